This is an optimization exercise on Yosys and OpenROAD, whose aim is small area, a short achievable clock period and few clock cycles per item, not a production implementation.
Function was checked by simulation only, so behaviour that the tests miss may differ from the original.
Runs are listed by start time; runs that overlapped did not see each other's results, and the first one shown may already differ from the original design.
Some runs may be left out. An edit can pass the tests and still lose a function that they never use.

[design/flow/run.sh]
#!/bin/bash
# synth_recipe.tcl (not shown) runs the flow's synth.tcl, then flattens the netlist and writes it again
# the make line also repeats each setting of config.mk as NAME=value (left out here)
make -C /OpenROAD-flow-scripts/flow DESIGN_CONFIG=/design/flow/config.mk WORK_HOME=/design/flow/orfs CLKGATE_MAP_FILE= SYNTH_SCRIPT=/design/flow/synth_recipe.tcl finish
[design/flow/design.v]
`timescale 1ns/100ps
module QuantizeBlock#(
 parameter BLOCK_SIZE   = 4,
 parameter IW   = 16
)(
 input                                             clk
,input                                             rst_n
,input                                             start
,input      [IW * BLOCK_SIZE * BLOCK_SIZE - 1 : 0] in
,input      [16 * BLOCK_SIZE * BLOCK_SIZE - 1 : 0] q
,input      [16 * BLOCK_SIZE * BLOCK_SIZE - 1 : 0] iq
,input      [32 * BLOCK_SIZE * BLOCK_SIZE - 1 : 0] bias
,input      [32 * BLOCK_SIZE * BLOCK_SIZE - 1 : 0] zthresh
,input      [16 * BLOCK_SIZE * BLOCK_SIZE - 1 : 0] sharpen
,output     [16 * BLOCK_SIZE * BLOCK_SIZE - 1 : 0] Rout
,output     [16 * BLOCK_SIZE * BLOCK_SIZE - 1 : 0] out
,output                                            nz
,output reg                                        done
);
wire signed [IW - 1:0]in_i     [BLOCK_SIZE * BLOCK_SIZE - 1 : 0];
wire signed [15    :0]q_i      [BLOCK_SIZE * BLOCK_SIZE - 1 : 0];
wire signed [15    :0]iq_i     [BLOCK_SIZE * BLOCK_SIZE - 1 : 0];
wire signed [31    :0]bias_i   [BLOCK_SIZE * BLOCK_SIZE - 1 : 0];
wire signed [31    :0]zthresh_i[BLOCK_SIZE * BLOCK_SIZE - 1 : 0];
wire signed [15    :0]sharpen_i[BLOCK_SIZE * BLOCK_SIZE - 1 : 0];
reg  signed [31    :0]level    [BLOCK_SIZE * BLOCK_SIZE - 1 : 0];
reg  signed [15    :0]Rout_i   [BLOCK_SIZE * BLOCK_SIZE - 1 : 0];
reg  signed [15    :0]out_i    [BLOCK_SIZE * BLOCK_SIZE - 1 : 0];
wire        [15    :0]t;
reg shift;
always @ (posedge clk or negedge rst_n)begin
    if(!rst_n)begin
        done  <= 'b0;
        shift <= 'b0;
    end
    else begin
        shift <= start;
        done  <= shift;
    end
end
genvar i;
generate
for(i = 0; i < BLOCK_SIZE * BLOCK_SIZE; i = i + 1)begin
    assign in_i     [i] = in     [IW * (i + 1) - 1 : IW * i];
    assign q_i      [i] = q      [16 * (i + 1) - 1 : 16 * i];
    assign iq_i     [i] = iq     [16 * (i + 1) - 1 : 16 * i];
    assign bias_i   [i] = bias   [32 * (i + 1) - 1 : 32 * i];
    assign zthresh_i[i] = zthresh[32 * (i + 1) - 1 : 32 * i];
    assign sharpen_i[i] = sharpen[16 * (i + 1) - 1 : 16 * i];
    assign Rout[16 * (i + 1) - 1 : 16 * i] = Rout_i[i];
end
for(i = 0; i < BLOCK_SIZE * BLOCK_SIZE; i = i + 1)begin
    wire sign;
    assign sign = in_i[i][IW - 1];
    wire[31:0]coeff;
    assign coeff = sign ? (sharpen_i[i] - in_i[i]) : (sharpen_i[i] + in_i[i]); 
    wire[31:0]mul_tmp;
    assign mul_tmp = coeff * iq_i[i];
    reg sign_tmp;
    reg[31:0]coeff_tmp;
    always @ (posedge clk or negedge rst_n)begin
        if(!rst_n)begin
            sign_tmp  <= 'b0;
            coeff_tmp <= 'b0;
            level[i]  <= 'b0;
        end
        else begin
            sign_tmp  <= sign;
            coeff_tmp <= coeff;
            level[i]  <= (mul_tmp + bias_i[i]) >>> 17;
        end
    end
    wire signed [31:0]level1;
    assign level1 = (level[i] > 'd2047) ? 'd2047 : level[i];
    wire signed [31:0]level2;
    assign level2 = sign_tmp ? (~level1 + 1'b1) : level1;
    always @ (posedge clk or negedge rst_n)begin
        if(!rst_n)begin
            Rout_i[i] <= 'b0;
            out_i [i] <= 'b0;
        end
        else begin
            if(coeff_tmp > zthresh_i[i])begin
                Rout_i[i] <= level2 * q_i[i];
                out_i [i] <= level2;
            end
            else begin
                Rout_i[i] <= 'b0;
                out_i [i] <= 'b0;
            end
        end
    end
    assign t[i] = out_i[i] != 'b0;
end
endgenerate
assign nz = t[ 0] | t[ 1] | t[ 2] | t[ 3] | t[ 4] | t[ 5] | t[ 6] | t[ 7] |
            t[ 8] | t[ 9] | t[10] | t[11] | t[12] | t[13] | t[14] | t[15];
assign out[ 15:  0] = out_i[ 0];
assign out[ 31: 16] = out_i[ 1];
assign out[ 47: 32] = out_i[ 4];
assign out[ 63: 48] = out_i[ 8];
assign out[ 79: 64] = out_i[ 5];
assign out[ 95: 80] = out_i[ 2];
assign out[111: 96] = out_i[ 3];
assign out[127:112] = out_i[ 6];
assign out[143:128] = out_i[ 9];
assign out[159:144] = out_i[12];
assign out[175:160] = out_i[13];
assign out[191:176] = out_i[10];
assign out[207:192] = out_i[ 7];
assign out[223:208] = out_i[11];
assign out[239:224] = out_i[14];
assign out[255:240] = out_i[15];
endmodule
[design/flow/config.mk]
export PLATFORM = sky130hd
export DESIGN_NAME = QuantizeBlock
export DESIGN_NICKNAME = QuantizeBlock
export VERILOG_FILES = /design/flow/design.v
export SDC_FILE = /design/flow/constraint.sdc
export NUM_CORES = 4
export LEC_CHECK = 0
export CAP_MARGIN = 20
export CORE_MARGIN = 2
export CORE_UTILIZATION = 40
export SLEW_MARGIN = 20
[design/flow/constraint.sdc]
create_clock -name core_clock -period 14.0 [get_ports {clk}]
set_input_delay 2.8000 -clock core_clock [delete_from_list [all_inputs] [get_ports {clk}]]
set_output_delay 2.8000 -clock core_clock [all_outputs]
set_load 0.01 [all_outputs]
==> results_dict.tcl, run 1 <==
set metrics [dict create \
    area_delta_synth_final_pct 15.6 \
    async_flop_share_pct 100 \
    fin_skew_ns 0.0616 \
    startpoint_type "input pin" \
    grt-ovfl-total 0 \
    rsz0062_at_grt "false" \
    syn_area_sq_um 294000 \
    post_cts_buffers 0 \
    netlist_top_cells_area "fa_1, ha_1, inv_1" \
    synth.top_cell.area_share_pct 40.4 \
    h-tree-depth 4 \
    setup_tns_ns 0 \
    crit_required_ns 14.90 \
    core_area_sq_um 732000 \
    holdWs_ns 0.357 \
    finalNetCount 46000 \
    track_usage_pct 28.7 \
    grt_start_max_net_pins 140 \
    syn_nets 43700 \
    via_per_inst 5.03 \
    wl_per_cell_um 23.5 \
    dp_slack_ns 0.463 \
    drt_iter0_markers 14500 \
    die_area_sq_um 742000 \
    start_util_pct 40.2 \
    cp_slowest_cell "xnor2_2" \
    hold_viol 0 \
    layout-drive-gt1-share_pct 3.04 \
    cpPeakStageDelay_ns 0.87 \
    min_to "done$_DFF_PN0_" \
    io_pins 2565 \
    dpl.hpwl_um 904000 \
    nFillCells 70500 \
    layout_min_cycle_time_ns 12.65 \
    ys_seq_area_share_pct 8.87 \
    holdPathStages 0 \
    hold_buffers 0 \
    die_w_um 861 \
    rrSetupSlack_ns 4.87 \
    post_dp_cell_area_sq_um 333000 \
    num_rows 314 \
    worstPathMaxFanout 8 \
    synthCells 32800 \
    slew-limit-headroom_pct 15.2 \
    gp_congestion 0.980 \
    critPathMostFrequentCell "fa_1" \
    ctsResizeCount 0 \
    r2r_cells 30 \
    grt_pass1_wl_um 1580000 \
    avgSynthCellArea_sq_um 8.97 \
    clock_sinks 1042 \
    port_buffers 2564 \
    netlist_top_cells_count "inv_1, fa_1, nand2_1, and2_1, ha_1" \
    critPathArrivalTime_ns 13.55 \
    yosysTopAreaCell "fa_1" \
    wl_um 1060000 \
    yosysUniqueCellTypes 107 \
    hp-class "reg2reg" \
    cts_root_buffer "clkbuf_16" \
    end_kind "flop" \
    first_global_vias 246000 \
    route.detailed.drc 0 \
    ys_ff_latch 1042 \
    clkLatencyLatePin_ns 1.01 \
    period_share_pct 90.4 \
    final_max_slew_viol_count 0 \
    antenna_found_initial 490 \
    timing.rr.start "level[7][13]$_DFF_PN0_" \
    synthFlopType "dfrtp_1" \
    worst_slew_pin_slew_ns 1.26 \
    final_area_sq_um 340000 \
    setup_slack_ns 1.35 \
    status "complete, no violations" \
    ant_nets 0 \
    cap_violations 0 \
    clk_pin_slew_ns 0.06 \
    cts_tree "done" \
    rr_endpoint "Rout_i[7][15]$_DFF_PN0_" \
    setup_violations 0 \
    max_freq_ghz 0.0790 \
    clk_path_buf_depth 4 \
    ys_warn_count 4 \
    min_from "shift$_DFF_PN0_" \
    yosysMostFrequentCell "inv_1" \
    vias 228000 \
    synth_enable_flop_cells 0 \
    crit_type "in2reg" \
    numCtsBuffers 165 \
    die_h_um 861 \
    drt_pre_antenna_iters 8 \
]
==> cell usage in the layout (no fill, tap or decap), types with 29 or more instances in the layout <==
| master | count |
|---|---|
| clkbuf_16 | 166 |
| o21a_1 | 163 |
| clkdlybuf4s50_1 | 2563 |
| or4_1 | 38 |
| o311ai_2 | 29 |
| o21bai_1 | 39 |
| xnor2_2 | 41 |
| and2_1 | 2891 |
| a21oi_1 | 666 |
| nand4_1 | 164 |
| buf_4 | 519 |
| xor2_1 | 353 |
| nor2b_1 | 664 |
| diode_2 | 314 |
| a31oi_1 | 48 |
| a211oi_1 | 52 |
| a21o_1 | 225 |
| or2_2 | 32 |
| fa_1 | 5935 |
| xnor2_1 | 1355 |
| o211ai_1 | 31 |
| ha_1 | 2873 |
| a22oi_1 | 51 |
| nand3_1 | 131 |
| dfrtp_1 | 1041 |
| a21boi_0 | 76 |
| nor4_1 | 125 |
| or3_1 | 65 |
| nand2b_1 | 195 |
| inv_1 | 8486 |
| nor2_1 | 1068 |
| o21ai_0 | 461 |
| and3_1 | 117 |
| nor3_1 | 300 |
| nand2_1 | 3572 |
==> worst max-delay path: cells and delay by family <==
family          cells  cell delay (ns)
compound gates     10             1.98
fa+ha+maj           8             4.06
simple gates       11             2.78
buf+inv             4             0.63
xor+xnor            4             1.27
==> area by class of cell <==
cell class                 count  area (sq um)  share of cell area [%]
antenna                      314           786                   0.231
clock buffer                 195          4400                    1.29
clock inverter                98          1340                   0.394
inverter                    8491         31900                    9.37
multi-input combinational  22300        234000                    68.7
sequential                  1042         26100                    7.67
tap                         9796         12300                    3.60
timing repair buffer        3091         29700                    8.74
==> metrics by stage <==
| step | util [%] | cells |
|---|---|---|
| final | 46.5 | 45300 |
| after global routing | 46.4 | 45200 |
| after CTS | 46.3 | 45000 |
| after detailed placement | 45.6 | 44700 |
| after global placement | 45.6 | 44700 |
| after floorplan | - | 32800 |
==> per-layer routing <==
metal	vias up	GRT usage, %	wire, um	part of all wire [%]
li1	102000	-	-	-
met4	212	18.0	80200	7.5
met2	7887	45.8	484000	46
met5	-	0	1370	0.13
met1	116000	35.1	411000	39
met3	2048	6.66	87300	8.2
==> registers in the layout, summed over array words and instances (netlist names) <==
| register | count |
|---|---|
| level | 240 |
| shift | 1 |
| done | 1 |
| Rout_i | 256 |
| out_i | 256 |
| genblk2.sign_tmp | 16 |
| genblk2.coeff_tmp | 272 |
==> kinds of logic (layout without fill, tap and decap cells) <==
family | count (synthesis) | count (layout) | share of synthesized area [%]
DFF | 1042 | 1042 | 8.87
AOI/OAI and AO/OA | 2197 | 2197 | 4.87
xor gates and xnor gates | 1777 | 1777 | 5.34
other | 0 | 314 | 0
buffers and inverters | 9464 | 11900 | 12.1
muxes | 23 | 23 | 0.0842
and+or+nand+nor | 9495 | 9495 | 16.1
adders and majority gates | 8808 | 8808 | 52.6
==> worst max-delay path by stage <==
stage | startpoint | end | slack [ns] | depth (start not counted)
4_1_cts | in[20] | level[1][14]$_DFF_PN0_ | 1.56 | 37
6_report | in[20] | level[1][14]$_DFF_PN0_ | 1.35 | 37
3_3_place_gp | in[20] | level[1][14]$_DFF_PN0_ | 0.39 | 38
2_1_floorplan | in[31] | level[1][14]$_DFF_PN0_ | 2.10 | 38
5_1_grt | in[20] | level[1][14]$_DFF_PN0_ | 0.76 | 40
3_5_place_dp | in[20] | level[1][14]$_DFF_PN0_ | 0.46 | 37
Testbench counts, summed over its fixed seeds: cycles 35,848, blocks 32,000.
Power of run 1 is left out: the tool's default activity adds up to more than one toggle a clock period on the data nets, which glitch-free logic cannot reach.
==> inputs of run 2 (changes only) <==
==> design/flow/design.v (replaced) <==
`timescale 1ns/100ps
module QuantizeBlock#(
 parameter BLOCK_SIZE   = 4,
 parameter IW   = 16
)(
 input                                             clk
,input                                             rst_n
,input                                             start
,input      [IW * BLOCK_SIZE * BLOCK_SIZE - 1 : 0] in
,input      [16 * BLOCK_SIZE * BLOCK_SIZE - 1 : 0] q
,input      [16 * BLOCK_SIZE * BLOCK_SIZE - 1 : 0] iq
,input      [32 * BLOCK_SIZE * BLOCK_SIZE - 1 : 0] bias
,input      [32 * BLOCK_SIZE * BLOCK_SIZE - 1 : 0] zthresh
,input      [16 * BLOCK_SIZE * BLOCK_SIZE - 1 : 0] sharpen
,output     [16 * BLOCK_SIZE * BLOCK_SIZE - 1 : 0] Rout
,output     [16 * BLOCK_SIZE * BLOCK_SIZE - 1 : 0] out
,output                                            nz
,output reg                                        done
);
reg s1, s2;
always @ (posedge clk or negedge rst_n)begin
    if(!rst_n)begin
        s1   <= 1'b0;
        s2   <= 1'b0;
        done <= 1'b0;
    end
    else begin
        s1   <= start;
        s2   <= s1;
        done <= s2;
    end
end
wire [15:0] lvl_o [15:0];
wire [15:0] t;
reg         nz_r;
localparam [31:0] SGN_K = 32'hAAAC0000;
genvar i, j;
generate
for(i = 0; i < 16; i = i + 1)begin : lane
    wire [15:0] x   = in     [16*i +: 16];
    wire [15:0] sh  = sharpen[16*i +: 16];
    wire [15:0] iqv = iq     [16*i +: 16];
    wire [31:0] zt  = zthresh[32*i +: 32];
    wire        neg = x[15];
    wire [17:0] c   = {{2{sh[15]}}, sh} + ({{2{x[15]}}, x} ^ {18{neg}}) + {17'd0, neg};
    wire [17:0] y   = {1'b0, iqv, 1'b0};
    wire [8:0]  b_one, b_two, b_neg;
    for(j = 0; j < 8; j = j + 1)begin : enc
        assign b_one[j] = y[2*j+1] ^ y[2*j];
        assign b_two[j] = (y[2*j+2] & ~y[2*j+1] & ~y[2*j]) | (~y[2*j+2] & y[2*j+1] & y[2*j]);
        assign b_neg[j] = y[2*j+2];
    end
    assign b_one[8] = iqv[15];
    assign b_two[8] = 1'b0;
    assign b_neg[8] = 1'b0;
    reg  [17:0] c_r;
    reg         neg_r;
    reg  [8:0]  one_r, two_r, ngd_r;
    reg  [15:0] q_r;
    reg  [31:0] bias_r;
    always @ (posedge clk) begin
        c_r    <= c;
        neg_r  <= neg;
        one_r  <= b_one;
        two_r  <= b_two;
        ngd_r  <= b_neg;
        q_r    <= q   [16*i +: 16];
        bias_r <= bias[32*i +: 32];
    end
    wire [18:0] cx = {c_r[17], c_r};
    wire [18:0] c2 = {c_r, 1'b0};
    wire [31:0] row [8:0];
    wire [31:0] ngv;
    for(j = 0; j < 9; j = j + 1)begin : pp
        wire [18:0] sel = ({19{one_r[j]}} & cx) | ({19{two_r[j]}} & c2);
        wire [18:0] pj  = sel ^ {19{ngd_r[j]}};
        if (j < 7) begin : lo
            wire [18:0] e = {~pj[18], pj[17:0]};
            assign row[j] = {{(13-2*j){1'b0}}, e[18:0], {(2*j){1'b0}}};
        end else if (j == 7) begin : r7
            assign row[j] = {pj[17:0], 14'd0};
        end else begin : r8
            assign row[j] = {pj[15:0], 16'd0};
        end
    end
    assign ngv = {15'd0, ngd_r[7], 1'b0, ngd_r[6], 1'b0, ngd_r[5], 1'b0, ngd_r[4], 1'b0,
                  ngd_r[3], 1'b0, ngd_r[2], 1'b0, ngd_r[1], 1'b0, ngd_r[0]};
    wire [31:0] s = row[0] + row[1] + row[2] + row[3] + row[4] + row[5] + row[6]
                  + row[7] + row[8] + ngv + bias_r + SGN_K;
    wire        ovf = |s[31:28];
    wire        zhz = ~|zt[31:17];
    wire        zho = &zt[31:17];
    wire        clo_gt = c_r[16:0] > zt[16:0];
    wire        gt  = c_r[17] ? (~zho | clo_gt) : (zhz & clo_gt);
    reg  [10:0] lq_r;
    reg         ovf_r, neg2_r, gt_r;
    always @ (posedge clk) begin
        lq_r   <= s[27:17];
        ovf_r  <= ovf;
        neg2_r <= neg_r;
        gt_r   <= gt;
    end
    wire        n3  = neg2_r;
    wire [15:0] kq  = q_r - {q_r[4:0], 11'd0};    
    wire [15:0] rr [10:0];
    for(j = 0; j < 11; j = j + 1)begin : rp
        wire [15:0] sq = q_r << j;
        assign rr[j] = (lq_r[j] ^ n3) ? sq : 16'd0;
    end
    wire [15:0] tsum = rr[0] + rr[1] + rr[2] + rr[3] + rr[4] + rr[5] + rr[6] + rr[7]
                     + rr[8] + rr[9] + rr[10] + (n3 ? kq : 16'd0);
    wire [15:0] rsat = n3 ? kq : (16'd0 - kq);
    wire [15:0] rv   = ovf_r ? rsat : tsum;
    wire [10:0] l1   = ovf_r ? 11'd2047 : lq_r;
    wire [15:0] l2   = ({5'd0, l1} ^ {16{n3}}) + {15'd0, n3};
    reg  [15:0] out_r, rout_r;
    always @ (posedge clk) begin
        out_r  <= gt_r ? l2 : 16'd0;
        rout_r <= gt_r ? rv : 16'd0;
    end
    assign t[i] = gt_r & (ovf_r | (|lq_r));
    assign lvl_o[i] = out_r;
    assign Rout[16*i +: 16] = rout_r;
end
endgenerate
always @ (posedge clk) nz_r <= |t;
assign nz = nz_r;
assign out[ 15:  0] = lvl_o[ 0];
assign out[ 31: 16] = lvl_o[ 1];
assign out[ 47: 32] = lvl_o[ 4];
assign out[ 63: 48] = lvl_o[ 8];
assign out[ 79: 64] = lvl_o[ 5];
assign out[ 95: 80] = lvl_o[ 2];
assign out[111: 96] = lvl_o[ 3];
assign out[127:112] = lvl_o[ 6];
assign out[143:128] = lvl_o[ 9];
assign out[159:144] = lvl_o[12];
assign out[175:160] = lvl_o[13];
assign out[191:176] = lvl_o[10];
assign out[207:192] = lvl_o[ 7];
assign out[223:208] = lvl_o[11];
assign out[239:224] = lvl_o[14];
assign out[255:240] = lvl_o[15];
endmodule
==> results_dict.tcl, run 2 <==
set metrics [dict create \
    status "complete, no violations" \
    clock_sinks 2196 \
    clkLatencyLatePin_ns 1.02 \
    period_share_pct 50.9 \
    final_common_cell "inv_1" \
    drt_iter0_markers 18200 \
    max_freq_ghz 0.140 \
    cts_tree "done" \
    netlist_top_cells_area "fa_1, dfxtp_1, ha_1" \
    clk_path_buf_depth 4 \
    critPathTopFamily "adder cells" \
    grt_start_max_net_pins 75 \
    clk_pin_slew_ns 0.06 \
    h-tree-depth 5 \
    port_buffers 2564 \
    setup_violations 0 \
    num_rows 303 \
    slew-limit-headroom_pct 19.0 \
    numCtsBuffers 280 \
    worstPathCellList "clkinv_1 -> xnor2_1 -> fa_1 -> fa_1 -> inv_1 -> fa_1 -> fa_1 -> fa_1 -> ha_1 -> a2111o_1 -> a211oi_1 -> o31a_1 -> o32ai_1 -> o311ai_1 -> o211ai_2 -> o211ai_2 -> a21oi_1 -> nor2_1 -> o21ai_0 -> a211o_1" \
    dpl.hpwl_um 819000 \
    finalNetCount 38900 \
    syn_nets 37800 \
    core_area_sq_um 681000 \
    crit_buf_inv 2 \
    start_util_pct 40.1 \
    route.detailed.drc 0 \
    netlist_top_cells_count "inv_1, fa_1, xnor2_1, ha_1, dfxtp_1" \
    async_flop_share_pct 0.137 \
    ctsResizeCount 0 \
    crit_type "reg2reg" \
    gp_congestion 0.982 \
    grt_pass1_wl_um 1490000 \
    cts_root_buffer "clkbuf_16" \
    yosysUniqueCellTypes 103 \
    yosysTopAreaCell "fa_1" \
    layout-drive-gt1-share_pct 3.32 \
    cap_violations 0 \
    hp-class "reg2reg" \
    reg.largest.list "lane.bias_r (512), lane.c_r (288)" \
    worst_slew_pin_slew_ns 1.21 \
    track_usage_pct 28.7 \
    grtUsageMet3_pct 6.16 \
    grt_util_met2_pct 46.0 \
    worstPathMaxFanout 14 \
    via_per_inst 5.39 \
    setup_tns_ns 0 \
    die_w_um 831 \
    grt-busiest-layer "met2" \
    syn_area_sq_um 273000 \
    drt_pre_antenna_iters 8 \
    fin_skew_ns 0.0717 \
    first_global_vias 223000 \
    synth_enable_flop_cells 0 \
    io_pins 2565 \
    startpoint_type "flop" \
    layout_common_cells "inv_1, fa_1, xnor2_1, clkdlybuf4s50_1, ha_1" \
    synthFlopType "dfxtp_1" \
    hold_buffers 0 \
    hold_viol 0 \
    final_max_slew_viol_count 0 \
    largest_register_ffs 512 \
    die_h_um 831 \
    ys_warn_count 1 \
    cp_slowest_cell "clkinv_1" \
    wl_per_cell_um 25.2 \
    vias 217000 \
    ys_seq_area_share_pct 16.1 \
    synth.top_cell.area_share_pct 27.4 \
    grt-ovfl-total 0 \
    crit_required_ns 14.84 \
    use_met1_pct 34.6 \
    layout_min_cycle_time_ns 7.13 \
    critPathArrivalTime_ns 7.97 \
    synthCells 29500 \
    cpPeakStageDelay_ns 0.72 \
    wl_um 1010000 \
    avgSynthCellArea_sq_um 9.25 \
    ys_ff_latch 2196 \
    regMostFlops "lane.bias_r" \
    area_delta_synth_final_pct 15.7 \
    antenna_found_initial 348 \
    rsz0062_at_grt "false" \
    critPathMostFrequentCell "fa_1" \
    die_area_sq_um 690000 \
    end_kind "flop" \
    ant_nets 0 \
    yosysMostFrequentCell "inv_1" \
    post_cts_buffers 0 \
]
[run 2: cell type report]
class	count	area, sq um
Antenna cell	399	998
Tap cell	8997	11300
Clock inverter	155	2110
Fill cell	64900	365000
Sequential cell	2196	44000
Timing Repair Buffer	2926	28400
Inverter	4307	16200
Multi-Input combinational cell	20900	205000
Clock buffer	353	7700
[run 2: cells by family (layout without fill, tap and decap cells)]
| family | Yosys count | after routing | share of synthesized area (%) |
|---|---|---|---|
| xor+xnor | 4246 | 4246 | 13.6 |
| other cells | 0 | 399 | 0 |
| flops | 2196 | 2196 | 16.1 |
| fa+ha+maj | 6177 | 6177 | 38.6 |
| simple gates | 5516 | 5516 | 10.1 |
| compound gates | 4930 | 4930 | 12.6 |
| buf+inv | 6396 | 7741 | 8.81 |
| mux | 69 | 69 | 0.255 |
[run 2: per-layer routing]
layer | part of all wire [%] | up-vias | routed length (um)
li1 | - | 97700 | -
met1 | 38 | 108000 | 385000
met2 | 46 | 8861 | 465000
met3 | 8.2 | 1922 | 83300
met4 | 7.8 | 120 | 79400
met5 | 0.081 | - | 817
[run 2: through the flow]
step                hold slack [ns]  area (sq um)  cells  setup slack [ns]  util, %
floorplan                     0.310        273000  29500              7.49        -
global placement              0.310        305000  39400              7.06     44.8
detailed placement            0.312        305000  39400              6.93     44.8
CTS                           0.321        315000  39900              6.92     46.3
global route                  0.323        316000  40200              6.45     46.4
finish                        0.323        316000  40300              6.87     46.4
[run 2: path summary, 6_finish.rpt]
| path | cells past startpoint | from | endpoint | slack (ns) |
|---|---|---|---|---|
| worst max register to register | 20 | lane[7].ngd_r[5]$_DFF_P_ | lane[7].ovf_r$_DFF_P_ | 6.87 |
| worst min-delay path | 0 | lane[5].neg_r$_DFF_P_ | lane[5].neg2_r$_DFF_P_ | 0.32 |
| worst max-delay path | 20 | lane[7].ngd_r[5]$_DFF_P_ | lane[7].ovf_r$_DFF_P_ | 6.87 |
| worst min register to register | 0 | lane[5].neg_r$_DFF_P_ | lane[5].neg2_r$_DFF_P_ | 0.32 |
| min in group asynchronous | 1 | rst_n | s1$_DFF_PN0_ | 1.99 |
| max in group asynchronous | 1 | rst_n | s2$_DFF_PN0_ | 11.87 |
[run 2: worst reg2reg max path, cell delays in order (launching register included)]
cell,delay (ns)
dfxtp_1,0.59
clkinv_1,0.72
xnor2_1,0.44
fa_1,0.48
fa_1,0.51
inv_1,0.06
fa_1,0.56
fa_1,0.44
fa_1,0.39
ha_1,0.25
a2111o_1,0.42
a211oi_1,0.23
o31a_1,0.25
o32ai_1,0.20
o311ai_1,0.39
o211ai_2,0.18
o211ai_2,0.24
a21oi_1,0.13
nor2_1,0.16
o21ai_0,0.11
a211o_1,0.26
Testbench counts for the RTL of run 2, summed over its fixed seeds: cycles 39,688, blocks 32,000.
Power of run 2 is left out for the same reason.
==> inputs of run 3 (changes only) <==
--- a/design/flow/design.v
+++ b/design/flow/design.v
@@ -42,7 +42,9 @@
     wire [15:0] iqv = iq     [16*i +: 16];
     wire [31:0] zt  = zthresh[32*i +: 32];
     wire        neg = x[15];
-    wire [17:0] c   = {{2{sh[15]}}, sh} + ({{2{x[15]}}, x} ^ {18{neg}}) + {17'd0, neg};
+    wire [17:0] ca  = {{2{sh[15]}}, sh} + {{2{x[15]}}, x};
+    wire [17:0] cb  = {{2{sh[15]}}, sh} - {{2{x[15]}}, x};
+    wire [17:0] c   = neg ? cb : ca;
     wire [17:0] y   = {1'b0, iqv, 1'b0};
     wire [8:0]  b_one, b_two, b_neg;
     for(j = 0; j < 8; j = j + 1)begin : enc
@@ -87,30 +89,33 @@
                   ngd_r[3], 1'b0, ngd_r[2], 1'b0, ngd_r[1], 1'b0, ngd_r[0]};
     wire [31:0] s = row[0] + row[1] + row[2] + row[3] + row[4] + row[5] + row[6]
                   + row[7] + row[8] + ngv + bias_r + SGN_K;
-    wire        ovf = |s[31:28];
     wire        zhz = ~|zt[31:17];
     wire        zho = &zt[31:17];
     wire        clo_gt = c_r[16:0] > zt[16:0];
     wire        gt  = c_r[17] ? (~zho | clo_gt) : (zhz & clo_gt);
-    reg  [10:0] lq_r;
-    reg         ovf_r, neg2_r, gt_r;
+    wire [15:0] kq  = q_r - {q_r[4:0], 11'd0};
+    wire [15:0] kqn = {q_r[4:0], 11'd0} - q_r;
+    wire [15:0] rsat = neg_r ? kq : kqn;
+    reg  [14:0] lv_r;
+    reg  [15:0] rsat_r;
+    reg         neg2_r, gt_r;
     always @ (posedge clk) begin
-        lq_r   <= s[27:17];
-        ovf_r  <= ovf;
+        lv_r   <= s[31:17];
+        rsat_r <= rsat;
         neg2_r <= neg_r;
         gt_r   <= gt;
     end
+    wire        ovf_r = |lv_r[14:11];
+    wire [10:0] lq_r  = lv_r[10:0];
     wire        n3  = neg2_r;
-    wire [15:0] kq  = q_r - {q_r[4:0], 11'd0};    
     wire [15:0] rr [10:0];
     for(j = 0; j < 11; j = j + 1)begin : rp
         wire [15:0] sq = q_r << j;
         assign rr[j] = (lq_r[j] ^ n3) ? sq : 16'd0;
     end
     wire [15:0] tsum = rr[0] + rr[1] + rr[2] + rr[3] + rr[4] + rr[5] + rr[6] + rr[7]
-                     + rr[8] + rr[9] + rr[10] + (n3 ? kq : 16'd0);
-    wire [15:0] rsat = n3 ? kq : (16'd0 - kq);
-    wire [15:0] rv   = ovf_r ? rsat : tsum;
+                     + rr[8] + rr[9] + rr[10] + (n3 ? rsat_r : 16'd0);
+    wire [15:0] rv   = ovf_r ? rsat_r : tsum;
     wire [10:0] l1   = ovf_r ? 11'd2047 : lq_r;
     wire [15:0] l2   = ({5'd0, l1} ^ {16{n3}}) + {15'd0, n3};
     reg  [15:0] out_r, rout_r;
--- a/design/flow/config.mk
+++ b/design/flow/config.mk
@@ -5,6 +5,7 @@
 export SDC_FILE = /design/flow/constraint.sdc
 export NUM_CORES = 4
 export LEC_CHECK = 0
+export ABC_AREA = 1
 export CAP_MARGIN = 20
 export CORE_MARGIN = 2
 export CORE_UTILIZATION = 40
==> results_dict.tcl, run 3 <==
set metrics [dict create \
    status "complete, no violations" \
    hold_buffers 0 \
    port_buffers 2564 \
    regMostFlops "lane.bias_r" \
    period_share_pct 45.5 \
    clk_pin_slew_ns 0.06 \
    dpl.hpwl_um 982000 \
    final_max_slew_viol_count 0 \
    yosysMostFrequentCell "inv_1" \
    ctsResizeCount 0 \
    post_cts_buffers 0 \
    first_global_vias 251000 \
    synthCells 35000 \
    ys_ff_latch 2484 \
    finalNetCount 45200 \
    slew-limit-headroom_pct 18.6 \
    cap_violations 0 \
    grt_util_met2_pct 49.4 \
    yosysTopAreaCell "fa_1" \
    min_to "done$_DFF_PN0_" \
    syn_area_sq_um 287000 \
    hp-class "reg2reg" \
    final_common_cell "inv_1" \
    area_delta_synth_final_pct 16.1 \
    fin_skew_ns 0.0608 \
    synthFlopType "dfxtp_1" \
    rsz0062_at_grt "false" \
    grtUsageMet3_pct 7.08 \
    drt_pre_antenna_iters 9 \
    numCtsBuffers 328 \
    die_area_sq_um 725000 \
    cts_tree "done" \
    netlist_top_cells_count "inv_1, nand2_1, fa_1, xor2_1, nor2_1" \
    clkLatencyLatePin_ns 1.05 \
    gp_congestion 1.01 \
    ys_warn_count 1 \
    io_pins 2565 \
    min_from "s2$_DFF_PN0_" \
    num_rows 311 \
    layout-drive-gt1-share_pct 2.89 \
    worstPathMaxFanout 35 \
    layout_min_cycle_time_ns 6.37 \
    ys_seq_area_share_pct 17.3 \
    clk_path_buf_depth 4 \
    clock_sinks 2484 \
    async_flop_share_pct 0.121 \
    h-tree-depth 5 \
    die_h_um 852 \
    end_kind "flop" \
    route.detailed.drc 0 \
    die_w_um 852 \
    crit_required_ns 14.98 \
    largest_register_ffs 512 \
    antenna_found_initial 451 \
    rrSetupSlack_ns 7.63 \
    holdPathStages 0 \
    critPathArrivalTime_ns 7.35 \
    use_met1_pct 37.3 \
    netlist_top_cells_area "fa_1, dfxtp_1, ha_1" \
    start_util_pct 40.1 \
    layout_common_cells "inv_1, nand2_1, fa_1, xor2_1, nor2_1" \
    grt_start_max_net_pins 37 \
    ant_nets 0 \
    grt-ovfl-total 0 \
    r2r_cells 24 \
    hold_viol 0 \
    rr_endpoint "lane[10].rout_r[14]$_SDFF_PN0_" \
    wl_um 1170000 \
    reg.largest.list "lane.bias_r (512), lane.c_r (272)" \
    startpoint_type "flop" \
    timing.rr.start "lane[10].neg2_r$_DFF_P_" \
    grt_pass1_wl_um 1690000 \
    syn_nets 43300 \
    wl_per_cell_um 24.9 \
    grt-busiest-layer "met2" \
    vias 249000 \
    worst_slew_pin_slew_ns 1.21 \
    avgSynthCellArea_sq_um 8.22 \
    setup_violations 0 \
    track_usage_pct 31.3 \
    synth_enable_flop_cells 0 \
    synth.top_cell.area_share_pct 26.1 \
    yosysUniqueCellTypes 68 \
    crit_type "reg2reg" \
    drt_iter0_markers 21200 \
    core_area_sq_um 717000 \
    max_freq_ghz 0.157 \
    via_per_inst 5.30 \
    cts_root_buffer "clkbuf_16" \
    setup_tns_ns 0 \
]
-- run 3: cell types whose count changed after synthesis, sizes merged, moves of 775 or more --
cell	change
nand2	+2867
nor2	+1919
a22oi	-2183
xnor2	-2498
a21oi	+775
and2	-1193
inv	+2572
clkbuf	-876
o22ai	+1989
xor2	+1781
-- run 3: per-stage QoR --
stage	area [sq um]	setup WS, ns	std cells	hold slack [ns]	util, %
after floorplan	287000	8.62	35000	0.329	-
after global placement	321000	6.16	46000	0.333	44.8
after detailed placement	321000	7.53	46000	0.337	44.8
after CTS	333000	7.51	46600	0.351	46.5
after global routing	334000	7.21	46900	0.359	46.5
final	334000	7.63	47000	0.358	46.6
-- run 3: worst max-delay path by stage --
stage                             start                        endpoint  slack, ns  cells past startpoint
2_1_floorplan  lane[6].ngd_r[6]$_DFF_P_        lane[6].lv_r[11]$_DFF_P_       8.62                     21
3_3_place_gp               zthresh[268]            lane[8].gt_r$_DFF_P_       6.16                      8
3_5_place_dp   lane[6].ngd_r[6]$_DFF_P_         lane[6].lv_r[0]$_DFF_P_       7.53                     16
4_1_cts        lane[6].ngd_r[6]$_DFF_P_         lane[6].lv_r[0]$_DFF_P_       7.51                     16
5_1_grt         lane[10].neg2_r$_DFF_P_  lane[10].rout_r[14]$_SDFF_PN0_       7.21                     24
6_report        lane[10].neg2_r$_DFF_P_  lane[10].rout_r[14]$_SDFF_PN0_       7.63                     24
-- run 3: layout make-up --
class | count | area [sq um]
fillers | 70400 | 383000
multi-input cells | 24100 | 206000
flip-flops and latches | 2484 | 49700
inverters | 7222 | 27100
repair buffers | 2657 | 26400
well taps | 9546 | 11900
clock buffers | 407 | 9020
clock inverters | 193 | 2590
diodes | 344 | 861
-- run 3: kinds of logic after synthesis --
logic type,synth area share (%)
adder cells (fa/ha/maj),37.1
AND/OR/NAND/NOR,12.8
multiplexers,0.449
XOR/XNOR,10.8
flip-flops,17.3
buffers and inverters,11.0
AO/OA/AOI/OAI,10.5
-- run 3: metal layers --
layer  up-vias  part of all wire, %
met5         -                 0.11
met4       192                  8.8
met3      2651                  8.5
met2     10900                   45
met1    121000                   38
li1     114000                    -
-- run 3: worst max-delay path: stages, from the launching register on --
cell and delay (ns):
dfxtp_1 0.30, buf_4 0.39, inv_2 0.23, nand2_1 0.12, nand2_1 0.25, inv_1 0.52
nand2_1 0.16, fa_1 0.51, inv_1 0.05, fa_1 0.47, inv_1 0.05, fa_1 0.47
fa_1 0.51, inv_1 0.06, fa_1 0.44, ha_1 0.36, a21oi_1 0.15, a21boi_0 0.32
o21ai_0 0.20, a21oi_1 0.15, o21ai_0 0.10, or2_2 0.29, nand3_1 0.09, nand2_1 0.07
inv_1 0.05
Testbench counts for the RTL of run 3, summed over its fixed seeds: cycles 39,688, blocks 32,000.
Power of run 3 is left out for the same reason.
==> inputs of run 4 (changes only) <==
--- a/design/flow/design.v
+++ b/design/flow/design.v
@@ -93,36 +93,37 @@
     wire        zho = &zt[31:17];
     wire        clo_gt = c_r[16:0] > zt[16:0];
     wire        gt  = c_r[17] ? (~zho | clo_gt) : (zhz & clo_gt);
-    wire [15:0] kq  = q_r - {q_r[4:0], 11'd0};
-    wire [15:0] kqn = {q_r[4:0], 11'd0} - q_r;
-    wire [15:0] rsat = neg_r ? kq : kqn;
     reg  [14:0] lv_r;
-    reg  [15:0] rsat_r;
     reg         neg2_r, gt_r;
     always @ (posedge clk) begin
         lv_r   <= s[31:17];
-        rsat_r <= rsat;
         neg2_r <= neg_r;
         gt_r   <= gt;
     end
     wire        ovf_r = |lv_r[14:11];
     wire [10:0] lq_r  = lv_r[10:0];
-    wire        n3  = neg2_r;
+    wire        n3   = neg2_r;
+    wire [15:0] kq   = q_r - {q_r[4:0], 11'd0};
+    wire [15:0] kqn  = {q_r[4:0], 11'd0} - q_r;
+    wire [15:0] rsat = n3 ? kq : kqn;
     wire [15:0] rr [10:0];
     for(j = 0; j < 11; j = j + 1)begin : rp
         wire [15:0] sq = q_r << j;
         assign rr[j] = (lq_r[j] ^ n3) ? sq : 16'd0;
     end
     wire [15:0] tsum = rr[0] + rr[1] + rr[2] + rr[3] + rr[4] + rr[5] + rr[6] + rr[7]
-                     + rr[8] + rr[9] + rr[10] + (n3 ? rsat_r : 16'd0);
-    wire [15:0] rv   = ovf_r ? rsat_r : tsum;
+                     + rr[8] + rr[9] + rr[10] + (n3 ? kq : 16'd0);
+    wire [15:0] rv   = ovf_r ? rsat : tsum;
     wire [10:0] l1   = ovf_r ? 11'd2047 : lq_r;
-    wire [15:0] l2   = ({5'd0, l1} ^ {16{n3}}) + {15'd0, n3};
-    reg  [15:0] out_r, rout_r;
+    reg  [10:0] mag_r;
+    reg         sgn_r;
+    reg  [15:0] rout_r;
     always @ (posedge clk) begin
-        out_r  <= gt_r ? l2 : 16'd0;
+        mag_r  <= gt_r ? l1 : 11'd0;
+        sgn_r  <= gt_r & n3;
         rout_r <= gt_r ? rv : 16'd0;
     end
+    wire [15:0] out_r = ({5'd0, mag_r} ^ {16{sgn_r}}) + {15'd0, sgn_r};
     assign t[i] = gt_r & (ovf_r | (|lq_r));
     assign lvl_o[i] = out_r;
     assign Rout[16*i +: 16] = rout_r;
==> design/flow/flow/run.sh (new file) <==
#!/bin/bash
# Layout flow: the standard layout (standard.sh, with flow/config.mk's
# settings), except that repair_timing after CTS and after global routing aims
# for a larger setup margin, so that it keeps shortening the critical paths
# past the point where the 14 ns clock is met. The synthesis, clock period and
# constraints are the standard ones.
set -euo pipefail
cd "$(dirname "$0")/.."
bash ./standard.sh SETUP_SLACK_MARGIN=8 finish > flow_make.log 2>&1
==> design/flow/standard.sh (new file) <==
#!/bin/bash
# synth_recipe.tcl (not shown) runs the flow's synth.tcl, then flattens the netlist and writes it again
# the make line also repeats each setting of config.mk as NAME=value (left out here)
make -C /OpenROAD-flow-scripts/flow DESIGN_CONFIG=/design/flow/config.mk WORK_HOME=/design/flow/orfs CLKGATE_MAP_FILE= SYNTH_SCRIPT=/design/flow/synth_recipe.tcl "${@:-finish}"
removed: design/flow/run.sh
==> results_dict.tcl, run 4 <==
set metrics [dict create \
    end_kind "output pin" \
    avgSynthCellArea_sq_um 8.21 \
    final_max_slew_viol_count 0 \
    yosysTopAreaCell "fa_1" \
    finalNetCount 45100 \
    hold_buffers 0 \
    yosysUniqueCellTypes 71 \
    layout_min_cycle_time_ns 5.98 \
    grt_pass1_wl_um 1670000 \
    cts_tree "done" \
    regMostFlops "lane.bias_r" \
    cts_root_buffer "clkbuf_16" \
    ys_ff_latch 2164 \
    numCtsBuffers 286 \
    gp_congestion 1.03 \
    worstPathMaxFanout 5 \
    h-tree-depth 5 \
    grt_start_max_net_pins 41 \
    vias 248000 \
    clkLatencyLatePin_ns 1.06 \
    nFillCells 67900 \
    setup_tns_ns 0 \
    ant_nets 0 \
    clk_pin_slew_ns 0.06 \
    start_util_pct 40.1 \
    ys_seq_area_share_pct 15.5 \
    area_delta_synth_final_pct 19.6 \
    dpl.hpwl_um 976000 \
    drt_iter0_markers 22100 \
    rsz0062_at_grt "true" \
    synth_enable_flop_cells 0 \
    yosysMostFrequentCell "inv_1" \
    critPathArrivalTime_ns 3.18 \
    die_w_um 841 \
    layout_common_cells "inv_1, nand2_1, fa_1, xor2_1, ha_1" \
    max_freq_ghz 0.167 \
    die_h_um 841 \
    status "complete, no violations" \
    cp_slowest_cell "clkdlybuf4s50_1" \
    ys_warn_count 1 \
    fin_skew_ns 0.0636 \
    multi_input_area_sq_um 208000 \
    io_pins 2565 \
    layout-drive-gt1-share_pct 7.18 \
    final_common_cell "inv_1" \
    num_rows 307 \
    period_share_pct 42.7 \
    die_area_sq_um 707000 \
    wl_per_cell_um 25.1 \
    synth.top_cell.area_share_pct 26.8 \
    clock_sinks 2164 \
    setup_violations 0 \
    clk_path_buf_depth 4 \
    netlist_top_cells_area "fa_1, dfxtp_1, ha_1" \
    hold_viol 0 \
    regArea_sq_um 43600 \
    syn_nets 42400 \
    hp-class "reg2reg" \
    worstPathCellList "buf_12 -> xnor2_4 -> inv_2 -> ha_4 -> nand2_4 -> xor2_1 -> clkdlybuf4s50_1" \
    synthCells 34100 \
    crit_type "reg2out" \
    first_global_vias 247000 \
    drt_pre_antenna_iters 7 \
    track_usage_pct 31.8 \
    netlist_top_cells_count "inv_1, nand2_1, fa_1, xor2_1, ha_1" \
    reg.largest.list "lane.bias_r (512), lane.c_r (272)" \
    slew-limit-headroom_pct 20.4 \
    startpoint_type "flop" \
    async_flop_share_pct 0.139 \
    via_per_inst 5.32 \
    route.detailed.drc 0 \
    port_buffers 2564 \
    largest_register_ffs 512 \
    synthFlopType "dfxtp_1" \
    crit_required_ns 11.20 \
    grt-ovfl-total 0 \
    wl_um 1170000 \
    worst_slew_pin_slew_ns 1.18 \
    core_area_sq_um 698000 \
    antenna_found_initial 446 \
    syn_area_sq_um 280000 \
    rrSetupSlack_ns 8.15 \
    cap_violations 0 \
    cpPeakStageDelay_ns 0.68 \
]
==> run 4: logic make-up (layout without fill, tap and decap cells) <==
kind of cell,Yosys count,in the layout,synth area share (%)
AOI/OAI and AO/OA,5229,5229,10.8
xor gates and xnor gates,3684,3684,11.6
buffers and inverters,8230,11100,11.2
other,0,400,0
adders and majority gates,6272,6272,38.0
DFF,2164,2164,15.5
and+or+nand+nor,8402,8402,12.3
muxes,144,144,0.579
==> run 4: metal layers <==
metal / routed length (um) / GRT usage (%) / vias to the layer above
met2: 509000 / 48.7 / 11300
met5: 1280 / 0 / -
met4: 95800 / 22.1 / 192
met1: 453000 / 39.5 / 121000
li1: - / - / 113000
met3: 110000 / 7.93 / 2603
==> run 4: what timing repair did <==
item,CTS,global route
setup buffers,159,646
pin swaps,89,68
cloned,0,8
gates resized for setup,534,714
endpoints found under the setup margin,312,303
==> run 4: cell type report <==
type,instances,share of cell area (%)
Multi-Input combinational cell,23700,61.9
Sequential cell,2164,13.0
Timing Repair Buffer,3495,9.91
Inverter,7073,8.35
Tap cell,9270,3.46
Clock buffer,353,2.35
Clock inverter,164,0.701
Antenna cell,400,0.299
Timing Repair inverter,3,0.00672
==> run 4: path summary, 6_finish.rpt <==
| check | start | to | cells past startpoint |
|---|---|---|---|
| max | lane[12].sgn_r$_DFF_P_ | out[148] | 7 |
| min | lane[6].neg_r$_DFF_P_ | lane[6].neg2_r$_DFF_P_ | 0 |
| max reg2reg | lane[8].c_r[3]$_DFF_P_ | lane[8].lv_r[10]$_DFF_P_ | 21 |
| min reg2reg | lane[6].neg_r$_DFF_P_ | lane[6].neg2_r$_DFF_P_ | 0 |
| max in group asynchronous | rst_n | s2$_DFF_PN0_ | 1 |
| min in group asynchronous | rst_n | done$_DFF_PN0_ | 1 |
==> run 4: worst max-delay path, delay by kind of cell, from the launching register on <==
kind          cells  cell delay, ns
buf+inv           3            0.87
fa+ha+maj         1            0.17
simple gates      1            0.08
flops             1            0.37
xor+xnor          2            0.67
==> run 4: through the flow <==
| step | cells | util (%) | instance area, sq um | hold slack (ns) | worst slack [ns] |
|---|---|---|---|---|---|
| after floorplan | 34100 | - | 280000 | 0.310 | 8.56 |
| after global placement | 44900 | 44.9 | 314000 | 0.310 | 6.93 |
| after detailed placement | 44900 | 44.9 | 314000 | 0.312 | 7.15 |
| after CTS | 45600 | 46.8 | 326000 | 0.324 | 7.80 |
| after global routing | 46600 | 47.9 | 335000 | 0.328 | 7.86 |
| final | 46700 | 48.0 | 335000 | 0.320 | 8.02 |
Testbench counts for the RTL of run 4, summed over its fixed seeds: cycles 39,688, blocks 32,000.
Power of run 4 is left out for the same reason.
==> inputs of run 5 (changes only) <==
--- a/design/flow/design.v
+++ b/design/flow/design.v
@@ -57,7 +57,7 @@
     assign b_neg[8] = 1'b0;
     reg  [17:0] c_r;
     reg         neg_r;
-    reg  [8:0]  one_r, two_r, ngd_r;
+    reg  [8:0]  one_r, two_r, ngd_r, one_n, two_n, ngd_n;
     reg  [15:0] q_r;
     reg  [31:0] bias_r;
     always @ (posedge clk) begin
@@ -66,6 +66,9 @@
         one_r  <= b_one;
         two_r  <= b_two;
         ngd_r  <= b_neg;
+        one_n  <= ~b_one;
+        two_n  <= ~b_two;
+        ngd_n  <= ~b_neg;
         q_r    <= q   [16*i +: 16];
         bias_r <= bias[32*i +: 32];
     end
@@ -74,8 +77,11 @@
     wire [31:0] row [8:0];
     wire [31:0] ngv;
     for(j = 0; j < 9; j = j + 1)begin : pp
-        wire [18:0] sel = ({19{one_r[j]}} & cx) | ({19{two_r[j]}} & c2);
-        wire [18:0] pj  = sel ^ {19{ngd_r[j]}};
+        wire [18:0] one_v = {{9{~one_n[j]}}, {10{one_r[j]}}};
+        wire [18:0] two_v = {{9{~two_n[j]}}, {10{two_r[j]}}};
+        wire [18:0] ngd_v = {{9{~ngd_n[j]}}, {10{ngd_r[j]}}};
+        wire [18:0] sel = (one_v & cx) | (two_v & c2);
+        wire [18:0] pj  = sel ^ ngd_v;
         if (j < 7) begin : lo
             wire [18:0] e = {~pj[18], pj[17:0]};
             assign row[j] = {{(13-2*j){1'b0}}, e[18:0], {(2*j){1'b0}}};
@@ -115,15 +121,12 @@
                      + rr[8] + rr[9] + rr[10] + (n3 ? kq : 16'd0);
     wire [15:0] rv   = ovf_r ? rsat : tsum;
     wire [10:0] l1   = ovf_r ? 11'd2047 : lq_r;
-    reg  [10:0] mag_r;
-    reg         sgn_r;
-    reg  [15:0] rout_r;
+    wire [15:0] l2   = ({5'd0, l1} ^ {16{n3}}) + {15'd0, n3};
+    reg  [15:0] out_r, rout_r;
     always @ (posedge clk) begin
-        mag_r  <= gt_r ? l1 : 11'd0;
-        sgn_r  <= gt_r & n3;
+        out_r  <= gt_r ? l2 : 16'd0;
         rout_r <= gt_r ? rv : 16'd0;
     end
-    wire [15:0] out_r = ({5'd0, mag_r} ^ {16{sgn_r}}) + {15'd0, sgn_r};
     assign t[i] = gt_r & (ovf_r | (|lq_r));
     assign lvl_o[i] = out_r;
     assign Rout[16*i +: 16] = rout_r;
==> design/flow/run.sh (new file) <==
#!/bin/bash
# synth_recipe.tcl (not shown) runs the flow's synth.tcl, then flattens the netlist and writes it again
# the make line also repeats each setting of config.mk as NAME=value (left out here)
make -C /OpenROAD-flow-scripts/flow DESIGN_CONFIG=/design/flow/config.mk WORK_HOME=/design/flow/orfs CLKGATE_MAP_FILE= SYNTH_SCRIPT=/design/flow/synth_recipe.tcl finish
removed: design/flow/flow/run.sh
removed: design/flow/standard.sh
==> results_dict.tcl, run 5 <==
set metrics [dict create \
    die_area_sq_um 733000 \
    setup_violations 0 \
    netlist_top_cells_area "fa_1, dfxtp_1, ha_1" \
    layout_min_cycle_time_ns 6.57 \
    synthFlopType "dfxtp_1" \
    netlist_top_cells_count "inv_1, nand2_1, fa_1, xor2_1, dfxtp_1" \
    dpl.hpwl_um 949000 \
    hp-class "reg2reg" \
    cap_violations 0 \
    hold_buffers 0 \
    clk_pin_slew_ns 0.06 \
    syn_area_sq_um 290000 \
    synth.top_cell.area_share_pct 25.8 \
    critPathArrivalTime_ns 7.50 \
    clk_path_buf_depth 4 \
    grt_pass1_wl_um 1630000 \
    crit_type "reg2reg" \
    yosysMostFrequentCell "inv_1" \
    status "complete, no violations" \
    reg.largest.list "lane.bias_r (512), lane.c_r (272)" \
    max_freq_ghz 0.152 \
    final_cell_count_no_fill 47500 \
    ys_warn_count 1 \
    numCtsBuffers 327 \
    yosysTopAreaCell "fa_1" \
    hold_viol 0 \
    layout-drive-gt1-share_pct 2.41 \
    ys_ff_latch 2612 \
    vias 248000 \
    drt_pre_antenna_iters 6 \
    route.detailed.drc 0 \
    finalNetCount 45700 \
    cts_root_buffer "clkbuf_16" \
    gp_congestion 0.997 \
    area_delta_synth_final_pct 15.9 \
    yosysUniqueCellTypes 69 \
    rsz0062_at_grt "false" \
    largest_register_ffs 512 \
    crit_required_ns 14.93 \
    core_area_sq_um 723000 \
    h-tree-depth 5 \
    syn_nets 43900 \
    async_flop_share_pct 0.115 \
    wl_per_cell_um 23.4 \
    clock_sinks 2612 \
    ys_seq_area_share_pct 18.0 \
    regMostFlops "lane.bias_r" \
    antenna_found_initial 413 \
    grt-ovfl-total 0 \
    start_util_pct 40.2 \
    ant_nets 0 \
    slew-limit-headroom_pct 22.1 \
    synth_enable_flop_cells 0 \
    setup_tns_ns 0 \
    final_max_slew_viol_count 0 \
    drt_iter0_markers 19700 \
    wl_um 1110000 \
    num_rows 312 \
    fin_skew_ns 0.0754 \
    clkLatencyLatePin_ns 1.07 \
    end_kind "flop" \
    avgSynthCellArea_sq_um 8.17 \
    die_w_um 856 \
    die_h_um 856 \
    ctsResizeCount 0 \
    worst_slew_pin_slew_ns 1.16 \
    worstPathMaxFanout 37 \
    final_common_cell "inv_1" \
    io_pins 2565 \
    layout_common_cells "inv_1, nand2_1, fa_1, xor2_1, dfxtp_1" \
    via_per_inst 5.22 \
    post_cts_buffers 0 \
    placed_cells 46600 \
    grt_start_max_net_pins 46 \
    cts_tree "done" \
    first_global_vias 250000 \
    startpoint_type "flop" \
    port_buffers 2564 \
    track_usage_pct 29.5 \
    synthCells 35500 \
    period_share_pct 47.0 \
]
run 5: path summary, 6_finish.rpt:
kind | startpoint | end | slack [ns] | cells after the start
min in group asynchronous | rst_n | done$_DFF_PN0_ | 1.91 | 1
max in group asynchronous | rst_n | s1$_DFF_PN0_ | 11.95 | 1
hold / removal | lane[0].neg_r$_DFF_P_ | lane[0].neg2_r$_DFF_P_ | 0.32 | 0
setup / recovery | lane[5].neg2_r$_DFF_P_ | lane[5].rout_r[15]$_SDFF_PN0_ | 7.43 | 24
hold reg to reg | lane[0].neg_r$_DFF_P_ | lane[0].neg2_r$_DFF_P_ | 0.32 | 0
setup reg to reg | lane[5].neg2_r$_DFF_P_ | lane[5].rout_r[15]$_SDFF_PN0_ | 7.43 | 24
run 5: worst max-delay path, stage by stage, from the launching register on:
cell and delay (ns):
dfxtp_1 0.31, buf_4 0.42, inv_2 0.37, nand2_1 0.19, and2_1 0.55, inv_1 0.24, nor2_1 0.19, fa_1 0.43
inv_1 0.08, fa_1 0.43, fa_1 0.51, fa_1 0.43, fa_1 0.53, inv_1 0.05, ha_1 0.33, a21o_1 0.20
a31oi_1 0.13, nand2_1 0.08, a31oi_1 0.45, nand3_1 0.18, nand2_1 0.10, nand2_1 0.05, nand2_1 0.05, nand2_1 0.04
a21oi_1 0.13
run 5: per-stage QoR:
stage | setup slack [ns] | hold slack [ns] | instance area, sq um | util [%]
after floorplan | 8.65 | 0.310 | 290000 | -
after global placement | 7.08 | 0.317 | 324000 | 44.8
after detailed placement | 7.16 | 0.314 | 324000 | 44.8
after CTS | 7.50 | 0.327 | 336000 | 46.5
after global routing | 7.10 | 0.334 | 336000 | 46.5
final | 7.43 | 0.325 | 336000 | 46.6
run 5: per-layer routing:
layer / share of wire [%] / vias up / track usage (%)
li1: - / 116000 / -
met1: 39 / 121000 / 35.5
met2: 46 / 9302 / 47.6
met3: 7.3 / 2195 / 5.97
met4: 8.0 / 118 / 20.0
met5: 0.069 / - / 0
run 5: area by class of cell:
type | instances | area, sq um
diodes | 281 | 703
clock buffers | 416 | 9040
clock inverters | 183 | 2630
fillers | 71200 | 386000
inverters | 7481 | 28100
multi-input cells | 24300 | 205000
flip-flops and latches | 2612 | 52300
well taps | 9577 | 12000
repair buffers | 2657 | 26400
run 5: cells by family (layout without fill, tap and decap cells):
family / count (synthesis) / in the layout / synth area share, %
AO/OA/AOI/OAI: 5520 / 5520 / 11.0
XOR/XNOR: 3347 / 3347 / 10.1
adder cells (fa/ha/maj): 6288 / 6288 / 36.8
buffers and inverters: 8643 / 10700 / 11.3
flip-flops: 2612 / 2612 / 18.0
other: 0 / 281 / 0
AND/OR/NAND/NOR: 9109 / 9109 / 12.8
Testbench counts for the RTL of run 5, summed over its fixed seeds: cycles 39,688, blocks 32,000.
Power of run 5 is left out for the same reason.
==> inputs of run 6 (changes only) <==
==> design/flow/flow/run.sh (new file) <==
#!/bin/bash
# Layout flow: the standard layout (standard.sh, with flow/config.mk's
# settings), except that repair_timing after CTS and after global routing aims
# for a larger setup margin, so that it keeps shortening the critical paths
# past the point where the 14 ns clock is met. The synthesis, clock period and
# constraints are the standard ones.
set -euo pipefail
cd "$(dirname "$0")/.."
bash ./standard.sh SETUP_SLACK_MARGIN=8 finish > flow_make.log 2>&1
==> design/flow/standard.sh (new file) <==
#!/bin/bash
# synth_recipe.tcl (not shown) runs the flow's synth.tcl, then flattens the netlist and writes it again
# the make line also repeats each setting of config.mk as NAME=value (left out here)
make -C /OpenROAD-flow-scripts/flow DESIGN_CONFIG=/design/flow/config.mk WORK_HOME=/design/flow/orfs CLKGATE_MAP_FILE= SYNTH_SCRIPT=/design/flow/synth_recipe.tcl "${@:-finish}"
--- a/design/flow/config.mk
+++ b/design/flow/config.mk
@@ -8,5 +8,5 @@
 export ABC_AREA = 1
 export CAP_MARGIN = 20
 export CORE_MARGIN = 2
-export CORE_UTILIZATION = 40
+export CORE_UTILIZATION = 50
 export SLEW_MARGIN = 20
removed: design/flow/run.sh
==> results_dict.tcl, run 6 <==
set metrics [dict create \
    status "complete, no violations" \
    largest_register_ffs 512 \
    ys_ff_latch 2612 \
    layout-drive-gt1-share_pct 4.61 \
    synthFlopType "dfxtp_1" \
    route.detailed.drc 0 \
    ant_nets 0 \
    crit_type "reg2reg" \
    setup_tns_ns 0 \
    async_flop_share_pct 0.115 \
    die_h_um 766 \
    gp_congestion 1.04 \
    final_common_cell "inv_1" \
    die_w_um 766 \
    max_freq_ghz 0.171 \
    synth_compound_area_share_pct 11.0 \
    yosysTopAreaCell "fa_1" \
    vias 254000 \
    drt_pre_antenna_iters 6 \
    synth.top_cell.area_share_pct 25.8 \
    cap_violations 0 \
    first_global_vias 251000 \
    numCtsBuffers 321 \
    dpl.hpwl_um 987000 \
    fin_skew_ns 0.0618 \
    regMostFlops "lane.bias_r" \
    synth_simple_gate_area_share_pct 12.8 \
    clock_sinks 2612 \
    clk_pin_slew_ns 0.06 \
    yosysUniqueCellTypes 69 \
    startpoint_type "flop" \
    clk_path_buf_depth 4 \
    die_area_sq_um 587000 \
    syn_area_sq_um 290000 \
    grt_start_max_net_pins 46 \
    crit_required_ns 14.89 \
    slew-limit-headroom_pct 16.6 \
    synthXorXnorAreaFrac_pct 10.1 \
    grt-ovfl-total 0 \
    synth_top_family_by_area "adder cells" \
    start_util_pct 50.3 \
    regArea_sq_um 52400 \
    clkLatencyLatePin_ns 1.05 \
    multi_input_area_sq_um 206000 \
    finalNetCount 46100 \
    synthMuxAreaShare_pct 0 \
    num_rows 279 \
    netlist_top_cells_area "fa_1, dfxtp_1, ha_1" \
    wl_per_cell_um 25.1 \
    cts_tree "done" \
    drt_iter0_markers 24000 \
    hold_viol 0 \
    synth-adder-area-share_pct 36.8 \
    worstPathMaxFanout 8 \
    core_area_sq_um 578000 \
    reg.largest.list "lane.bias_r (512), lane.c_r (272)" \
    crit_buf_inv 6 \
    rsz0062_at_grt "true" \
    critPathTopFamily "adder cells" \
    layout_common_cells "inv_1, nand2_1, fa_1, xor2_1, clkdlybuf4s50_1" \
    setup_violations 0 \
    syn_nets 43900 \
    ys_warn_count 1 \
    h-tree-depth 5 \
    layout_min_cycle_time_ns 5.84 \
    antenna_found_initial 452 \
    io_pins 2565 \
    worst_slew_pin_slew_ns 1.23 \
    end_kind "flop" \
    track_usage_pct 38.5 \
    grt_pass1_wl_um 1680000 \
    cp_slowest_cell "fa_1" \
    wl_um 1160000 \
    synth_enable_flop_cells 0 \
    ys_seq_area_share_pct 18.0 \
    hp-class "reg2reg" \
    netlist_top_cells_count "inv_1, nand2_1, fa_1, xor2_1, dfxtp_1" \
    critPathArrivalTime_ns 6.73 \
    final_max_slew_viol_count 0 \
    worstPathCellList "clkinvlp_4 -> buf_4 -> buf_4 -> o22ai_1 -> xor2_1 -> fa_1 -> fa_1 -> inv_1 -> fa_1 -> inv_1 -> fa_1 -> ha_1 -> ha_1 -> a21o_1 -> a21oi_1 -> o21ai_0 -> a21oi_1 -> inv_1 -> a31oi_1 -> o21bai_1 -> xor2_1" \
    cts_root_buffer "clkbuf_16" \
    yosysMostFrequentCell "inv_1" \
    period_share_pct 41.7 \
    area_delta_synth_final_pct 16.9 \
    critPathMostFrequentCell "fa_1" \
    avgSynthCellArea_sq_um 8.17 \
    cpPeakStageDelay_ns 0.51 \
    port_buffers 2564 \
    synthCells 35500 \
    nFillCells 52900 \
    via_per_inst 5.50 \
]
==> run 6: cell types whose count changed in the layout (fill, tap and decap cells not counted), moves of 76 or more <==
cell        previous run  this run
inv_1               6877      6743
clkinv_1             512       388
buf_4                 93       514
clkinvlp_4            34       247
dfxtp_2                2        78
dfxtp_1             2607      2530
diode_2              281       497
==> run 6: path summary, 6_finish.rpt <==
| path | from | endpoint | slack, ns | cells after the start |
|---|---|---|---|---|
| min in group asynchronous | rst_n | done$_DFF_PN0_ | 1.96 | 1 |
| max in group asynchronous | rst_n | s1$_DFF_PN0_ | 11.89 | 1 |
| min reg2reg | lane[10].neg_r$_DFF_P_ | lane[10].neg2_r$_DFF_P_ | 0.33 | 0 |
| min | lane[10].neg_r$_DFF_P_ | lane[10].neg2_r$_DFF_P_ | 0.33 | 0 |
| max | lane[11].c_r[4]$_DFF_P_ | lane[11].lv_r[7]$_DFF_P_ | 8.16 | 21 |
| max reg2reg | lane[11].c_r[4]$_DFF_P_ | lane[11].lv_r[7]$_DFF_P_ | 8.16 | 21 |
==> run 6: layout make-up <==
class	count	share of cell area (%)
multi-input cells	24300	60.6
flip-flops and latches	2612	15.4
repair buffers	3117	8.92
inverters	7481	8.54
well taps	7727	2.85
clock buffers	414	2.63
clock inverters	173	0.692
diodes	497	0.366
repair inverters	7	0.0111
==> run 6: cells by family after synthesis <==
| kind of cell | Yosys count |
|---|---|
| flops | 2612 |
| compound gates | 5520 |
| xor+xnor | 3347 |
| fa+ha+maj | 6288 |
| buf+inv | 8643 |
| simple gates | 9109 |
==> run 6: what timing repair did <==
action / 4_1_cts / 5_1_grt
resized for setup: 68 / 444
pin swaps: 0 / 1
hold buffers: 0 / 0
cloned: 5 / 6
setup buffers: 30 / 422
endpoints found under the setup margin: 91 / 216
==> run 6: metal layers <==
layer | vias to the layer above | GRT usage [%] | routed length, um
met5 | - | 0 | 735
met4 | 112 | 30.7 | 111000
met3 | 2606 | 9.57 | 111000
met2 | 12100 | 58.2 | 500000
met1 | 123000 | 46.9 | 441000
li1 | 117000 | - | -
==> run 6: through the flow <==
| step | hold slack [ns] | worst slack, ns | std cells | util [%] | area [sq um] |
|---|---|---|---|---|---|
| after floorplan | 0.310 | 8.65 | 35500 | - | 290000 |
| after global placement | 0.318 | 7.62 | 44700 | 55.7 | 322000 |
| after detailed placement | 0.318 | 7.58 | 44700 | 55.7 | 322000 |
| after CTS | 0.331 | 7.92 | 45400 | 57.7 | 333000 |
| after global routing | 0.338 | 7.93 | 46200 | 58.7 | 339000 |
| final | 0.331 | 8.16 | 46300 | 58.8 | 340000 |
==> run 6: worst register-to-register path, delay by kind of cell (launching register included) <==
family                   cells  cell delay (ns)
AO/OA/AOI/OAI                7             1.44
buffers and inverters        6             0.84
adder cells (fa/ha/maj)      6             2.44
flip-flops                   1             0.47
XOR/XNOR                     2             0.54
Power of run 6 is left out for the same reason.
==> inputs of run 7 (changes only) <==
==> design/flow/flow/run.sh (replaced) <==
#!/bin/bash
# Layout flow: the standard layout (standard.sh, with flow/config.mk's
# settings) with two changes:
#  - every port still gets its own buffer, but a plain buf_1 instead of the
#    clkdlybuf4s50_1 delay cell that buffer_ports picks by default;
#  - repair_timing after CTS and after global routing aims for a larger setup
#    margin, so that it keeps shortening the critical paths past the point
#    where the 14 ns clock is met.
# The synthesis, clock period and constraints are the standard ones.
set -euo pipefail
cd "$(dirname "$0")/.."
bash ./standard.sh SETUP_SLACK_MARGIN=8 \
  "BUFFER_PORTS_ARGS=-buffer_cell sky130_fd_sc_hd__buf_1" finish > flow_make.log 2>&1
==> results_dict.tcl, run 7 <==
set metrics [dict create \
    yosysTopAreaCell "fa_1" \
    vias 253000 \
    numCtsBuffers 320 \
    syn_nets 43900 \
    crit_end "lane[15].lv_r[14]$_DFF_P_" \
    worstPathMaxFanout 8 \
    grt-ovfl-total 0 \
    yosysUniqueCellTypes 69 \
    final_common_cell "inv_1" \
    layout_common_cells "inv_1, nand2_1, fa_1, xor2_1, buf_1" \
    clk_path_buf_depth 4 \
    grtUsageMet3_pct 8.92 \
    cap_violations 0 \
    clkLatencyLatePin_ns 1.03 \
    wl_per_cell_um 25.0 \
    async_flop_share_pct 0.115 \
    finalNetCount 46100 \
    post_dp_cell_area_sq_um 306000 \
    avgSynthCellArea_sq_um 8.17 \
    use_met1_pct 46.8 \
    first_global_vias 250000 \
    die_w_um 766 \
    yosysMostFrequentCell "inv_1" \
    cts_root_buffer "clkbuf_16" \
    antenna_found_initial 461 \
    ys_seq_area_share_pct 18.0 \
    syn_area_sq_um 290000 \
    netlist_top_cells_area "fa_1, dfxtp_1, ha_1" \
    clock_sinks 2612 \
    grt-busiest-layer "met2" \
    setup_tns_ns 0 \
    largest_register_ffs 512 \
    grt_util_met2_pct 57.7 \
    drt_iter0_markers 23900 \
    rsz0062_at_grt "true" \
    hold_buffers 0 \
    grt_pass1_wl_um 1660000 \
    io_pins 2565 \
    regMostFlops "lane.bias_r" \
    crit_type "reg2reg" \
    layout-drive-gt1-share_pct 4.34 \
    crit_required_ns 14.86 \
    layout_min_cycle_time_ns 5.85 \
    die_h_um 766 \
    route.detailed.drc 0 \
    period_share_pct 41.8 \
    track_usage_pct 38.2 \
    reg.largest.list "lane.bias_r (512), lane.c_r (272)" \
    start_util_pct 50.3 \
    synth_enable_flop_cells 0 \
    hp-class "reg2reg" \
    status "complete, no violations" \
    timing.rr.start "lane[15].c_r[16]$_DFF_P_" \
    wl_um 1150000 \
    fin_skew_ns 0.0619 \
    ys_ff_latch 2612 \
    grt_start_max_net_pins 45 \
    core_area_sq_um 578000 \
    worst_slew_pin_slew_ns 1.31 \
    synthFlopType "dfxtp_1" \
    ys_warn_count 1 \
    ant_nets 0 \
    drt_pre_antenna_iters 10 \
    startpoint_type "flop" \
    die_area_sq_um 587000 \
    rr_endpoint "lane[15].lv_r[14]$_DFF_P_" \
    port_buffers 2564 \
    via_per_inst 5.49 \
    slew-limit-headroom_pct 12.8 \
    setup_violations 0 \
    clk_pin_slew_ns 0.06 \
    max_freq_ghz 0.171 \
    netlist_top_cells_count "inv_1, nand2_1, fa_1, xor2_1, dfxtp_1" \
    synthCells 35500 \
    cts_tree "done" \
    rrSetupSlack_ns 8.15 \
    startpoint "lane[15].c_r[16]$_DFF_P_" \
    critPathArrivalTime_ns 6.71 \
    final_max_slew_viol_count 0 \
    final_area_sq_um 323000 \
    end_kind "flop" \
    num_rows 279 \
    h-tree-depth 5 \
    gp_congestion 1.05 \
    hold_viol 0 \
    synth.top_cell.area_share_pct 25.8 \
    area_delta_synth_final_pct 11.2 \
    r2r_cells 18 \
    dpl.hpwl_um 982000 \
]
-- run 7: logic make-up (layout without fill, tap and decap cells) --
kind of cell	after synthesis	after routing	share of synthesized area (%)
buf+inv	8643	11100	11.3
xor+xnor	3347	3347	10.1
fa+ha+maj	6288	6288	36.8
compound gates	5520	5520	11.0
simple gates	9109	9109	12.8
other cells	0	462	0
flops	2612	2612	18.0
-- run 7: how the worst min path moves through the flow --
stage | from | to | slack, ns | cells after the start
floorplan | lane[0].neg_r$_DFF_P_ | lane[0].neg2_r$_DFF_P_ | 0.31 | 0
global route | lane[8].neg_r$_DFF_P_ | lane[8].neg2_r$_DFF_P_ | 0.33 | 0
global placement | lane[10].neg_r$_DFF_P_ | lane[10].neg2_r$_DFF_P_ | 0.31 | 0
finish | lane[10].neg_r$_DFF_P_ | lane[10].neg2_r$_DFF_P_ | 0.30 | 0
detailed placement | lane[0].neg_r$_DFF_P_ | lane[0].neg2_r$_DFF_P_ | 0.31 | 0
CTS | lane[10].neg_r$_DFF_P_ | lane[10].neg2_r$_DFF_P_ | 0.32 | 0
-- run 7: final cells by class --
cell class	count	area, sq um
multi-input cells	24300	206000
fillers	55000	255000
clock inverters	179	2620
well taps	7727	9670
repair inverters	9	50.0
flip-flops and latches	2612	52400
diodes	462	1160
repair buffers	3023	13600
clock buffers	404	8750
inverters	7481	28900
-- run 7: metal layers --
layer / wire, um / vias up
li1: - / 117000
met1: 439000 / 122000
met2: 496000 / 11900
met3: 105000 / 2542
met4: 112000 / 120
met5: 807 / -
-- run 7: worst max-delay path: stages (launching register included) --
cell and delay [ns]:
dfxtp_1 0.79, clkinvlp_4 0.19, buf_4 0.22, buf_12 0.15, o22ai_1 0.16, xor2_1 0.28, fa_1 0.50, fa_1 0.54
inv_1 0.06, fa_1 0.51, fa_1 0.48, ha_1 0.31, ha_1 0.40, a21o_1 0.23, a31oi_1 0.33, nor2_1 0.08
nor3_1 0.17, o21ai_0 0.13, xor2_1 0.15
-- run 7: through the flow --
step | hold WS, ns | setup slack [ns] | instances | utilization, %
5_1_grt | 0.326 | 7.93 | 46000 | 55.8
3_3_place_gp | 0.310 | 7.65 | 44700 | 52.9
3_5_place_dp | 0.312 | 7.66 | 44700 | 52.9
2_1_floorplan | 0.310 | 8.65 | 35500 | -
6_report | 0.305 | 8.15 | 46200 | 55.9
4_1_cts | 0.315 | 8.00 | 45400 | 55.0
-- run 7: what timing repair did --
action                                  CTS  global route
endpoints found under the setup margin   84           213
gates cloned                              4             9
resized for setup                        76           432
endpoints found under the hold margin     0             0
pin swaps                                 0             0
setup buffers                            29           334
Power of run 7 is left out for the same reason.
==> inputs of run 8 (changes only) <==
--- a/design/flow/design.v
+++ b/design/flow/design.v
@@ -42,9 +42,7 @@
     wire [15:0] iqv = iq     [16*i +: 16];
     wire [31:0] zt  = zthresh[32*i +: 32];
     wire        neg = x[15];
-    wire [17:0] ca  = {{2{sh[15]}}, sh} + {{2{x[15]}}, x};
-    wire [17:0] cb  = {{2{sh[15]}}, sh} - {{2{x[15]}}, x};
-    wire [17:0] c   = neg ? cb : ca;
+    wire [17:0] c   = {{2{sh[15]}}, sh} + ({{2{x[15]}}, x} ^ {18{neg}}) + {17'd0, neg};
     wire [17:0] y   = {1'b0, iqv, 1'b0};
     wire [8:0]  b_one, b_two, b_neg;
     for(j = 0; j < 8; j = j + 1)begin : enc
@@ -57,7 +55,7 @@
     assign b_neg[8] = 1'b0;
     reg  [17:0] c_r;
     reg         neg_r;
-    reg  [8:0]  one_r, two_r, ngd_r, one_n, two_n, ngd_n;
+    reg  [8:0]  one_r, two_r, ngd_r;
     reg  [15:0] q_r;
     reg  [31:0] bias_r;
     always @ (posedge clk) begin
@@ -66,9 +64,6 @@
         one_r  <= b_one;
         two_r  <= b_two;
         ngd_r  <= b_neg;
-        one_n  <= ~b_one;
-        two_n  <= ~b_two;
-        ngd_n  <= ~b_neg;
         q_r    <= q   [16*i +: 16];
         bias_r <= bias[32*i +: 32];
     end
@@ -77,11 +72,8 @@
     wire [31:0] row [8:0];
     wire [31:0] ngv;
     for(j = 0; j < 9; j = j + 1)begin : pp
-        wire [18:0] one_v = {{9{~one_n[j]}}, {10{one_r[j]}}};
-        wire [18:0] two_v = {{9{~two_n[j]}}, {10{two_r[j]}}};
-        wire [18:0] ngd_v = {{9{~ngd_n[j]}}, {10{ngd_r[j]}}};
-        wire [18:0] sel = (one_v & cx) | (two_v & c2);
-        wire [18:0] pj  = sel ^ ngd_v;
+        wire [18:0] sel = ({19{one_r[j]}} & cx) | ({19{two_r[j]}} & c2);
+        wire [18:0] pj  = sel ^ {19{ngd_r[j]}};
         if (j < 7) begin : lo
             wire [18:0] e = {~pj[18], pj[17:0]};
             assign row[j] = {{(13-2*j){1'b0}}, e[18:0], {(2*j){1'b0}}};
@@ -100,28 +92,37 @@
     wire        clo_gt = c_r[16:0] > zt[16:0];
     wire        gt  = c_r[17] ? (~zho | clo_gt) : (zhz & clo_gt);
     reg  [14:0] lv_r;
-    reg         neg2_r, gt_r;
+    reg         neg2_r, neg2_n, gt_r;
     always @ (posedge clk) begin
         lv_r   <= s[31:17];
         neg2_r <= neg_r;
+        neg2_n <= ~neg_r;
         gt_r   <= gt;
     end
     wire        ovf_r = |lv_r[14:11];
     wire [10:0] lq_r  = lv_r[10:0];
-    wire        n3   = neg2_r;
-    wire [15:0] kq   = q_r - {q_r[4:0], 11'd0};
-    wire [15:0] kqn  = {q_r[4:0], 11'd0} - q_r;
-    wire [15:0] rsat = n3 ? kq : kqn;
-    wire [15:0] rr [10:0];
-    for(j = 0; j < 11; j = j + 1)begin : rp
-        wire [15:0] sq = q_r << j;
-        assign rr[j] = (lq_r[j] ^ n3) ? sq : 16'd0;
+    wire        n3   = neg2_r;      
+    wire        n3b  = ~neg2_n;     
+    wire [15:0] kq   = {q_r[15:11] - q_r[4:0], q_r[10:0]};
+    wire [15:0] rsat = n3b ? kq : (16'd0 - kq);
+    wire [12:0] ly   = {1'b0, lq_r, 1'b0};
+    wire [15:0] rr [5:0];
+    wire [15:0] rng;
+    for(j = 0; j < 6; j = j + 1)begin : rp
+        wire        d1 = ly[2*j+1] ^ ly[2*j];
+        wire        d2 = (ly[2*j+2] & ~ly[2*j+1] & ~ly[2*j]) | (~ly[2*j+2] & ly[2*j+1] & ly[2*j]);
+        wire        dn = ly[2*j+2] ^ n3;
+        wire [15:0] sl = ({16{d1}} & q_r) | ({16{d2}} & {q_r[14:0], 1'b0});
+        wire [15:0] sx = sl ^ {16{dn}};
+        assign rr[j] = sx << (2*j);
+        assign rng[2*j]   = dn;
+        assign rng[2*j+1] = 1'b0;
     end
-    wire [15:0] tsum = rr[0] + rr[1] + rr[2] + rr[3] + rr[4] + rr[5] + rr[6] + rr[7]
-                     + rr[8] + rr[9] + rr[10] + (n3 ? kq : 16'd0);
+    assign rng[15:12] = 4'd0;
+    wire [15:0] tsum = rr[0] + rr[1] + rr[2] + rr[3] + rr[4] + rr[5] + rng;
     wire [15:0] rv   = ovf_r ? rsat : tsum;
     wire [10:0] l1   = ovf_r ? 11'd2047 : lq_r;
-    wire [15:0] l2   = ({5'd0, l1} ^ {16{n3}}) + {15'd0, n3};
+    wire [15:0] l2   = ({5'd0, l1} ^ {16{n3b}}) + {15'd0, n3b};
     reg  [15:0] out_r, rout_r;
     always @ (posedge clk) begin
         out_r  <= gt_r ? l2 : 16'd0;
==> design/flow/flow/run.sh (replaced) <==
#!/bin/bash
# Layout flow: the standard layout (standard.sh, with flow/config.mk's
# settings) with three changes:
#  - synthesis skips the generic "abc -fast" pass at the end of Yosys's coarse
#    synthesis (SYNTH_ARGS=-noabc), so the adder trees reach extract_fa in the
#    form maccmap built them; registers are untouched by this;
#  - every port still gets its own buffer, but a plain buf_1 instead of the
#    clkdlybuf4s50_1 delay cell that buffer_ports picks by default;
#  - repair_timing after CTS and after global routing aims for a larger setup
#    margin, so that it keeps shortening the critical paths past the point
#    where the 14 ns clock is met.
# The clock period and constraints are the standard ones.
set -euo pipefail
cd "$(dirname "$0")/.."
bash ./standard.sh SYNTH_ARGS=-noabc SETUP_SLACK_MARGIN=9 \
  "BUFFER_PORTS_ARGS=-buffer_cell sky130_fd_sc_hd__buf_1" finish > flow_make.log 2>&1
--- a/design/flow/config.mk
+++ b/design/flow/config.mk
@@ -8,5 +8,6 @@
 export ABC_AREA = 1
 export CAP_MARGIN = 20
 export CORE_MARGIN = 2
-export CORE_UTILIZATION = 50
+export CORE_UTILIZATION = 45
 export SLEW_MARGIN = 20
+export TNS_END_PERCENT = 0
==> results_dict.tcl, run 8 <==
set metrics [dict create \
    drt_iter0_markers 23600 \
    die_h_um 762 \
    syn_nets 37500 \
    netlist_top_cells_count "xor2_1, nand2_1, inv_1, o22ai_1, fa_1" \
    drt_pre_antenna_iters 9 \
    clock_sinks 2260 \
    dpl.hpwl_um 875000 \
    cpPeakStageDelay_ns 0.52 \
    period_share_pct 37.9 \
    startpoint_type "flop" \
    ys_warn_count 1 \
    port_buffers 2564 \
    rsz0062_at_grt "true" \
    crit_type "reg2reg" \
    layout_common_cells "xor2_1, nand2_1, inv_1, o22ai_1, fa_1" \
    final_max_slew_viol_count 0 \
    setup_violations 0 \
    slew-limit-headroom_pct 11.3 \
    clkLatencyLatePin_ns 1.02 \
    track_usage_pct 36.0 \
    route.detailed.drc 0 \
    ys_seq_area_share_pct 17.5 \
    yosysMostFrequentCell "xor2_1" \
    critPathTopFamily "adder cells" \
    yosysUniqueCellTypes 64 \
    critPathMostFrequentCell "fa_1" \
    start_util_pct 45.1 \
    clk_pin_slew_ns 0.06 \
    vias 236000 \
    worstPathCellList "clkinvlp_4 -> buf_4 -> o22ai_2 -> xor2_1 -> fa_1 -> fa_1 -> fa_1 -> fa_1 -> fa_1 -> ha_1 -> a21oi_2 -> o21ai_0 -> o21bai_1 -> a21oi_2 -> inv_1 -> nand2_1 -> nand2_2 -> a21oi_2 -> xnor2_1" \
    async_flop_share_pct 0.133 \
    synthCells 29900 \
    finalNetCount 40300 \
    layout-drive-gt1-share_pct 11.4 \
    setup_tns_ns 0 \
    avgSynthCellArea_sq_um 8.63 \
    wl_per_cell_um 26.5 \
    status "complete, no violations" \
    die_w_um 762 \
    first_global_vias 232000 \
    core_area_sq_um 573000 \
    num_rows 278 \
    cp_slowest_cell "fa_1" \
    gp_congestion 1.09 \
    layout_min_cycle_time_ns 5.30 \
    grt_start_max_net_pins 35 \
    numCtsBuffers 283 \
    area_delta_synth_final_pct 16.9 \
    hp-class "reg2reg" \
    via_per_inst 5.77 \
    yosysTopAreaCell "fa_1" \
    ant_nets 0 \
    clk_path_buf_depth 4 \
    netlist_top_cells_area "fa_1, dfxtp_1, xor2_1" \
    largest_register_ffs 512 \
    end_kind "flop" \
    max_freq_ghz 0.189 \
    grt-ovfl-total 0 \
    cts_root_buffer "clkbuf_16" \
    grt_pass1_wl_um 1560000 \
    critPathArrivalTime_ns 6.19 \
    ys_ff_latch 2260 \
    hold_viol 0 \
    wl_um 1080000 \
    reg.largest.list "lane.bias_r (512), lane.c_r (288)" \
    antenna_found_initial 405 \
    syn_area_sq_um 259000 \
    synthFlopType "dfxtp_1" \
    final_common_cell "xor2_1" \
    synth.top_cell.area_share_pct 22.3 \
    cts_tree "done" \
    crit_buf_inv 3 \
    die_area_sq_um 581000 \
    regMostFlops "lane.bias_r" \
    cap_violations 0 \
    worst_slew_pin_slew_ns 1.33 \
    h-tree-depth 5 \
    synth_enable_flop_cells 0 \
    fin_skew_ns 0.0776 \
    io_pins 2565 \
    worstPathMaxFanout 7 \
    crit_required_ns 14.89 \
]
-- run 8: cell types whose count changed in the layout (fill, tap and decap cells not counted), sizes merged, moves of 99 or more --
cell,change
mux2,+112
clkinvlp,+99
o21ai,-114
o22ai,+987
dfxtp,-352
inv,-3700
buf,+751
clkinv,-111
xnor2,-167
diode,-141
nand2,-1474
fa,-864
xor2,+1369
nor2,-1165
-- run 8: metal layers --
metal | global-route usage, % | part of all wire [%]
met1 | 44.2 | 38
met4 | 28.1 | 9.4
met3 | 9.71 | 9.9
met5 | 0 | 0.13
met2 | 53.7 | 42
-- run 8: cell type report --
class                   count  area (sq um)
fillers                 53700        271000
repair buffers           3774         20100
clock buffers             358          7800
diodes                    321           803
clock inverters           154          2230
inverters                3750         16200
multi-input cells       22600        199000
repair inverters           36           248
well taps                7560          9460
flip-flops and latches   2260         46300
-- run 8: cells by family (layout without fill, tap and decap cells) --
logic type	after synthesis	after routing	synth area share, %
compound gates	6233	6233	14.2
xor+xnor	4549	4549	15.4
fa+ha+maj	5488	5488	34.9
buf+inv	5043	8072	7.39
flops	2260	2260	17.5
mux	112	112	0.488
other cells	0	321	0
simple gates	6256	6256	10.1
-- run 8: path summary, 6_finish.rpt --
path,from,end,slack (ns),cells after the start
setup reg to reg,lane[5].c_r[5]$_DFF_P_,lane[5].lv_r[13]$_DFF_P_,8.70,19
max in group asynchronous,rst_n,s1$_DFF_PN0_,12.26,1
hold reg to reg,s2$_DFF_PN0_,done$_DFF_PN0_,0.35,0
hold / removal,s2$_DFF_PN0_,done$_DFF_PN0_,0.35,0
setup / recovery,lane[5].c_r[5]$_DFF_P_,lane[5].lv_r[13]$_DFF_P_,8.70,19
min in group asynchronous,rst_n,done$_DFF_PN0_,1.59,1
-- run 8: timing repair --
action | 4_1_cts | 5_1_grt
cloned | 32 | 4
setup buffers | 842 | 193
hold buffers | 0 | 0
resized for setup | 1876 | 596
pin swaps | 278 | 267
setup endpoints to repair | 335 | 343
-- run 8: worst reg2reg max path, stage by stage, from the launching register on --
cell and delay, ns:
dfxtp_4 0.40, clkinvlp_4 0.23, buf_4 0.20, o22ai_2 0.12
xor2_1 0.25, fa_1 0.48, fa_1 0.51, fa_1 0.46
fa_1 0.52, fa_1 0.44, ha_1 0.33, a21oi_2 0.19
o21ai_0 0.10, o21bai_1 0.19, a21oi_2 0.19, inv_1 0.08
nand2_1 0.10, nand2_2 0.10, a21oi_2 0.17, xnor2_1 0.15
-- run 8: through the flow --
stage / instance area (sq um) / utilization [%] / worst slack [ns] / hold WS [ns] / std cells
2_1_floorplan: 259000 / - / 8.86 / 0.331 / 29900
3_3_place_gp: 274000 / 47.8 / 7.85 / 0.335 / 38900
3_5_place_dp: 274000 / 47.8 / 7.88 / 0.337 / 38900
4_1_cts: 297000 / 51.9 / 8.85 / 0.352 / 40300
5_1_grt: 302000 / 52.7 / 8.59 / 0.354 / 40700
6_report: 302000 / 52.7 / 8.70 / 0.351 / 40900
Testbench counts for the RTL of run 8, summed over its fixed seeds: cycles 39,688, blocks 32,000.
Power of run 8 is left out for the same reason.
==> inputs of run 9 (changes only) <==
==> design/flow/flow/run.sh (replaced) <==
#!/bin/bash
# Layout flow: the standard layout (standard.sh, with flow/config.mk's
# settings) with two changes:
#  - every port still gets its own buffer, but a plain buf_1 instead of the
#    clkdlybuf4s50_1 delay cell that buffer_ports picks by default;
#  - repair_timing after CTS and after global routing aims for a larger setup
#    margin, so that it keeps shortening the critical paths past the point
#    where the 14 ns clock is met.
# The synthesis, clock period and constraints are the standard ones.
set -euo pipefail
cd "$(dirname "$0")/.."
bash ./standard.sh SETUP_SLACK_MARGIN=9 \
  "BUFFER_PORTS_ARGS=-buffer_cell sky130_fd_sc_hd__buf_1" finish > flow_make.log 2>&1
==> results_dict.tcl, run 9 <==
set metrics [dict create \
    clk_path_buf_depth 4 \
    netlist_top_cells_area "fa_1, dfxtp_1, xor2_1" \
    layout_common_cells "inv_1, xor2_1, nand2_1, o22ai_1, fa_1" \
    largest_register_ffs 512 \
    nFillCells 56500 \
    synthCells 32000 \
    hold_viol 0 \
    regMostFlops "lane.bias_r" \
    yosysUniqueCellTypes 75 \
    avgSynthCellArea_sq_um 8.28 \
    die_h_um 771 \
    synth-adder-area-share_pct 33.1 \
    setup_tns_ns 0 \
    port_buffers 2564 \
    synthMuxAreaShare_pct 0.493 \
    vias 242000 \
    hp-class "reg2reg" \
    drt_iter0_markers 22100 \
    worst_slew_pin_slew_ns 1.18 \
    layout_min_cycle_time_ns 5.29 \
    dpl.hpwl_um 879000 \
    ant_nets 0 \
    synthFlopType "dfxtp_1" \
    drt_pre_antenna_iters 9 \
    ys_warn_count 1 \
    gp_congestion 1.02 \
    syn_area_sq_um 265000 \
    synth_top_family_by_area "adder cells" \
    rsz0062_at_grt "true" \
    max_freq_ghz 0.189 \
    synth_compound_area_share_pct 14.0 \
    synthXorXnorAreaFrac_pct 15.2 \
    io_pins 2565 \
    synth_simple_gate_area_share_pct 9.86 \
    route.detailed.drc 0 \
    startpoint_type "flop" \
    h-tree-depth 5 \
    ys_seq_area_share_pct 17.1 \
    critPathArrivalTime_ns 6.20 \
    status "complete, no violations" \
    async_flop_share_pct 0.133 \
    core_area_sq_um 586000 \
    final_max_slew_viol_count 0 \
    die_area_sq_um 595000 \
    clock_sinks 2260 \
    ys_ff_latch 2260 \
    area_delta_synth_final_pct 16.0 \
    fin_skew_ns 0.0814 \
    crit_required_ns 14.91 \
    period_share_pct 37.8 \
    grt-ovfl-total 0 \
    cap_violations 0 \
    cts_root_buffer "clkbuf_16" \
    hold_buffers 0 \
    numCtsBuffers 283 \
    netlist_top_cells_count "inv_1, xor2_1, nand2_1, o22ai_1, fa_1" \
    num_rows 281 \
    final_common_cell "inv_1" \
    yosysTopAreaCell "fa_1" \
    wl_per_cell_um 25.1 \
    syn_nets 39400 \
    grt_start_max_net_pins 34 \
    cts_tree "done" \
    slew-limit-headroom_pct 21.0 \
    first_global_vias 237000 \
    track_usage_pct 35.0 \
    worstPathMaxFanout 6 \
    synth_enable_flop_cells 0 \
    start_util_pct 45.2 \
    reg.largest.list "lane.bias_r (512), lane.c_r (288)" \
    wl_um 1080000 \
    crit_type "reg2reg" \
    clk_pin_slew_ns 0.06 \
    clkLatencyLatePin_ns 1.03 \
    via_per_inst 5.60 \
    yosysMostFrequentCell "inv_1" \
    end_kind "flop" \
    finalNetCount 42200 \
    grt_pass1_wl_um 1550000 \
    synth.top_cell.area_share_pct 21.3 \
    layout-drive-gt1-share_pct 10.8 \
    setup_violations 0 \
    die_w_um 771 \
    antenna_found_initial 374 \
]
-- run 9: cell count changes in the layout (fill, tap and decap cells not counted), moves of 47 or more --
cell     previous run  this run
ha_1             2467      2395
inv_4              52       144
nand2_1          3484      3345
xor2_1           4185      4109
o21ai_0          1012      1074
xnor2_1           282       362
fa_2               75        28
ha_4              106        59
a21oi_1          1344      1400
inv_1            3071      5159
-- run 9: cell type report --
class                      count  area (sq um)  share of cell area [%]
multi-input combinational  22600        196000                    63.8
clock buffer                 357          7790                    2.54
timing repair buffer        3775         20000                    6.49
timing repair inverter        21           153                  0.0497
tap                         7782          9740                    3.17
antenna                      340           851                   0.277
clock inverter               151          2090                   0.680
inverter                    5931         24400                    7.95
sequential                  2260         46300                    15.1
-- run 9: cells by family after synthesis --
logic type	count (synthesis)
simple gates	6240
mux	116
compound gates	6345
flops	2260
fa+ha+maj	5313
buf+inv	7181
xor+xnor	4553
-- run 9: what timing repair did --
item | CTS | global route
gates resized for setup | 1252 | 1147
setup endpoints to repair | 330 | 374
setup buffers | 784 | 318
cloned | 16 | 6
pin swaps | 7 | 266
-- run 9: final timing paths --
path	from	end	slack [ns]	cells past startpoint
min reg2reg	lane[3].neg_r$_DFF_P_	lane[3].neg2_r$_DFF_P_	0.34	0
min	lane[3].neg_r$_DFF_P_	lane[3].neg2_r$_DFF_P_	0.34	0
min in group asynchronous	rst_n	s1$_DFF_PN0_	1.60	1
max	lane[5].c_r[13]$_DFF_P_	lane[5].lv_r[13]$_DFF_P_	8.71	18
max in group asynchronous	rst_n	done$_DFF_PN0_	12.25	1
max reg2reg	lane[5].c_r[13]$_DFF_P_	lane[5].lv_r[13]$_DFF_P_	8.71	18
-- run 9: routing by layer --
layer / routed length, um / up-vias / track usage, % / share of wire, %
li1: - / 110000 / - / -
met1: 409000 / 116000 / 42.3 / 38
met2: 467000 / 12100 / 52.8 / 43
met3: 102000 / 2887 / 8.78 / 9.4
met4: 102000 / 162 / 28.2 / 9.4
met5: 1090 / - / 0.185 / 0.10
-- run 9: stage by stage --
step	area (sq um)	util [%]	setup slack (ns)	std cells	hold slack, ns
3_5_place_dp	280000	47.8	7.61	41200	0.338
3_3_place_gp	280000	47.8	7.58	41200	0.337
5_1_grt	307000	52.4	8.56	43100	0.361
6_report	307000	52.4	8.71	43200	0.344
2_1_floorplan	265000	-	8.81	32000	0.331
4_1_cts	300000	51.2	8.70	42500	0.347
-- run 9: worst max-delay path, stage by stage, from the launching register on --
cell and delay [ns]:
dfxtp_4 0.42, clkinvlp_4 0.24, buf_4 0.24, o22ai_1 0.16
xor2_1 0.21, fa_1 0.48, fa_1 0.56, fa_1 0.42
fa_1 0.55, inv_1 0.06, ha_1 0.28, ha_2 0.43
nand2_1 0.08, nor2_1 0.27, inv_1 0.10, nor2_1 0.12
nand4_1 0.15, o2111ai_1 0.14, xor2_1 0.25
Power of run 9 is left out for the same reason.
==> inputs of run 10 (changes only) <==
==> design/flow/flow/run.sh (replaced) <==
#!/bin/bash
# Layout flow: the standard layout (standard.sh, with flow/config.mk's
# settings) with three changes:
#  - synthesis skips the generic "abc -fast" pass at the end of Yosys's coarse
#    synthesis (SYNTH_ARGS=-noabc), so the adder trees reach extract_fa in the
#    form maccmap built them; registers are untouched by this;
#  - every port still gets its own buffer, but a plain buf_1 instead of the
#    clkdlybuf4s50_1 delay cell that buffer_ports picks by default;
#  - gate sizing may pick cells of any footprint (MATCH_CELL_FOOTPRINT=0);
#  - repair_timing after CTS and after global routing aims for a larger setup
#    margin, so that it keeps shortening the critical paths past the point
#    where the 14 ns clock is met.
# The clock period and constraints are the standard ones.
set -euo pipefail
cd "$(dirname "$0")/.."
bash ./standard.sh SYNTH_ARGS=-noabc SETUP_SLACK_MARGIN=9 MATCH_CELL_FOOTPRINT=0 \
  "BUFFER_PORTS_ARGS=-buffer_cell sky130_fd_sc_hd__buf_1" finish > flow_make.log 2>&1
==> results_dict.tcl, run 10 <==
set metrics [dict create \
    min_from "lane[7].neg_r$_DFF_P_" \
    status "complete, no violations" \
    async_flop_share_pct 0.133 \
    worstPathMaxFanout 4 \
    grt_start_max_net_pins 35 \
    route.detailed.drc 0 \
    first_global_vias 236000 \
    synthFlopType "dfxtp_1" \
    final_max_slew_viol_count 0 \
    cts_tree "done" \
    num_rows 278 \
    synth.top_cell.area_share_pct 22.3 \
    setup_tns_ns 0 \
    clkLatencyLatePin_ns 1.00 \
    clk_path_buf_depth 4 \
    track_usage_pct 36.4 \
    cts_root_buffer "clkbuf_16" \
    yosysUniqueCellTypes 64 \
    ys_seq_area_share_pct 17.5 \
    min_to "lane[7].neg2_r$_DFF_P_" \
    layout-drive-gt1-share_pct 14.4 \
    crit_type "reg2reg" \
    hold_buffers 0 \
    drt_pre_antenna_iters 6 \
    grt_pass1_wl_um 1580000 \
    core_area_sq_um 573000 \
    wl_um 1110000 \
    max_freq_ghz 0.186 \
    clk_pin_slew_ns 0.06 \
    ys_ff_latch 2260 \
    end_kind "flop" \
    worst_slew_pin_slew_ns 1.44 \
    finalNetCount 41300 \
    avgSynthCellArea_sq_um 8.63 \
    io_pins 2565 \
    startpoint_type "flop" \
    reg.largest.list "lane.bias_r (512), lane.c_r (288)" \
    rrSetupSlack_ns 8.62 \
    cap_violations 0 \
    crit_required_ns 14.82 \
    critPathArrivalTime_ns 6.19 \
    port_buffers 2564 \
    netlist_top_cells_area "fa_1, dfxtp_1, xor2_1" \
    vias 242000 \
    antenna_found_initial 397 \
    layout_common_cells "xor2_1, nand2_1, inv_1, o22ai_1, fa_1" \
    start_util_pct 45.1 \
    hp-class "reg2reg" \
    ys_warn_count 1 \
    syn_nets 37500 \
    syn_area_sq_um 259000 \
    via_per_inst 5.79 \
    grt-ovfl-total 0 \
    yosysMostFrequentCell "xor2_1" \
    slew-limit-headroom_pct 3.44 \
    die_area_sq_um 581000 \
    drt_iter0_markers 26300 \
    setup_violations 0 \
    largest_register_ffs 512 \
    period_share_pct 38.4 \
    gp_congestion 1.04 \
    wl_per_cell_um 26.4 \
    r2r_cells 16 \
    dpl.hpwl_um 873000 \
    timing.rr.start "lane[15].one_r[5]$_DFF_P_" \
    yosysTopAreaCell "fa_1" \
    rr_endpoint "lane[15].lv_r[14]$_DFF_P_" \
    die_w_um 762 \
    h-tree-depth 5 \
    netlist_top_cells_count "xor2_1, nand2_1, inv_1, o22ai_1, fa_1" \
    ant_nets 0 \
    rsz0062_at_grt "true" \
    numCtsBuffers 286 \
    regMostFlops "lane.bias_r" \
    holdPathStages 0 \
    hold_viol 0 \
    area_delta_synth_final_pct 20.3 \
    synthCells 29900 \
    die_h_um 762 \
    clock_sinks 2260 \
    final_common_cell "xor2_1" \
    fin_skew_ns 0.0592 \
    layout_min_cycle_time_ns 5.38 \
    synth_enable_flop_cells 0 \
]
run 10: cell types whose count changed after synthesis, sizes merged, moves of 29 or more:
cell | before | now
a21boi | 92 | 44
a21oi | 1507 | 1470
o211ai | 67 | 38
o21ai | 1200 | 1116
o221ai | 17 | 50
xor2 | 4161 | 4261
clkbuf | 846 | 876
clkinv | 403 | 349
inv | 5528 | 3401
xnor2 | 392 | 288
nand2 | 3468 | 3589
fa | 2816 | 2880
nor2 | 1291 | 1243
ha | 2497 | 2608
run 10: kinds of logic (layout without fill, tap and decap cells):
kind of cell / after synthesis / in the layout / synth area share, %
AO/OA/AOI/OAI: 6233 / 6233 / 14.2
XOR/XNOR: 4549 / 4549 / 15.4
adder cells (fa/ha/maj): 5488 / 5488 / 34.9
buffers and inverters: 5043 / 9063 / 7.39
flip-flops: 2260 / 2260 / 17.5
multiplexers: 112 / 112 / 0.488
other: 0 / 338 / 0
AND/OR/NAND/NOR: 6256 / 6256 / 10.1
run 10: area by class of cell:
| cell class | count | area [sq um] |
|---|---|---|
| fill | 52700 | 262000 |
| multi-input combinational | 22600 | 199000 |
| sequential | 2260 | 46500 |
| timing repair buffer | 4740 | 28200 |
| inverter | 3750 | 16200 |
| tap | 7560 | 9460 |
| clock buffer | 358 | 7850 |
| clock inverter | 151 | 2090 |
| antenna | 338 | 846 |
| timing repair inverter | 64 | 425 |
run 10: what timing repair did:
action                     in CTS  in global routing
gates cloned                   49                 16
resized for setup            1411               1074
buffers inserted             1503                482
pin swaps                     102                427
setup endpoints to repair     356                358
run 10: metal layers:
layer	GRT usage, %	routed length, um
met1	44.6	415000
met2	53.8	465000
met5	0	997
met4	28.9	108000
met3	9.97	118000
run 10: metrics by stage:
stage	std cells	utilization, %	worst slack (ns)	hold slack, ns	cell area, sq um
floorplan	29900	-	8.86	0.331	259000
global placement	39000	47.9	6.98	0.334	274000
detailed placement	39000	47.9	7.07	0.338	274000
CTS	41000	52.7	8.79	0.358	302000
global route	41800	54.2	8.47	0.363	311000
finish	41900	54.3	8.62	0.348	311000
run 10: worst max path at each step:
| stage | start | to | slack, ns | cells past startpoint |
|---|---|---|---|---|
| 2_1_floorplan | in[175] | lane[10].c_r[13]$_DFF_P_ | 8.86 | 12 |
| 3_5_place_dp | in[47] | lane[2].c_r[14]$_DFF_P_ | 7.07 | 14 |
| 6_report | lane[15].one_r[5]$_DFF_P_ | lane[15].lv_r[14]$_DFF_P_ | 8.62 | 16 |
| 5_1_grt | lane[3].c_r[5]$_DFF_P_ | lane[3].lv_r[11]$_DFF_P_ | 8.47 | 19 |
| 3_3_place_gp | in[47] | lane[2].c_r[16]$_DFF_P_ | 6.98 | 15 |
| 4_1_cts | lane[15].c_r[7]$_DFF_P_ | lane[15].lv_r[11]$_DFF_P_ | 8.79 | 19 |
run 10: critical path, stage by stage (launching register included):
cell and delay (ns):
dfxtp_1 0.34, o21ai_0 1.04, xor2_1 0.21, fa_1 0.58
inv_1 0.06, fa_1 0.52, fa_1 0.45, ha_1 0.32
ha_1 0.30, ha_1 0.36, a21oi_1 0.27, o21bai_1 0.09
a21oi_1 0.22, o21ai_0 0.13, a21oi_1 0.12, nand2_1 0.08
xnor2_1 0.12
Power of run 10 is left out for the same reason.
==> inputs of run 11 (changes only) <==
--- a/design/flow/flow/run.sh
+++ b/design/flow/flow/run.sh
@@ -6,12 +6,11 @@
 #    form maccmap built them; registers are untouched by this;
 #  - every port still gets its own buffer, but a plain buf_1 instead of the
 #    clkdlybuf4s50_1 delay cell that buffer_ports picks by default;
-#  - gate sizing may pick cells of any footprint (MATCH_CELL_FOOTPRINT=0);
 #  - repair_timing after CTS and after global routing aims for a larger setup
 #    margin, so that it keeps shortening the critical paths past the point
 #    where the 14 ns clock is met.
 # The clock period and constraints are the standard ones.
 set -euo pipefail
 cd "$(dirname "$0")/.."
-bash ./standard.sh SYNTH_ARGS=-noabc SETUP_SLACK_MARGIN=9 MATCH_CELL_FOOTPRINT=0 \
+bash ./standard.sh SYNTH_ARGS=-noabc SETUP_SLACK_MARGIN=9 \
   "BUFFER_PORTS_ARGS=-buffer_cell sky130_fd_sc_hd__buf_1" finish > flow_make.log 2>&1
--- a/design/flow/config.mk
+++ b/design/flow/config.mk
@@ -8,6 +8,8 @@
 export ABC_AREA = 1
 export CAP_MARGIN = 20
 export CORE_MARGIN = 2
-export CORE_UTILIZATION = 45
+export CORE_UTILIZATION = 40
+export CTS_CLUSTER_DIAMETER = 100
+export CTS_CLUSTER_SIZE = 30
 export SLEW_MARGIN = 20
 export TNS_END_PERCENT = 0
==> results_dict.tcl, run 11 <==
set metrics [dict create \
    avgSynthCellArea_sq_um 8.63 \
    hold_viol 0 \
    crit_required_ns 14.84 \
    drt_iter0_markers 22300 \
    track_usage_pct 32.1 \
    layout_common_cells "xor2_1, nand2_1, inv_1, o22ai_1, fa_1" \
    synthFlopType "dfxtp_1" \
    syn_area_sq_um 259000 \
    clkLatencyLatePin_ns 0.98 \
    num_rows 295 \
    setup_violations 0 \
    ant_nets 0 \
    h-tree-depth 4 \
    wl_per_cell_um 26.2 \
    port_buffers 2564 \
    numCtsBuffers 149 \
    status "complete, no violations" \
    min_from "lane[12].neg_r$_DFF_P_" \
    vias 233000 \
    cpPeakStageDelay_ns 0.59 \
    end_kind "flop" \
    synthCells 29900 \
    start_util_pct 40.1 \
    rsz0062_at_grt "true" \
    first_global_vias 230000 \
    layout-drive-gt1-share_pct 10.3 \
    largest_register_ffs 512 \
    yosysUniqueCellTypes 64 \
    drt_pre_antenna_iters 8 \
    finalNetCount 40200 \
    grt_pass1_wl_um 1570000 \
    syn_nets 37500 \
    yosysTopAreaCell "fa_1" \
    placed_cells 40000 \
    crit_type "reg2reg" \
    crit_buf_inv 3 \
    worstPathMaxFanout 7 \
    critPathArrivalTime_ns 6.12 \
    ys_seq_area_share_pct 17.5 \
    cts_root_buffer "clkbuf_16" \
    clk_pin_slew_ns 0.11 \
    regMostFlops "lane.bias_r" \
    final_cell_count_no_fill 41600 \
    critPathTopFamily "adder cells" \
    synth_enable_flop_cells 0 \
    die_h_um 808 \
    async_flop_share_pct 0.133 \
    layout_min_cycle_time_ns 5.28 \
    hp-class "reg2reg" \
    clock_sinks 2260 \
    cts_tree "done" \
    netlist_top_cells_count "xor2_1, nand2_1, inv_1, o22ai_1, fa_1" \
    core_area_sq_um 645000 \
    io_pins 2565 \
    fin_skew_ns 0.0706 \
    max_freq_ghz 0.189 \
    grt-ovfl-total 0 \
    route.detailed.drc 0 \
    final_common_cell "xor2_1" \
    timing.rr.start "lane[15].c_r[5]$_DFF_P_" \
    grt_start_max_net_pins 35 \
    cap_violations 0 \
    wl_um 1090000 \
    via_per_inst 5.60 \
    gp_congestion 1.04 \
    yosysMostFrequentCell "xor2_1" \
    synth.top_cell.area_share_pct 22.3 \
    worstPathCellList "clkinvlp_4 -> buf_4 -> o22ai_1 -> xor2_1 -> fa_1 -> fa_1 -> fa_1 -> fa_1 -> ha_1 -> ha_1 -> a21oi_1 -> inv_1 -> a31oi_1 -> o31ai_1 -> nand2_1 -> o2111ai_1 -> xor2_1" \
    period_share_pct 37.7 \
    die_area_sq_um 653000 \
    netlist_top_cells_area "fa_1, dfxtp_1, xor2_1" \
    slew-limit-headroom_pct 20.9 \
    setup_tns_ns 0 \
    ys_warn_count 1 \
    final_max_slew_viol_count 0 \
    area_delta_synth_final_pct 15.4 \
    dpl.hpwl_um 887000 \
    worst_slew_pin_slew_ns 1.18 \
    hold_buffers 0 \
    antenna_found_initial 394 \
    clk_path_buf_depth 4 \
    die_w_um 808 \
    cp_slowest_cell "fa_1" \
    startpoint "lane[15].c_r[5]$_DFF_P_" \
    startpoint_type "flop" \
    critPathMostFrequentCell "fa_1" \
    ys_ff_latch 2260 \
    reg.largest.list "lane.bias_r (512), lane.c_r (288)" \
]
==> run 11: worst reg2reg max path: stages (launching register included) <==
cell	delay, ns
dfxtp_4	0.40
clkinvlp_4	0.19
buf_4	0.23
o22ai_1	0.18
xor2_1	0.22
fa_1	0.51
fa_1	0.59
fa_1	0.45
fa_1	0.56
ha_1	0.34
ha_1	0.33
a21oi_1	0.15
inv_1	0.07
a31oi_1	0.27
o31ai_1	0.16
nand2_1	0.10
o2111ai_1	0.21
xor2_1	0.21
==> run 11: area by class of cell <==
| type | instances | area (sq um) |
|---|---|---|
| clock buffer | 155 | 3790 |
| tap | 8613 | 10800 |
| timing repair buffer | 3801 | 20300 |
| multi-input combinational | 22600 | 198000 |
| sequential | 2260 | 46300 |
| fill | 63500 | 347000 |
| antenna | 301 | 753 |
| timing repair inverter | 27 | 195 |
| clock inverter | 100 | 1820 |
| inverter | 3750 | 16300 |
==> run 11: final timing paths <==
kind / end / slack [ns] / cells past startpoint
min in group asynchronous: done$_DFF_PN0_ / 1.67 / 1
worst min-delay path: lane[12].neg2_r$_DFF_P_ / 0.35 / 0
worst min register to register: lane[12].neg2_r$_DFF_P_ / 0.35 / 0
worst max-delay path: lane[15].lv_r[10]$_DFF_P_ / 8.72 / 17
max in group asynchronous: s1$_DFF_PN0_ / 12.19 / 1
worst max register to register: lane[15].lv_r[10]$_DFF_P_ / 8.72 / 17
==> run 11: timing repair <==
item	4_1_cts	5_1_grt
buffers inserted	866	166
pin swaps	192	241
resized for setup	1748	560
gates cloned	25	2
endpoints found under the setup margin	343	353
==> run 11: per-layer routing <==
layer	global-route usage (%)	routed length, um	vias to the layer above
li1	-	-	105000
met1	40.0	425000	114000
met2	49.2	479000	11400
met3	7.07	94200	2681
met5	0	713	-
met4	23.3	92800	120
==> run 11: cells by family (layout without fill, tap and decap cells) <==
family	count (synthesis)	count (layout)	synth area share (%)
buf+inv	5043	7833	7.39
flops	2260	2260	17.5
xor+xnor	4549	4549	15.4
simple gates	6256	6256	10.1
compound gates	6233	6233	14.2
fa+ha+maj	5488	5488	34.9
other cells	0	301	0
mux	112	112	0.488
==> run 11: metrics by stage <==
step,cell area [sq um],hold WS (ns),utilization [%],setup WS [ns]
6_report,298000,0.354,46.2,8.72
5_1_grt,298000,0.367,46.2,8.56
4_1_cts,294000,0.358,45.6,8.83
3_5_place_dp,276000,0.336,42.7,7.68
3_3_place_gp,276000,0.347,42.7,7.66
2_1_floorplan,259000,0.331,-,8.86
Power of run 11 is left out for the same reason.
==> inputs of run 12 (changes only) <==
==> design/flow/config.mk (replaced) <==
export PLATFORM = sky130hd
export DESIGN_NAME = QuantizeBlock
export DESIGN_NICKNAME = QuantizeBlock
export VERILOG_FILES = /design/flow/design.v
export SDC_FILE = /design/flow/constraint.sdc
export NUM_CORES = 4
export LEC_CHECK = 0
export ABC_AREA = 1
export CAP_MARGIN = 10
export CORE_MARGIN = 2
export CORE_UTILIZATION = 45
export SLEW_MARGIN = 10
export TNS_END_PERCENT = 0
==> results_dict.tcl, run 12 <==
set metrics [dict create \
    netlist_top_cells_count "xor2_1, nand2_1, inv_1, o22ai_1, fa_1" \
    worst_slew_pin_slew_ns 1.29 \
    yosysUniqueCellTypes 64 \
    crit_type "reg2reg" \
    yosysMostFrequentCell "xor2_1" \
    dpl.hpwl_um 874000 \
    hold_viol 0 \
    drt_pre_antenna_iters 7 \
    ys_seq_area_share_pct 17.5 \
    grt-ovfl-total 0 \
    slew-limit-headroom_pct 13.0 \
    critPathArrivalTime_ns 6.23 \
    layout_min_cycle_time_ns 5.30 \
    hp-class "reg2reg" \
    ant_nets 0 \
    die_h_um 762 \
    track_usage_pct 36.0 \
    synthCells 29900 \
    setup_tns_ns 0 \
    syn_nets 37500 \
    syn_area_sq_um 259000 \
    cap_violations 0 \
    holdPathStages 0 \
    async_flop_share_pct 0.133 \
    rsz0062_at_grt "true" \
    max_freq_ghz 0.189 \
    critPathMostFrequentCell "fa_1" \
    crit_required_ns 14.93 \
    startpoint_type "flop" \
    hold_buffers 0 \
    end_kind "flop" \
    die_w_um 762 \
    min_from "s2$_DFF_PN0_" \
    fin_skew_ns 0.0455 \
    h-tree-depth 5 \
    reg.largest.list "lane.bias_r (512), lane.c_r (288)" \
    cp_slowest_cell "fa_1" \
    core_area_sq_um 573000 \
    synth.top_cell.area_share_pct 22.3 \
    layout_common_cells "xor2_1, nand2_1, inv_1, o22ai_1, fa_1" \
    die_area_sq_um 581000 \
    final_common_cell "xor2_1" \
    dp_slack_ns 7.88 \
    timing.rr.start "lane[5].c_r[4]$_DFF_P_" \
    cts_tree "done" \
    gp_congestion 1.09 \
    port_buffers 2564 \
    drt_iter0_markers 23900 \
    clk_path_buf_depth 4 \
    min_to "done$_DFF_PN0_" \
    first_global_vias 233000 \
    final_util_pct 52.3 \
    via_per_inst 5.76 \
    status "complete, no violations" \
    nFillCells 54000 \
    clk_pin_slew_ns 0.06 \
    num_rows 278 \
    grt_start_max_net_pins 35 \
    yosysTopAreaCell "fa_1" \
    avgSynthCellArea_sq_um 8.63 \
    route.detailed.drc 0 \
    post_dp_cell_area_sq_um 274000 \
    netlist_top_cells_area "fa_1, dfxtp_1, xor2_1" \
    final_area_sq_um 300000 \
    ys_warn_count 1 \
    cts_root_buffer "clkbuf_16" \
    r2r_cells 18 \
    period_share_pct 37.9 \
    worstPathMaxFanout 8 \
    setup_slack_ns 8.70 \
    clock_sinks 2260 \
    rr_endpoint "lane[5].lv_r[13]$_DFF_P_" \
    grt_pass1_wl_um 1560000 \
    numCtsBuffers 280 \
    synth_enable_flop_cells 0 \
    io_pins 2565 \
    antenna_found_initial 398 \
    finalNetCount 40200 \
    area_delta_synth_final_pct 16.0 \
    start_util_pct 45.1 \
    largest_register_ffs 512 \
    regMostFlops "lane.bias_r" \
    rrSetupSlack_ns 8.70 \
    layout-drive-gt1-share_pct 10.4 \
    vias 235000 \
    synthFlopType "dfxtp_1" \
    clkLatencyLatePin_ns 1.02 \
    wl_per_cell_um 26.6 \
    cpPeakStageDelay_ns 0.52 \
    worstPathCellList "clkinvlp_4 -> o22ai_1 -> xor2_1 -> fa_1 -> fa_1 -> fa_1 -> fa_1 -> fa_1 -> ha_1 -> a21oi_2 -> o21ai_0 -> o21bai_1 -> a21oi_2 -> inv_1 -> nand2_1 -> nand2_1 -> a21oi_2 -> xnor2_1" \
    final_max_slew_viol_count 0 \
    wl_um 1080000 \
    ys_ff_latch 2260 \
    setup_violations 0 \
]
run 12: cell types whose count changed in the layout (fill, tap and decap cells not counted), moves of 19 or more:
cell and change:
clkbuf_1 +38, clkbuf_8 +28, bufinv_16 +31, clkinv_2 +96, inv_4 -22, fa_1 -28
fa_2 +28, dfxtp_1 +19, dfxtp_4 -35, clkinv_4 -25, clkbuf_16 +133, buf_4 -139
run 12: critical path: cells and delay by family, from the launching register on:
family / cells / cell delay (ns)
xor+xnor: 2 / 0.36
compound gates: 6 / 1.18
simple gates: 2 / 0.20
buf+inv: 2 / 0.30
fa+ha+maj: 6 / 2.74
flops: 1 / 0.42
run 12: metrics by stage:
step / hold WS [ns] / std cells
6_report: 0.352 / 40700
3_5_place_dp: 0.337 / 38900
5_1_grt: 0.357 / 40600
2_1_floorplan: 0.331 / 29900
3_3_place_gp: 0.335 / 38900
4_1_cts: 0.351 / 40400
run 12: final cells by class:
type / instances / area [sq um] / share of cell area, %
antenna: 315 / 788 / 0.263
clock inverter: 151 / 2110 / 0.705
tap: 7560 / 9460 / 3.15
multi-input combinational: 22600 / 198000 / 66.0
timing repair inverter: 32 / 225 / 0.0751
inverter: 3750 / 16100 / 5.37
clock buffer: 354 / 7650 / 2.55
timing repair buffer: 3669 / 19300 / 6.44
sequential: 2260 / 46200 / 15.4
run 12: repair_timing:
item | 4_1_cts | 5_1_grt
pin swaps | 421 | 52
cloned | 30 | 3
setup endpoints to repair | 337 | 350
gates resized for setup | 1966 | 221
setup buffers | 879 | 52
run 12: metal layers:
metal | global-route usage [%] | wire length (um)
met5 | 0 | 1280
met4 | 28.0 | 100000
met3 | 9.51 | 109000
met2 | 53.8 | 461000
met1 | 44.3 | 410000
run 12: worst max path at each step:
stage                                  start  slack [ns]                        end  depth (start not counted)
floorplan                            in[191]        8.86   lane[11].c_r[13]$_DFF_P_                         12
global placement    lane[7].ngd_r[6]$_DFF_P_        7.85   lane[7].lv_r[10]$_DFF_P_                         17
detailed placement                   in[175]        7.88   lane[10].c_r[16]$_DFF_P_                         13
CTS                  lane[15].c_r[3]$_DFF_P_        8.86  lane[15].lv_r[10]$_DFF_P_                         18
global route          lane[8].c_r[6]$_DFF_P_        8.53   lane[8].lv_r[11]$_DFF_P_                         22
finish                lane[5].c_r[4]$_DFF_P_        8.70   lane[5].lv_r[13]$_DFF_P_                         18
run 12: logic make-up (layout without fill, tap and decap cells):
logic type / after synthesis / in the layout / share of synthesized area [%]
other cells: 0 / 315 / 0
xor+xnor: 4549 / 4549 / 15.4
flops: 2260 / 2260 / 17.5
buf+inv: 5043 / 7956 / 7.39
mux: 112 / 112 / 0.488
fa+ha+maj: 5488 / 5488 / 34.9
compound gates: 6233 / 6233 / 14.2
simple gates: 6256 / 6256 / 10.1
Power of run 12 is left out for the same reason.
==> inputs of run 13 (changes only) <==
--- a/design/flow/config.mk
+++ b/design/flow/config.mk
@@ -8,6 +8,8 @@
 export ABC_AREA = 1
 export CAP_MARGIN = 10
 export CORE_MARGIN = 2
-export CORE_UTILIZATION = 45
+export CORE_UTILIZATION = 40
+export CTS_CLUSTER_DIAMETER = 100
+export CTS_CLUSTER_SIZE = 30
 export SLEW_MARGIN = 10
 export TNS_END_PERCENT = 0
==> results_dict.tcl, run 13 <==
set metrics [dict create \
    status "complete, no violations" \
    track_usage_pct 32.2 \
    port_buffers 2564 \
    crit_type "reg2reg" \
    start_util_pct 40.1 \
    ys_warn_count 1 \
    cts_root_buffer "clkbuf_16" \
    setup_violations 0 \
    hold_viol 0 \
    h-tree-depth 4 \
    grt_start_max_net_pins 35 \
    reg.largest.list "lane.bias_r (512), lane.c_r (288)" \
    fin_skew_ns 0.0669 \
    vias 233000 \
    critPathArrivalTime_ns 6.15 \
    netlist_top_cells_area "fa_1, dfxtp_1, xor2_1" \
    ys_ff_latch 2260 \
    rsz0062_at_grt "true" \
    num_rows 295 \
    die_area_sq_um 653000 \
    clk_pin_slew_ns 0.12 \
    wl_per_cell_um 26.2 \
    route.detailed.drc 0 \
    post_dp_cell_area_sq_um 276000 \
    slew-limit-headroom_pct 11.6 \
    async_flop_share_pct 0.133 \
    drt_pre_antenna_iters 13 \
    syn_area_sq_um 259000 \
    gp_congestion 1.04 \
    yosysMostFrequentCell "xor2_1" \
    grt_pass1_wl_um 1570000 \
    io_pins 2565 \
    ys_seq_area_share_pct 17.5 \
    setup_tns_ns 0 \
    grt-ovfl-total 0 \
    area_delta_synth_final_pct 14.6 \
    hp-class "reg2reg" \
    die_w_um 808 \
    layout_min_cycle_time_ns 5.31 \
    die_h_um 808 \
    layout_common_cells "xor2_1, nand2_1, inv_1, o22ai_1, fa_1" \
    antenna_found_initial 398 \
    max_freq_ghz 0.188 \
    synth.top_cell.area_share_pct 22.3 \
    synth_enable_flop_cells 0 \
    period_share_pct 37.9 \
    final_area_sq_um 296000 \
    netlist_top_cells_count "xor2_1, nand2_1, inv_1, o22ai_1, fa_1" \
    via_per_inst 5.61 \
    final_common_cell "xor2_1" \
    layout-drive-gt1-share_pct 9.44 \
    clkLatencyLatePin_ns 0.97 \
    clock_sinks 2260 \
    regMostFlops "lane.bias_r" \
    wl_um 1090000 \
    crit_required_ns 14.85 \
    final_max_slew_viol_count 0 \
    synthFlopType "dfxtp_1" \
    yosysUniqueCellTypes 64 \
    dpl.hpwl_um 888000 \
    ant_nets 0 \
    holdWs_ns 0.354 \
    startpoint_type "flop" \
    cap_violations 0 \
    yosysTopAreaCell "fa_1" \
    synthCells 29900 \
    end_kind "flop" \
    core_area_sq_um 645000 \
    clk_path_buf_depth 4 \
    cts_tree "done" \
    worst_slew_pin_slew_ns 1.31 \
    drt_iter0_markers 22300 \
    avgSynthCellArea_sq_um 8.63 \
    largest_register_ffs 512 \
    worstPathMaxFanout 5 \
    first_global_vias 231000 \
    finalNetCount 40100 \
    syn_nets 37500 \
    numCtsBuffers 150 \
]
run 13: cell types whose count changed in the layout (fill, tap and decap cells not counted), moves of 31 or more:
cell,before,now
fa_1,2809,2852
buf_4,960,1043
clkbuf_8,32,1
clkinv_2,163,105
ha_4,99,67
o22ai_1,2967,3009
fa_2,71,28
clkbuf_1,40,3
clkbuf_16,282,152
o22ai_2,68,26
run 13: worst max-delay path, stage by stage (launching register included):
cell and delay [ns]:
dfxtp_1 0.62, clkinvlp_4 0.30, buf_12 0.20, o22ai_1 0.20
xor2_1 0.22, fa_1 0.47, fa_1 0.59, fa_1 0.45
fa_1 0.48, ha_1 0.37, nand2_1 0.08, o21ai_0 0.29
nand2_1 0.10, o2111ai_1 0.19, nand3b_1 0.17, nand3_1 0.16
a21oi_4 0.30
run 13: final timing paths:
kind,start,to,slack [ns],depth (start not counted)
max in group asynchronous,rst_n,done$_DFF_PN0_,12.20,1
max reg2reg,lane[2].q_r[2]$_DFF_P_,lane[2].rout_r[15]$_SDFF_PN0_,8.69,16
min in group asynchronous,rst_n,s2$_DFF_PN0_,1.66,1
min reg2reg,lane[12].neg_r$_DFF_P_,lane[12].neg2_r$_DFF_P_,0.35,0
max,lane[2].q_r[2]$_DFF_P_,lane[2].rout_r[15]$_SDFF_PN0_,8.69,16
min,lane[12].neg_r$_DFF_P_,lane[12].neg2_r$_DFF_P_,0.35,0
run 13: cell type report:
class | instances | area (sq um)
fillers | 63700 | 349000
multi-input cells | 22600 | 197000
flip-flops and latches | 2260 | 46200
repair buffers | 3728 | 19600
inverters | 3750 | 16200
well taps | 8613 | 10800
clock buffers | 156 | 3830
clock inverters | 104 | 1920
diodes | 289 | 723
repair inverters | 19 | 130
run 13: stage by stage:
stage                     std cells  util [%]  worst slack, ns
after floorplan               29900         -             8.86
after global placement        40000      42.7             7.66
final                         41600      46.0             8.69
after detailed placement      40000      42.7             7.70
after global routing          41500      45.9             8.51
after CTS                     41200      45.8             8.87
run 13: cell families (layout without fill, tap and decap cells):
| group | after synthesis | in the layout | synth area share, % |
|---|---|---|---|
| adder cells (fa/ha/maj) | 5488 | 5488 | 34.9 |
| AO/OA/AOI/OAI | 6233 | 6233 | 14.2 |
| flip-flops | 2260 | 2260 | 17.5 |
| multiplexers | 112 | 112 | 0.488 |
| buffers and inverters | 5043 | 7757 | 7.39 |
| other | 0 | 289 | 0 |
| XOR/XNOR | 4549 | 4549 | 15.4 |
| AND/OR/NAND/NOR | 6256 | 6256 | 10.1 |
run 13: what timing repair did:
| item | CTS | global route |
|---|---|---|
| hold buffers | 0 | 0 |
| setup endpoints to repair | 344 | 364 |
| pin swaps | 257 | 14 |
| gates resized for setup | 1889 | 81 |
| cloned | 18 | 1 |
| buffers inserted | 937 | 24 |
run 13: routing by layer:
metal | global-route usage (%) | vias up | routed length, um
met5 | 0 | - | 786
li1 | - | 105000 | -
met2 | 49.4 | 11400 | 477000
met1 | 40.0 | 114000 | 423000
met3 | 7.10 | 2684 | 94500
met4 | 23.0 | 130 | 92800
Power of run 13 is left out for the same reason.

==> port drivers added, routing unchanged <==
In the flow no input, the clock included, has a driving cell. The finished layouts below were timed again as built, in two steps. Step 1: set_driving_cell puts a clkbuf_16 on clk and a buf_2 on each other input, an assumption about the parent block. Step 2 also shifts input and output timing later by t, the mid clock arrival at the registers, as if the neighbouring blocks saw the same clock. a / b / c = ideal ports / drivers / drivers and shift; a / b = the first two.
run | t, ns | slack for setup (ns) | worst data-port slew with drivers (ns) | pins driven straight from the clock port
run 1 | 1.092 | 1.349 / 1.351 / 0.259 | 0.52 | 1
run 2 | 1.135 | 6.869 / 6.869 / 6.869 | 0.57 | 1
run 3 | 1.177 | 7.629 / 7.629 / 7.376 | 0.51 | 1
run 4 | 1.163 | 8.023 / 7.877 / 7.180 | 0.70 | 1
run 5 | 1.181 | 7.427 / 7.427 / 7.196 | 0.41 | 1
run 6 | 1.156 | 8.157 / 8.157 / 7.534 | 0.75 | 1
run 7 | 1.139 | 8.147 / 8.147 / 7.730 | 0.68 | 1
run 8 | 1.133 | 8.699 / 8.699 / 7.934 | 0.73 | 1
run 9 | 1.137 | 8.712 / 8.712 / 7.788 | 0.50 | 1
run 10 | 1.114 | 8.625 / 8.625 / 7.792 | 0.62 | 1
run 11 | 1.093 | 8.716 / 8.716 / 7.974 | 0.44 | 1
run 12 | 1.120 | 8.698 / 8.698 / 7.868 | 0.75 | 1
run 13 | 1.097 | 8.695 / 8.695 / 7.846 | 0.47 | 1
After both steps every run listed still meets setup and hold. For run 1, which loses most, drivers alone change the setup slack by +0.002 ns; drivers and shift together by -1.090 ns.
